Source: an optimization exercise on an open RTL-to-GDS flow (aim: small area, a short achievable clock period and few clock cycles). Production flows keep margins and buffers that such runs may drop. Where RTL was checked, it was by simulation tests only, not by an equivalence proof against the original. Order is by start time. A run may have started before the one above it ended, and the first run may already hold edits. The series may have gaps, and a smaller design here may also do less where the tests do not look. For runs 2 and 4, only the layout was checked, not whether the RTL still works.

`config.mk`:
```
export PLATFORM = sky130hd
export DESIGN_NAME = divider
export DESIGN_NICKNAME = divider
export VERILOG_FILES = /design/flow/design.v
export SDC_FILE = /design/flow/constraint.sdc
export NUM_CORES = 4
export LEC_CHECK = 0
export CAP_MARGIN = 20
export CORE_MARGIN = 2
export CORE_UTILIZATION = 40
export PLACE_DENSITY = 0.6
export SLEW_MARGIN = 20
```
`constraint.sdc`:
```
create_clock -name core_clock -period 5.5 [get_ports {clk}]
set_input_delay 1.1000 -clock core_clock [delete_from_list [all_inputs] [get_ports {clk}]]
set_output_delay 1.1000 -clock core_clock [all_outputs]
set_load 0.01 [all_outputs]
```
`design.v`:
```
module divider(
	      input wire 	 clk,
	      input wire 	 resetn,
	      input wire 	 div,
	      input wire 	 isSigned,
	      input wire [31:0]  A,
	      input wire [31:0]  B,
	      output wire [31:0] Q,
	      output wire [31:0] R,
	      output wire 	 complete
	      );
    wire [31:0] 			 absoluteA;
    wire [31:0] 			 absoluteB;
    wire [32:0] 			 extendedA;
    wire [32:0] 			 extendedB;
    wire                  zeroCounter;
    reg [63:0] 			 tempResult;
    reg [6:0] 			 counter;
    reg [31:0] 			 regQ;
    reg [63:0] 			 regA;
    reg [32:0] 			 regB;
    wire 			 Less;
    wire [31:0] 			 remainder;
    assign absoluteA = (isSigned && A[31]) ? ~A+1 : A;
    assign absoluteB = (isSigned && B[31]) ? ~B+1 : B;
    assign extendedA = {32'b0, absoluteA[31:0]};
    assign extendedB = {1'b0, absoluteB[31:0]};
    assign Less = (tempResult[63:31] < extendedB);
    assign complete = (counter == 7'd33);
    assign zeroCounter = (counter == 7'b0);
    always@(posedge clk) begin
        counter <=  (!resetn )?         7'b0 :
	                (div && !complete)? counter + 1 : 
                                        counter;
        tempResult  <=  (!resetn) ?     64'b0 :
                        (complete)?     tempResult : 
	     	            (zeroCounter)?  extendedA : 
	     	            (Less) ?        tempResult << 1 :
                                        {tempResult[63:31] - extendedB, tempResult[30:0]} << 1;
        regQ <= (~resetn || zeroCounter) ? 32'b0 :
                (complete)? regQ :
	            (Less) ?    regQ << 1 : 
                            (regQ << 1) | 32'b1 ;
    end
    assign Q = (complete && (~isSigned)) ? regQ :
	          (complete && (A[31] ^ B[31])) ? ~regQ+1 : regQ;
    assign R = (complete && (~isSigned)) ? tempResult[63:32] :
	          (complete && A[31]) ? ~tempResult[63:32]+1 : tempResult[63:32];
endmodule
```
`run.sh`:
```
#!/bin/bash
# synth_recipe.tcl (not shown) runs the flow's synth.tcl, then flattens the netlist and writes it again
# the make line also repeats each setting of config.mk as NAME=value (left out here)
make -C /OpenROAD-flow-scripts/flow DESIGN_CONFIG=/design/flow/config.mk WORK_HOME=/design/flow/orfs CLKGATE_MAP_FILE= SYNTH_SCRIPT=/design/flow/synth_recipe.tcl finish
```
==> reports/results.txt, run 1 <==
Crit path top cell by count -> buf_4
synth cell count leaders -> 137 x nand2_1, 134 x a21oi_1, 103 x dfxtp_1, 86 x xnor2_1, 79 x o21ai_0
Max stage delay on crit path -> 0.54 ns
met1 Usage GRT -> 30.96%
outcome -> timing/DRC/antenna clean
clock latency on the worst-skew pair -> 0.34 ns
Final GP Congestion -> 0.9089
fin cells -> 1,556
first-pass GRT wire length -> 40,380 um
# diodes -> 0
Core ar. -> 0.02010 sq mm
area delta synth->final -> 34.43%
final worst-path cycle share -> 96.41%
Initial Util -> 40.45%
CP required -> 5.70 ns
Setup crit end kind -> register
DRC viols -> 0
ranking of synthesized cells by area -> dfxtp_1 25%, xnor2_1 9.3%, a21oi_1 8.2%
antenna violations before repair -> 0
detailed-route via count -> 8,559
synthesized area per cell -> 7.579 sq um
Top FF cell, synth -> dfxtp_1
drt pass-1 iters -> 5
placed instance count -> 1,534
Final Util -> 54.38%
gr busiest metal -> met2
Root Buffer -> clkbuf_16
WL/cell -> 15.77 um
chip height -> 146.6 um
RSZ-0062 raised after global routing -> no
hold_buf cts -> 0
CP cell instances -> clkbuf_2, or4_4, or4_4, buf_6, nor4b_4, buf_4, nand3b_1, o41ai_2, buf_4, xor2_1, ha_1, and4_4, or3b_4, o2bb2ai_4, and2_4, a21oi_2, buf_4, o21ai_4, buf_6, buf_16, mux2i_1, o21ai_0
Slew @ Worst Pin -> 0.9820 ns
Arr. time, crit path -> 5.50 ns
Vias/cell -> 5.501
CP Class -> in -> reg
cell family with most CP delay -> simple AND/OR/NAND/NOR gates
hold crit path type -> reg -> reg
drt initial violations -> 494
FP Rows -> 52
cts bufs inserted -> 9
warnings from Yosys -> 1
HPWL after detailed placement -> 18,440 um
Yosys top cell by area -> dfxtp_1
Port Buffers -> 132
clk_skew -> 0.007931 ns
Synth top area share -> 25.35%
vias in the first global route -> 8,056
layout cell share with drive strength beyond 1 -> 13.61%
Synth Register Bits -> 103
Post-Syn Area -> 0.008133 sq mm
Fmax -> 0.1886 GHz
GRT overflow -> 0
final max-slew violation count -> 0
Final Hold Fails -> 0
CTS H-Tree Depth -> 3
Yosys cell types -> 65
Post-synth EDFFs -> 0
number of setup violations in the final report -> 0
CP bufs+invs -> 7
slowest cell on the critical path -> or4_4
met2 Usage GRT -> 38.22%
startpoint types -> input port
Die Footprint -> 0.02149 sq mm
top-count cell post-synth -> nand2_1
Post-Syn Nets -> 1,181
Crit Path Max Fanout -> 6
Setup TNS Final -> 0 ns
Final ANT Viol Nets -> 0
fin crit period -> 5.302 ns
number of clock sinks -> 103
final wirelength -> 24,530 um
I/O pin cnt -> 133
nets -> 1,390
GRT Overall Usage -> 22.58%
asr flop ratio synth -> 0%
die width -> 146.6 um
Max-slew headroom -> 34.38%
max-cap viol count -> 0
GR met3 Demand/Resource -> 2.750%
clock-pin slew on the worst setup and hold paths -> 0.07 ns
Clock Path Buffers -> 2
Post-Synthesis Cells -> 1,073
CTS tree -> yes
largest net degree at the start of global routing -> 68
sequential fraction of the synthesis area -> 25.35%
==> placed cells by master (no fill, tap or decap), types with 4 or more instances in the layout <==
cell             Yosys  routed
dfxtp_1            103     103
or4_1                7       7
nor3_1              23      23
o21ai_0             79      69
o31ai_1             23      23
a21o_1              14      14
xnor2_1             86      86
o41ai_1             13      13
a31oi_1             11      11
nor4_1              15      15
inv_1               26      26
a22o_1               4       4
a21boi_0             6       6
nor2_1              71      70
nand3_1             17      16
a21oi_2              0       6
o21ai_1              1      11
buf_6                0       6
a32oi_1              9       9
clkdlybuf4s50_1      0     128
nor2b_1              4       4
nand2b_1             7       7
and2_1              11      10
a21oi_1            134     128
xor2_1              61      61
nand4_1              9       9
or3_1                6       6
ha_1                39      39
mux2i_1             11      11
buf_4                3     116
o221ai_1            32      31
clkbuf_16            0       9
o21bai_1             4       4
nand2_1            137     136
==> final cells by class <==
cell class / instances / area, sq um
multi-input cells: 887 / 5853
clock buffers: 10 / 229.0
clock inverters: 5 / 81.33
inverters: 26 / 97.59
fillers: 1950 / 9171
repair buffers: 255 / 2272
flip-flops and latches: 103 / 2062
well taps: 270 / 337.8
==> worst paths after layout <==
path	startpoint	to	slack, ns	cells after the start
max reg2reg	tempResult[31]	tempResult[60]	2.16	14
min	regQ[31]	regQ[31]	0.46	2
min reg2reg	regQ[31]	regQ[31]	0.46	2
max	B[2]	tempResult[46]	0.20	22
==> cells by family (layout without fill, tap and decap cells) <==
logic type      count (synthesis)  count (layout)  synth area share, %
compound gates                357             357                27.43
simple gates                  331             331                19.63
xor+xnor                      147             147                15.83
flops                         103             103                25.35
buf+inv                        83             296                4.015
fa+ha+maj                      40              40                6.246
mux                            12              12                1.492
==> flip-flops by register name, summed over array words and instances, names as in the netlist <==
signal	cells
counter	7
regQ	32
tempResult	64
==> repair_timing <==
| action | in CTS | in global routing |
|---|---|---|
| endpoints found under the setup margin | 32 | 33 |
| pin swaps | 18 | 16 |
| setup buffers | 7 | 0 |
| gates resized for setup | 32 | 16 |
| cloned | 1 | 0 |
==> worst reg2reg max path, delay by kind of cell, from the launching register on <==
kind	cells	cell delay, ns
AOI/OAI and AO/OA	8	1.75
adders and majority gates	2	0.60
DFF	1	0.34
buffers and inverters	3	0.31
muxes	1	0.26
==> through the flow <==
stage	setup WS [ns]	instance area [sq um]	hold WS, ns
3_5_place_dp	-0.5167	10460	0.4585
3_3_place_gp	-0.4421	10460	0.4530
5_1_grt	0.006815	10930	0.4922
2_1_floorplan	0.008343	8143	0.4436
4_1_cts	0.01562	10930	0.4682
6_report	0.1975	10930	0.4636
==> metal layers <==
| metal | wire (um) | up-vias |
|---|---|---|
| met5 | 0 | - |
| li1 | - | 4314 |
| met3 | 806 | 27 |
| met4 | 343 | 0 |
| met1 | 11860 | 4028 |
| met2 | 11520 | 190 |
Testbench counts, summed over its fixed seeds: cycles 81,600.
Power of run 1 is not shown: the default activity estimate is doubtful for this run.
==> inputs of run 2 (changes only) <==
==> design.v (replaced) <==
module divider(
	      input wire 	 clk,
	      input wire 	 resetn,
	      input wire 	 div,
	      input wire 	 isSigned,
	      input wire [31:0]  A,
	      input wire [31:0]  B,
	      output wire [31:0] Q,
	      output wire [31:0] R,
	      output wire 	 complete
	      );
    localparam IDLE = 2'd0, NORM = 2'd1, ITER = 2'd2, DONE = 2'd3;
    reg [1:0]  st;
    reg        sA, sB;      
    reg [31:0] P;           
    reg [33:0] M;           
    reg [31:0] Qr;          
    reg [4:0]  cnt;
    function [5:0] clz32(input [31:0] x);
        reg [15:0] x16; reg [7:0] x8; reg [3:0] x4; reg [1:0] x2;
        reg z16, z8, z4, z2, z1;
        begin
            z16 = ~|x[31:16]; x16 = z16 ? x[15:0]  : x[31:16];
            z8  = ~|x16[15:8]; x8 = z8  ? x16[7:0] : x16[15:8];
            z4  = ~|x8[7:4];   x4 = z4  ? x8[3:0]  : x8[7:4];
            z2  = ~|x4[3:2];   x2 = z2  ? x4[1:0]  : x4[3:2];
            z1  = ~x2[1];
            clz32 = (x == 32'd0) ? 6'd32 : {1'b0, z16, z8, z4, z2, z1};
        end
    endfunction
    wire [31:0] X   = P ^ {32{sA}};           
    wire [31:0] Y   = M[31:0] ^ {32{sB}};     
    wire [5:0]  cA  = clz32(X);
    wire [5:0]  cB  = clz32(Y);
    wire signed [7:0] s = $signed({2'b0, cB}) - $signed({2'b0, cA}) + $signed({7'b0, sA});
    wire [4:0]  sc  = (s > 8'sd31) ? 5'd31 : s[4:0];
    wire [33:0] Bx  = {{2{sB}}, M[31:0]};
    wire [33:0] Msh = (Bx << sc) ^ {34{~sB}};
    wire [31:0] absP = sA ? (~P + 32'd1) : P;
    wire [33:0] T   = {2'b0, P} + M + {33'd0, ~sB};
    wire        q   = ~T[33];
    always @(posedge clk) begin
        if (!resetn) begin
            st <= IDLE;
        end else begin
            case (st)
            IDLE: begin
                P  <= A;
                M  <= {2'b0, B};
                sA <= isSigned & A[31];
                sB <= isSigned & B[31];
                if (div) st <= NORM;
            end
            NORM: begin
                P   <= absP;
                M   <= Msh;
                cnt <= sc;
                Qr  <= 32'd0;
                st  <= s[7] ? DONE : ITER;
            end
            ITER: begin
                if (q) P <= T[31:0];
                M   <= {M[33], M[33:1]};
                Qr  <= {Qr[30:0], q};
                cnt <= cnt - 5'd1;
                if (cnt == 5'd0) st <= DONE;
            end
            default: ;
            endcase
        end
    end
    assign complete = (st == DONE);
    assign Q = (sA ^ sB) ? (~Qr + 32'd1) : Qr;
    assign R = sA ? (~P + 32'd1) : P;
endmodule
==> reports/results.txt, run 2 <==
Fmax -> 0.1386 GHz
warnings from Yosys -> 1
cell family with most CP delay -> compound AO/OA/AOI/OAI gates
most frequent cells in the layout -> 339 x buf_4, 157 x nor2_1, 131 x clkdlybuf4s50_1
max reg flops -> 34
largest net degree at the start of global routing -> 57
CP bufs+invs -> 5
FP Rows -> 62
slowest cell on the critical path -> or4_4
GRT Overall Usage -> 33.26%
biggest regs -> M: 34 flops, P: 32 flops, Qr: 32 flops
synthesized area per cell -> 8.116 sq um
Max-slew headroom -> 44.62%
Yosys top cell by area -> edfxtp_1
Max stage delay on crit path -> 0.58 ns
CP Class -> reg -> reg
asr flop ratio synth -> 0%
Slew @ Worst Pin -> 0.8308 ns
Synth top area share -> 26.70%
layout check fault list -> setup timing
ranking of synthesized cells by area -> edfxtp_1 27%, xnor2_1 6.3%, nor2_1 5.3%
top-count cell post-synth -> nor2_1
final worst-path cycle share -> 131.2%
area delta synth->final -> 44.63%
fin cells -> 2,237
Vias/cell -> 6.061
Core ar. -> 0.02886 sq mm
drt initial violations -> 1,514
Synth Register Bits -> 107
clk_skew -> 0.009080 ns
Crit Path Max Fanout -> 7
CTS tree -> yes
synth cell count leaders -> 167 x nor2_1, 105 x edfxtp_1, 94 x nand2_1, 90 x o21ai_0, 88 x clkbuf_1
I/O pin cnt -> 133
number of clock sinks -> 107
startpoint types -> register
# diodes -> 0
fin crit period -> 7.215 ns
hold crit path type -> reg -> reg
RSZ-0062 raised after global routing -> yes
WL/cell -> 23.41 um
drt pass-1 iters -> 6
Final ANT Viol Nets -> 0
Post-synth EDFFs -> 105
placed instance count -> 2,184
vias in the first global route -> 12,800
clock latency on the worst-skew pair -> 0.38 ns
Yosys cell types -> 79
Largest Register -> M
Final WS setup -> -1.715 ns
max-cap viol count -> 0
commonest non-fill, non-tap cell in the layout -> buf_4
Setup crit end kind -> register
Final Hold Fails -> 0
sequential fraction of the synthesis area -> 27.04%
Root Buffer -> clkbuf_16
Post-Synthesis Cells -> 1,455
hold_ws -> 0.6127 ns
Post-Syn Nets -> 1,573
Arr. time, crit path -> 7.35 ns
HPWL after detailed placement -> 40,160 um
final max-slew violation count -> 0
CTS H-Tree Depth -> 3
chip height -> 175.8 um
Post-Syn Area -> 0.01181 sq mm
Initial Util -> 40.92%
antenna violations before repair -> 0
DRC viols -> 0
CP required -> 5.63 ns
clock-pin slew on the worst setup and hold paths -> 0.09 ns
number of setup violations in the final report -> 39
outcome -> complete, but fails checks
Final GP Congestion -> 1.014
detailed-route via count -> 13,560
GRT overflow -> 0
nets -> 1,966
die width -> 175.8 um
cts bufs inserted -> 9
Die Footprint -> 0.03091 sq mm
Final Util -> 59.18%
Clock Path Buffers -> 2
first-pass GRT wire length -> 78,180 um
Top FF cell, synth -> edfxtp_1
Port Buffers -> 132
final wirelength -> 52,380 um
layout cell share with drive strength beyond 1 -> 27.52%
-- run 2: cell type report --
type | instances | area [sq um]
inverters | 44 | 165.2
clock buffers | 9 | 225.2
well taps | 384 | 480.5
fillers | 2668 | 11780
flip-flops and latches | 107 | 3193
clock inverters | 7 | 78.83
repair buffers | 499 | 4290
multi-input cells | 1187 | 8646
-- run 2: kinds of logic (layout without fill, tap and decap cells) --
| family | after synthesis | in the layout | synth area share, % |
|---|---|---|---|
| flip-flops | 107 | 107 | 27.04 |
| adder cells (fa/ha/maj) | 50 | 50 | 5.488 |
| multiplexers | 68 | 68 | 5.849 |
| buffers and inverters | 161 | 559 | 5.435 |
| AO/OA/AOI/OAI | 456 | 456 | 26.88 |
| AND/OR/NAND/NOR | 497 | 497 | 20.70 |
| XOR/XNOR | 116 | 116 | 8.603 |
-- run 2: per-stage QoR --
stage	setup slack [ns]	TNS (ns)	cell area [sq um]
2_1_floorplan	-1.130	-32.59	12050
3_3_place_gp	-1.796	-57.49	15850
5_1_grt	-1.914	-61.45	17080
6_report	-1.715	-53.67	17080
3_5_place_dp	-1.897	-60.28	15850
4_1_cts	-1.549	-47.47	16640
-- run 2: worst reg2reg max path: cells and delay by family (launching register included) --
| kind | cells | cell delay, ns |
|---|---|---|
| compound gates | 13 | 2.39 |
| mux | 4 | 0.84 |
| fa+ha+maj | 2 | 0.65 |
| buf+inv | 5 | 0.72 |
| flops | 1 | 0.53 |
| simple gates | 7 | 1.82 |
-- run 2: final timing paths --
kind	slack (ns)	depth (start not counted)	end	from
worst min-delay path	0.61	1	Qr[5]	Qr[4]
worst min register to register	0.61	1	Qr[5]	Qr[4]
worst max-delay path	-1.72	31	M[25]	sA
worst max register to register	-1.72	31	M[25]	sA
-- run 2: what timing repair did --
action / 4_1_cts / 5_1_grt
pin swaps: 18 / 13
hold buffers: 0 / 0
resized for setup: 71 / 59
cloned: 2 / 2
endpoints found under the hold margin: 0 / 0
buffers inserted: 17 / 17
setup endpoints to repair: 39 / 42
-- run 2: per-layer routing --
| metal | share of wire (%) | global-route usage [%] | wire, um | vias to the layer above |
|---|---|---|---|---|
| li1 | - | - | - | 6264 |
| met1 | 45 | 47.57 | 23360 | 6483 |
| met2 | 44 | 51.26 | 22890 | 712 |
| met3 | 8.5 | 5.325 | 4476 | 100 |
| met4 | 3.1 | 10.54 | 1648 | 0 |
| met5 | 0 | 0 | 0 | - |
Power of run 2 is left out: the tool's default activity adds up to more than one toggle a clock period on the data nets, which glitch-free logic cannot reach.
==> inputs of run 3 (changes only) <==
--- a/design.v
+++ b/design.v
@@ -18,2 +18,3 @@
     reg [4:0]  cnt;
+    reg [5:0]  cA, cB;      
     function [5:0] clz32(input [31:0] x);
@@ -30,8 +31,6 @@
     endfunction
-    wire [31:0] X   = P ^ {32{sA}};           
-    wire [31:0] Y   = M[31:0] ^ {32{sB}};     
-    wire [5:0]  cA  = clz32(X);
-    wire [5:0]  cB  = clz32(Y);
-    wire signed [7:0] s = $signed({2'b0, cB}) - $signed({2'b0, cA}) + $signed({7'b0, sA});
-    wire [4:0]  sc  = (s > 8'sd31) ? 5'd31 : s[4:0];
+    wire       nA = isSigned & A[31];
+    wire       nB = isSigned & B[31];
+    wire [6:0]  s   = {1'b0, cB} - {1'b0, cA} + {6'd0, sA};
+    wire [4:0]  sc  = s[4:0] | {5{s[5]}};
     wire [33:0] Bx  = {{2{sB}}, M[31:0]};
@@ -49,4 +48,6 @@
                 M  <= {2'b0, B};
-                sA <= isSigned & A[31];
-                sB <= isSigned & B[31];
+                sA <= nA;
+                sB <= nB;
+                cA <= clz32(A ^ {32{nA}});
+                cB <= clz32(B ^ {32{nB}});
                 if (div) st <= NORM;
@@ -58,3 +59,3 @@
                 Qr  <= 32'd0;
-                st  <= s[7] ? DONE : ITER;
+                st  <= s[6] ? DONE : ITER;
             end
==> reports/results.txt, run 3 <==
I/O pin cnt -> 133
FP Rows -> 65
drt initial violations -> 1,916
first-pass GRT wire length -> 77,380 um
Top FF cell, synth -> edfxtp_1
post-CTS sizing -> 0
Final GP Congestion -> 0.9739
CTS tree -> yes
Post-Syn Area -> 0.01297 sq mm
max-cap viol count -> 0
CTS H-Tree Depth -> 4
Post-Syn Nets -> 1,708
post-CTS setup buffers -> 0
fin crit period -> 4.962 ns
RSZ-0062 raised after global routing -> no
sequential fraction of the synthesis area -> 27.39%
vias in the first global route -> 12,590
hold_buf cts -> 0
outcome -> timing/DRC/antenna clean
CP Class -> reg -> out
Largest Register -> M
number of clock sinks -> 119
final wirelength -> 51,460 um
final max-slew violation count -> 0
synth cell count leaders -> 163 x nor2_1, 117 x edfxtp_1, 112 x nand2_1, 107 x xnor2_1, 105 x a21oi_1
Post-Synthesis Cells -> 1,586
Vias/cell -> 6.592
Final Hold Fails -> 0
CP required -> 4.40 ns
Port Buffers -> 132
warnings from Yosys -> 1
Max stage delay on crit path -> 0.55 ns
hold crit path type -> reg -> reg
Initial Util -> 40.91%
GRT Overall Usage -> 30.10%
final worst-path cycle share -> 90.21%
clock-pin slew on the worst setup and hold paths -> 0.06 ns
slowest cell on the critical path -> clkdlybuf4s50_1
Final ANT Viol Nets -> 0
clock latency on the worst-skew pair -> 0.45 ns
Clock Path Buffers -> 2
detailed-route via count -> 13,760
startpoint types -> register
chip height -> 184.1 um
number of setup violations in the final report -> 0
Post-synth EDFFs -> 117
ranking of synthesized cells by area -> edfxtp_1 27%, xnor2_1 7.2%, ha_1 4.9%
HPWL after detailed placement -> 38,360 um
Arr. time, crit path -> 3.86 ns
Max-slew headroom -> 25.67%
Slew @ Worst Pin -> 1.115 ns
clk_skew -> 0.01309 ns
CP cell instances -> or4_1, or3_1, nor3_1, or3b_1, nand2_1, nand2_1, a21oi_1, xnor2_1, clkdlybuf4s50_1
WL/cell -> 24.64 um
drt pass-1 iters -> 6
Yosys cell types -> 95
layout cell share with drive strength beyond 1 -> 7.770%
GRT overflow -> 0
Setup TNS Final -> 0 ns
max reg flops -> 34
cts bufs inserted -> 17
biggest regs -> M: 34 flops, P: 32 flops, Qr: 32 flops
most frequent cells in the layout -> 162 x nor2_1, 132 x clkdlybuf4s50_1, 117 x edfxtp_1
top-count cell post-synth -> nor2_1
Yosys top cell by area -> edfxtp_1
Synth top area share -> 27.08%
Crit path top cell by count -> nand2_1
largest net degree at the start of global routing -> 62
# diodes -> 0
commonest non-fill, non-tap cell in the layout -> nor2_1
Die Footprint -> 0.03389 sq mm
nets -> 1,795
Core ar. -> 0.03172 sq mm
Fmax -> 0.2015 GHz
area delta synth->final -> 18.46%
die width -> 184.1 um
synthesized area per cell -> 8.181 sq um
Root Buffer -> clkbuf_16
antenna violations before repair -> 0
DRC viols -> 0
Synth Register Bits -> 119
asr flop ratio synth -> 0%
Crit Path Max Fanout -> 6
Setup crit end kind -> output port
==> run 3: changes by cell type in the layout (fill, tap and decap cells not counted), sizes merged, moves of 13 or more <==
cell    change
buf       -323
mux2i      -23
nand3      +23
xnor2      +22
a21oi      +21
nor3       +18
nor4       +18
nand2      +17
o221ai     +14
a221o      -13
inv        +13
o31ai      -13
==> run 3: metrics by stage <==
step	hold WS (ns)	setup WS (ns)	instance area [sq um]	cells	util, %
2_1_floorplan	0.5277	0.7873	12990	1586	-
3_5_place_dp	0.5660	0.6381	14710	2056	46.37
3_3_place_gp	0.5591	0.7524	14710	2056	46.37
4_1_cts	0.5752	0.4901	15370	2088	48.46
5_1_grt	0.6145	0.3290	15370	2088	48.46
6_report	0.5820	0.5384	15370	2088	48.46
==> run 3: worst paths after layout <==
path / startpoint / end / slack (ns) / cells past startpoint
worst max-delay path: Qr[6] / Q[31] / 0.54 / 9
worst min-delay path: st[1] / st[1] / 0.58 / 2
worst max register to register: M[0] / P[22] / 0.98 / 12
worst min register to register: st[1] / st[1] / 0.58 / 2
==> run 3: worst max-delay path: cells and delay by family (launching register included) <==
family,cells,cell delay (ns)
DFF,1,0.48
and+or+nand+nor,6,2.06
AOI/OAI and AO/OA,1,0.18
xor gates and xnor gates,1,0.13
buffers and inverters,1,0.55
==> run 3: routing by layer <==
metal / GRT usage [%] / vias to the layer above / wire length [um]
li1: - / 6220 / -
met1: 41.77 / 6574 / 21630
met5: 0 / - / 0
met4: 13.73 / 0 / 2329
met2: 45.81 / 833 / 22560
met3: 4.959 / 137 / 4939
==> run 3: final cells by class <==
class	instances	area, sq um
fillers	3153	16350
inverters	54	202.7
multi-input cells	1307	8812
clock buffers	17	425.4
repair buffers	174	1637
well taps	402	503.0
flip-flops and latches	119	3553
clock inverters	15	236.5
==> run 3: logic make-up (layout without fill, tap and decap cells) <==
logic type / count (synthesis) / in the layout / synth area share [%]
AOI/OAI and AO/OA: 495 / 495 / 26.92
and+or+nand+nor: 573 / 573 / 22.01
buffers and inverters: 160 / 260 / 4.976
DFF: 119 / 119 / 27.39
xor gates and xnor gates: 132 / 132 / 8.910
muxes: 53 / 53 / 4.417
adders and majority gates: 54 / 54 / 5.381
Testbench counts for the RTL of run 3, summed over its fixed seeds: cycles 27,305.
Power of run 3 is not shown: the default activity estimate is doubtful for this run.
==> inputs of run 4 (changes only) <==
--- a/design.v
+++ b/design.v
@@ -20,19 +20,33 @@
     function [5:0] clz32(input [31:0] x);
-        reg [15:0] x16; reg [7:0] x8; reg [3:0] x4; reg [1:0] x2;
-        reg z16, z8, z4, z2, z1;
+        reg [15:0] v1, c1; reg [7:0] v2; reg [15:0] c2;
+        reg [3:0] v3; reg [11:0] c3; reg [1:0] v4; reg [7:0] c4; reg [4:0] c5;
+        integer i;
         begin
-            z16 = ~|x[31:16]; x16 = z16 ? x[15:0]  : x[31:16];
-            z8  = ~|x16[15:8]; x8 = z8  ? x16[7:0] : x16[15:8];
-            z4  = ~|x8[7:4];   x4 = z4  ? x8[3:0]  : x8[7:4];
-            z2  = ~|x4[3:2];   x2 = z2  ? x4[1:0]  : x4[3:2];
-            z1  = ~x2[1];
-            clz32 = (x == 32'd0) ? 6'd32 : {1'b0, z16, z8, z4, z2, z1};
+            for (i = 0; i < 16; i = i + 1) begin
+                v1[i] = x[2*i+1] | x[2*i];
+                c1[i] = ~x[2*i+1];
+            end
+            for (i = 0; i < 8; i = i + 1) begin
+                v2[i] = v1[2*i+1] | v1[2*i];
+                c2[2*i+:2] = v1[2*i+1] ? {1'b0, c1[2*i+1]} : {1'b1, c1[2*i]};
+            end
+            for (i = 0; i < 4; i = i + 1) begin
+                v3[i] = v2[2*i+1] | v2[2*i];
+                c3[3*i+:3] = v2[2*i+1] ? {1'b0, c2[4*i+2+:2]} : {1'b1, c2[4*i+:2]};
+            end
+            for (i = 0; i < 2; i = i + 1) begin
+                v4[i] = v3[2*i+1] | v3[2*i];
+                c4[4*i+:4] = v3[2*i+1] ? {1'b0, c3[6*i+3+:3]} : {1'b1, c3[6*i+:3]};
+            end
+            c5 = v4[1] ? {1'b0, c4[7:4]} : {1'b1, c4[3:0]};
+            clz32 = (v4[1] | v4[0]) ? {1'b0, c5} : 6'd32;
         end
     endfunction
-    wire       nA = isSigned & A[31];
-    wire       nB = isSigned & B[31];
-    wire [6:0]  s   = {1'b0, cB} - {1'b0, cA} + {6'd0, sA};
+    wire        nA = isSigned & A[31];
+    wire        nB = isSigned & B[31];
+    wire [31:0] XA = nA ? {~A[30:0], 1'b1} : A;
+    wire [31:0] YB = B ^ {32{nB}};
+    wire [6:0]  s   = {1'b0, cB} - {1'b0, cA};
     wire [4:0]  sc  = s[4:0] | {5{s[5]}};
-    wire [33:0] Bx  = {{2{sB}}, M[31:0]};
-    wire [33:0] Msh = (Bx << sc) ^ {34{~sB}};
+    wire [33:0] Msh = ({2'b11, M[31:0]} << sc) | ~({34{1'b1}} << sc) & {34{~sB}};
     wire [31:0] absP = sA ? (~P + 32'd1) : P;
@@ -47,7 +61,7 @@
                 P  <= A;
-                M  <= {2'b0, B};
+                M  <= {2'b11, ~YB};
                 sA <= nA;
                 sB <= nB;
-                cA <= clz32(A ^ {32{nA}});
-                cB <= clz32(B ^ {32{nB}});
+                cA <= clz32(XA);
+                cB <= clz32(YB);
                 if (div) st <= NORM;
--- a/config.mk
+++ b/config.mk
@@ -11,2 +11,3 @@
 export PLACE_DENSITY = 0.6
+export SETUP_SLACK_MARGIN = 1.5
 export SLEW_MARGIN = 20
==> reports/results.txt, run 4 <==
outcome -> timing/DRC/antenna clean
clk_skew -> 0.01362 ns
biggest regs -> M: 34 flops, P: 32 flops, Qr: 32 flops
number of setup violations in the final report -> 0
CTS tree -> yes
Die Footprint -> 0.03234 sq mm
antenna violations before repair -> 0
fin crit period -> 4.140 ns
worst reg2reg path endpoint -> M[25]
clock-pin slew on the worst setup and hold paths -> 0.06 ns
# diodes -> 0
CP required -> 4.40 ns
Root Buffer -> clkbuf_16
top-count cell post-synth -> nand2_1
Final Hold Fails -> 0
synth cell count leaders -> 142 x nand2_1, 125 x nor2_1, 124 x a21oi_1, 117 x edfxtp_1, 94 x xnor2_1
layout cell share with drive strength beyond 1 -> 13.51%
nets -> 1,761
commonest non-fill, non-tap cell in the layout -> nand2_1
Slew @ Worst Pin -> 1.054 ns
RSZ-0062 raised after global routing -> yes
Vias/cell -> 6.284
asr flop ratio synth -> 0%
critical path endpoint -> R[23]
drt initial violations -> 1,436
detailed-route via count -> 12,910
HPWL after detailed placement -> 31,960 um
first-pass GRT wire length -> 68,080 um
Port Buffers -> 132
worst reg2reg path depth -> 12
DRC viols -> 0
warnings from Yosys -> 1
Core ar. -> 0.03051 sq mm
Post-Synthesis Cells -> 1,507
Fmax -> 0.2415 GHz
max-cap viol count -> 0
RR Startpoint -> cA[0]
drt pass-1 iters -> 5
max reg flops -> 34
I/O pin cnt -> 133
Final GP Congestion -> 0.9989
hold_buf cts -> 0
Setup TNS Final -> 0 ns
startpoint types -> register
largest net degree at the start of global routing -> 71
final wirelength -> 45,130 um
Clock Path Buffers -> 2
ranking of synthesized cells by area -> edfxtp_1 28%, xnor2_1 6.7%, mux2i_1 6.3%
Hold Crit Depth -> 1
Setup crit end kind -> output port
Synth Register Bits -> 119
Yosys cell types -> 80
number of clock sinks -> 119
Yosys top cell by area -> edfxtp_1
area delta synth->final -> 25.63%
vias in the first global route -> 11,740
R2R Setup Slk -> 1.48 ns
GRT overflow -> 0
final worst-path cycle share -> 75.28%
WL/cell -> 21.97 um
clock latency on the worst-skew pair -> 0.43 ns
Synth top area share -> 28.41%
CP Class -> reg -> out
final max-slew violation count -> 0
Post-Syn Nets -> 1,623
Top FF cell, synth -> edfxtp_1
Arr. time, crit path -> 3.04 ns
Post-Syn Area -> 0.01237 sq mm
chip height -> 179.8 um
Max-slew headroom -> 29.72%
Crit. Startpoint -> P[10]
GRT Overall Usage -> 26.43%
CTS H-Tree Depth -> 4
Crit Path Max Fanout -> 7
Final ANT Viol Nets -> 0
design area -> 0.01553 sq mm
Placed Area -> 0.01405 sq mm
sequential fraction of the synthesis area -> 28.74%
Post-synth EDFFs -> 117
hold crit path type -> reg -> reg
FP Rows -> 64
most frequent cells in the layout -> 139 x nand2_1, 123 x a21oi_1, 122 x nor2_1
die width -> 179.8 um
cts bufs inserted -> 17
synthesized area per cell -> 8.205 sq um
Initial Util -> 40.53%
Largest Register -> M
## run 4: timing repair
action	in CTS	in global routing
setup endpoints to repair	84	86
pin swaps	12	20
buffers inserted	32	22
gates cloned	1	2
gates resized for setup	82	81
## run 4: layer usage
metal	GRT usage (%)	share of wire (%)
met5	0	0
met3	5.592	9.6
met1	35.85	42
met2	40.72	44
met4	11.19	4.3
## run 4: final cells by class
| class | instances | area, sq um |
|---|---|---|
| clock inverters | 15 | 152.6 |
| fillers | 2884 | 14970 |
| inverters | 59 | 222.7 |
| flip-flops and latches | 119 | 3553 |
| well taps | 396 | 495.5 |
| repair buffers | 215 | 1943 |
| multi-input cells | 1233 | 8742 |
| clock buffers | 17 | 425.4 |
## run 4: cell families after synthesis
group | Yosys count | share of synthesized area (%)
DFF | 119 | 28.74
and+or+nand+nor | 499 | 19.62
xor gates and xnor gates | 119 | 8.429
muxes | 83 | 6.860
buffers and inverters | 158 | 5.079
adders and majority gates | 48 | 5.039
AOI/OAI and AO/OA | 481 | 26.24
## run 4: worst min-delay path by stage
| stage | to | startpoint | slack, ns |
|---|---|---|---|
| 2_1_floorplan | st[1] | st[1] | 0.53 |
| 3_3_place_gp | Qr[31] | Qr[30] | 0.54 |
| 3_5_place_dp | Qr[31] | Qr[30] | 0.56 |
| 4_1_cts | Qr[31] | Qr[30] | 0.57 |
| 5_1_grt | Qr[31] | Qr[30] | 0.61 |
| 6_report | Qr[31] | Qr[30] | 0.56 |
## run 4: critical path, cell delays in order (launching register included)
cell and delay [ns]:
edfxtp_1 0.41, or4_4 0.58, nor4_4 0.20, nand2b_2 0.11, or4_4 0.52, buf_4 0.19
o31ai_4 0.26, xnor2_2 0.17, buf_2 0.17
## run 4: metrics by stage
step                utilization (%)  instances  setup WS [ns]  hold slack, ns
global placement              46.06       1965          1.042          0.5425
finish                        50.92       2054          1.360          0.5642
CTS                           49.27       2030          1.299          0.5748
detailed placement            46.06       1965         0.8752          0.5595
global route                  50.92       2054          1.268          0.6058
floorplan                         -       1507          1.768          0.5277
Power of run 4 is not shown: the default activity estimate is doubtful for this run.
==> inputs of run 5 (changes only) <==
--- a/design.v
+++ b/design.v
@@ -11,7 +11,7 @@
 	      );
-    localparam IDLE = 2'd0, NORM = 2'd1, ITER = 2'd2, DONE = 2'd3;
-    reg [1:0]  st;
+    localparam IDLE = 3'd0, NORM = 3'd1, ITER = 3'd2, FIX = 3'd3, DONE = 3'd4;
+    reg [2:0]  st;
     reg        sA, sB;      
     reg [31:0] P;           
-    reg [33:0] M;           
+    reg [32:0] M;           
     reg [31:0] Qr;          
@@ -50,6 +50,7 @@
     wire [4:0]  sc  = s[4:0] | {5{s[5]}};
-    wire [33:0] Msh = ({2'b11, M[31:0]} << sc) | ~({34{1'b1}} << sc) & {34{~sB}};
+    wire [32:0] Msh = ({1'b1, M[31:0]} << sc) | ~({33{1'b1}} << sc) & {33{~sB}};
     wire [31:0] absP = sA ? (~P + 32'd1) : P;
-    wire [33:0] T   = {2'b0, P} + M + {33'd0, ~sB};
-    wire        q   = ~T[33];
+    wire [31:0] negQ = (sA ^ sB) ? (~Qr + 32'd1) : Qr;
+    wire [32:0] T   = {1'b0, P} + M + {32'd0, ~sB};
+    wire        q   = ~T[32];
     always @(posedge clk) begin
@@ -61,3 +62,3 @@
                 P  <= A;
-                M  <= {2'b11, ~YB};
+                M  <= {1'b1, ~YB};
                 sA <= nA;
@@ -69,3 +70,3 @@
             NORM: begin
-                P   <= absP;
+                if (!s[6]) P <= absP;
                 M   <= Msh;
@@ -77,6 +78,11 @@
                 if (q) P <= T[31:0];
-                M   <= {M[33], M[33:1]};
+                M   <= {M[32], M[32:1]};
                 Qr  <= {Qr[30:0], q};
                 cnt <= cnt - 5'd1;
-                if (cnt == 5'd0) st <= DONE;
+                if (cnt == 5'd0) st <= (sA | sB) ? FIX : DONE;
+            end
+            FIX: begin
+                P   <= absP;
+                Qr  <= negQ;
+                st  <= DONE;
             end
@@ -87,4 +93,4 @@
     assign complete = (st == DONE);
-    assign Q = (sA ^ sB) ? (~Qr + 32'd1) : Qr;
-    assign R = sA ? (~P + 32'd1) : P;
+    assign Q = Qr;
+    assign R = P;
 endmodule
--- a/config.mk
+++ b/config.mk
@@ -7,2 +7,3 @@
 export LEC_CHECK = 0
+export ABC_AREA = 1
 export CAP_MARGIN = 20
@@ -11,3 +12,3 @@
 export PLACE_DENSITY = 0.6
-export SETUP_SLACK_MARGIN = 1.5
+export SETUP_SLACK_MARGIN = 2.5
 export SLEW_MARGIN = 20
==> reports/results.txt, run 5 <==
Root Buffer -> clkbuf_16
fin crit period -> 2.950 ns
DRC viols -> 0
antenna violations before repair -> 0
final max-slew violation count -> 0
sequential fraction of the synthesis area -> 29.21%
simple-gate share of the synthesized area -> 36.19%
most frequent cells in the layout -> 447 x nand2_1, 244 x nand3_1, 200 x inv_1
CTS tree -> yes
Core ar. -> 0.02972 sq mm
die width -> 178.2 um
clock-pin slew on the worst setup and hold paths -> 0.06 ns
post-synthesis mux area share -> 0.09282%
I/O pin cnt -> 133
pre-CTS setup slack -> 1.468 ns
Synth Area in XOR/XNOR -> 2.816%
CP required -> 5.65 ns
biggest regs -> M: 33 flops, P: 32 flops, Qr: 32 flops
Max-slew headroom -> 48.04%
ranking of synthesized cells by area -> edfxtp_1 29%, nand2_1 14%, nand3_1 10%
Synth Area in Compound Gates -> 17.40%
number of clock sinks -> 119
Yosys top cell by area -> edfxtp_1
drt pass-1 iters -> 8
GRT overflow -> 0
hold crit path type -> reg -> reg
CP Class -> reg -> reg
WL/cell -> 20.29 um
layout cell share with drive strength beyond 1 -> 11.17%
synthesized area per cell -> 6.604 sq um
Yosys cell types -> 57
Initial Util -> 40.82%
clock latency on the worst-skew pair -> 0.45 ns
drt initial violations -> 1,484
# diodes -> 0
Final Hold Fails -> 0
Setup TNS Final -> 0 ns
Fmax -> 0.3389 GHz
detailed-route via count -> 14,090
max-cap viol count -> 0
Final WS setup -> 2.550 ns
Slew @ Worst Pin -> 0.7722 ns
outcome -> timing/DRC/antenna clean
Top FF cell, synth -> edfxtp_1
Post-Syn Area -> 0.01213 sq mm
Final GP Congestion -> 0.9585
first-pass GRT wire length -> 72,500 um
Post-Syn Nets -> 1,950
Crit Path Max Fanout -> 8
nets -> 2,114
final wirelength -> 48,780 um
Arr. time, crit path -> 3.10 ns
Post-Synthesis Cells -> 1,837
top-count cell post-synth -> nand2_1
Vias/cell -> 5.862
synth cell count leaders -> 459 x nand2_1, 251 x nand3_1, 206 x inv_1, 147 x o21ai_0, 132 x nor2_1
Largest Register -> M
hold_buf cts -> 0
vias in the first global route -> 12,750
CTS H-Tree Depth -> 4
RSZ-0062 raised after global routing -> yes
cts bufs inserted -> 17
Setup crit end kind -> register
max reg flops -> 33
Synth Area in Adders -> 4.827%
number of setup violations in the final report -> 0
clk_skew -> 0.01386 ns
Post-synth EDFFs -> 116
Synth Register Bits -> 119
FP Rows -> 63
Final ANT Viol Nets -> 0
asr flop ratio synth -> 0%
Die Footprint -> 0.03174 sq mm
largest net degree at the start of global routing -> 57
HPWL after detailed placement -> 35,910 um
area delta synth->final -> 26.42%
final worst-path cycle share -> 53.64%
Port Buffers -> 132
commonest non-fill, non-tap cell in the layout -> nand2_1
startpoint types -> register
warnings from Yosys -> 1
GRT Overall Usage -> 30.12%
chip height -> 178.2 um
Synth top area share -> 28.71%
largest family of logic cells by synthesized area -> simple AND/OR/NAND/NOR gates
Clock Path Buffers -> 2
run 5: changes by cell type in the layout (fill, tap and decap cells not counted), sizes merged, moves of 78 or more:
cell and change:
nand2 +324, nand3 +212, inv +155, xnor2 -89, o21ai +88, mux2i -78
run 5: worst paths after layout:
check	startpoint	to	slack, ns	depth (start not counted)
max	M[10]	P[25]	2.55	13
min	st[1]	st[1]	0.52	2
max reg2reg	M[10]	P[25]	2.55	13
min reg2reg	st[1]	st[1]	0.52	2
run 5: logic make-up after synthesis:
group / Yosys count
buffers and inverters: 281
and+or+nand+nor: 980
AOI/OAI and AO/OA: 372
muxes: 1
xor gates and xnor gates: 39
adders and majority gates: 45
DFF: 119
run 5: area by class of cell:
class	instances	area [sq um]
fillers	2974	14380
multi-input cells	1441	7821
flip-flops and latches	119	3543
repair buffers	203	1966
inverters	217	854.6
well taps	390	488.0
clock buffers	17	425.4
clock inverters	15	224.0
repair inverters	2	15.01
run 5: routing by layer:
metal / routed length, um / track usage, %
met1: 20810 / 41.21
met5: 0 / 0
met3: 4563 / 5.328
met4: 1624 / 10.52
met2: 21780 / 47.76
run 5: what timing repair did:
item / 4_1_cts / 5_1_grt
pin swaps: 6 / 20
gates cloned: 5 / 3
endpoints found under the setup margin: 118 / 117
resized for setup: 53 / 63
buffers inserted: 19 / 30
run 5: through the flow:
step	utilization (%)	hold slack (ns)	instances	area, sq um
floorplan	-	0.4716	1837	12150
global placement	46.41	0.5010	2315	13790
detailed placement	46.41	0.5085	2315	13790
CTS	49.93	0.5150	2371	14840
global route	51.61	0.5573	2404	15340
finish	51.61	0.5226	2404	15340
run 5: critical path, stage by stage, from the launching register on:
cell and delay, ns:
edfxtp_1 0.57, ha_1 0.44, nand2_1 0.15, o21a_1 0.25
o21ai_0 0.25, a21oi_1 0.07, inv_1 0.13, nand3_2 0.08
nand2_1 0.09, nand2_2 0.06, nand3_2 0.09, nand3_4 0.14
clkinvlp_4 0.17, buf_12 0.16
Testbench counts for the RTL of run 5, summed over its fixed seeds: cycles 27,961.
Power of run 5 is not shown: the default activity estimate is doubtful for this run.
==> inputs of run 6 (changes only) <==
--- a/design.v
+++ b/design.v
@@ -11,3 +11,3 @@
 	      );
-    localparam IDLE = 3'd0, NORM = 3'd1, ITER = 3'd2, FIX = 3'd3, DONE = 3'd4;
+    localparam IDLE = 3'd0, NORM = 3'd1, ITER = 3'd2, NEGR = 3'd3, NEGQ = 3'd4, DONE = 3'd5;
     reg [2:0]  st;
@@ -51,6 +51,37 @@
     wire [32:0] Msh = ({1'b1, M[31:0]} << sc) | ~({33{1'b1}} << sc) & {33{~sB}};
-    wire [31:0] absP = sA ? (~P + 32'd1) : P;
-    wire [31:0] negQ = (sA ^ sB) ? (~Qr + 32'd1) : Qr;
-    wire [32:0] T   = {1'b0, P} + M + {32'd0, ~sB};
+    wire [31:0] ngi = (st == NEGQ) ? Qr : P;
+    wire [31:0] ngo = ~ngi + 32'd1;
+    reg  [33:0] g, p, gn, pn;
+    reg  [32:0] T;
+    integer i, k;
+    always @* begin
+        g[0] = ~sB; p[0] = 1'b0;
+        for (i = 0; i < 33; i = i + 1) begin
+            g[i+1] = (i < 32 ? P[i] : 1'b0) & M[i];
+            p[i+1] = (i < 32 ? P[i] : 1'b0) ^ M[i];
+        end
+        for (k = 1; k < 34; k = k * 2) begin
+            gn = g; pn = p;
+            for (i = 0; i < 34; i = i + 1)
+                if (i >= k) begin
+                    gn[i] = g[i] | (p[i] & g[i-k]);
+                    pn[i] = p[i] & p[i-k];
+                end
+            g = gn; p = pn;
+        end
+        for (i = 0; i < 33; i = i + 1)
+            T[i] = (i < 32 ? P[i] : 1'b0) ^ M[i] ^ g[i];
+    end
     wire        q   = ~T[32];
+    always @(posedge clk) begin
+        sA <= nA;
+        sB <= nB;
+        cA <= clz32(XA);
+        cB <= clz32(YB);
+    end
+    always @(posedge clk) begin
+        cnt <= (st == NORM) ? sc : cnt - 5'd1;
+        M   <= (st == IDLE) ? {1'b1, ~YB} :
+               (st == NORM) ? Msh : {M[32], M[32:1]};
+    end
     always @(posedge clk) begin
@@ -62,7 +93,2 @@
                 P  <= A;
-                M  <= {1'b1, ~YB};
-                sA <= nA;
-                sB <= nB;
-                cA <= clz32(XA);
-                cB <= clz32(YB);
                 if (div) st <= NORM;
@@ -70,5 +96,3 @@
             NORM: begin
-                if (!s[6]) P <= absP;
-                M   <= Msh;
-                cnt <= sc;
+                if (!s[6] && sA) P <= ngo;
                 Qr  <= 32'd0;
@@ -78,10 +102,11 @@
                 if (q) P <= T[31:0];
-                M   <= {M[32], M[32:1]};
                 Qr  <= {Qr[30:0], q};
-                cnt <= cnt - 5'd1;
-                if (cnt == 5'd0) st <= (sA | sB) ? FIX : DONE;
+                if (cnt == 5'd0) st <= sA ? NEGR : sB ? NEGQ : DONE;
             end
-            FIX: begin
-                P   <= absP;
-                Qr  <= negQ;
+            NEGR: begin
+                P   <= ngo;
+                st  <= sB ? DONE : NEGQ;
+            end
+            NEGQ: begin
+                Qr  <= ngo;
                 st  <= DONE;
--- a/config.mk
+++ b/config.mk
@@ -12,3 +12,3 @@
 export PLACE_DENSITY = 0.6
-export SETUP_SLACK_MARGIN = 2.5
+export SETUP_SLACK_MARGIN = 2.8
 export SLEW_MARGIN = 20
==> reports/results.txt, run 6 <==
number of clock sinks -> 119
Max-slew headroom -> 46.09%
die width -> 176.0 um
CP Class -> reg -> out
worst reg2reg path depth -> 13
Setup TNS Final -> 0 ns
max layer used -> met4
FP Rows -> 62
Hold Path Sink -> cnt[0]
worst reg2reg path endpoint -> P[28]
outcome -> timing/DRC/antenna clean
ranking of synthesized cells by area -> edfxtp_1 16%, nand2_1 15%, nand3_1 11%
Synth top area share -> 16.50%
Multi-input gate area -> 0.008780 sq mm
Fmax -> 0.3577 GHz
final max-slew violation count -> 0
clock latency on the worst-skew pair -> 0.44 ns
top-count cell post-synth -> nand2_1
Largest Register -> M
largest net degree at the start of global routing -> 40
Slew @ Worst Pin -> 0.8077 ns
hold wc startpoint -> cnt[0]
final worst-path cycle share -> 50.83%
CP required -> 4.40 ns
Hold Crit Depth -> 1
R2R Setup Slk -> 2.77 ns
fin crit period -> 2.796 ns
Die Footprint -> 0.03097 sq mm
synthesized area per cell -> 6.317 sq um
most frequent cells in the layout -> 436 x nand2_1, 242 x nand3_1, 213 x inv_1
area delta synth->final -> 42.30%
Root Buffer -> clkbuf_16
max-cap viol count -> 0
synth cell count leaders -> 476 x nand2_1, 262 x nand3_1, 227 x inv_1, 130 x o21ai_0, 126 x nor2_1
first-pass GRT wire length -> 80,010 um
# diodes -> 0
hold_buf cts -> 0
Post-Syn Area -> 0.01183 sq mm
GRT Overall Usage -> 34.19%
Post-Syn Nets -> 1,984
Post-synth EDFFs -> 65
Final GP Congestion -> 1.020
Final Hold Fails -> 0
routed wl met2 -> 24,640 um
CTS tree -> yes
WL/cell -> 22.54 um
final wirelength -> 56,770 um
Yosys top cell by area -> edfxtp_1
RSZ-0062 raised after global routing -> yes
Vias/cell -> 5.919
commonest non-fill, non-tap cell in the layout -> nand2_1
CTS H-Tree Depth -> 4
layout cell share with drive strength beyond 1 -> 22.44%
Synth Register Bits -> 119
I/O pin cnt -> 133
GRT overflow -> 0
Port Buffers -> 132
cts bufs inserted -> 17
asr flop ratio synth -> 0%
detailed-route via count -> 14,910
startpoint types -> register
Initial Util -> 40.89%
Post-Synthesis Cells -> 1,873
max reg flops -> 33
Yosys cell types -> 56
DRC viols -> 0
Final ANT Viol Nets -> 0
hold crit path type -> reg -> reg
Clock Path Buffers -> 2
antenna violations before repair -> 2
sequential fraction of the synthesis area -> 25.63%
warnings from Yosys -> 1
FF/Latch Area -> 0.003072 sq mm
Metal-1 WL -> 24,270 um
Arr. time, crit path -> 1.70 ns
Final Util -> 58.19%
metal3 WL -> 6148 um
HPWL after detailed placement -> 38,480 um
chip height -> 176.0 um
clk_skew -> 0.02061 ns
RR Startpoint -> P[6]
drt pass-1 iters -> 6
Setup crit end kind -> output port
drt initial violations -> 1,993
Top FF cell, synth -> edfxtp_1
Core ar. -> 0.02894 sq mm
number of setup violations in the final report -> 0
biggest regs -> M: 33 flops, P: 32 flops, Qr: 32 flops
nets -> 2,233
clock-pin slew on the worst setup and hold paths -> 0.07 ns
Crit Path Max Fanout -> 2
fill count -> 2,779
vias in the first global route -> 13,310
run 6: through the flow:
| step | setup slack [ns] | std cells | instance area, sq um | hold WS, ns |
|---|---|---|---|---|
| finish | 2.704 | 2519 | 16840 | 0.4926 |
| CTS | 2.729 | 2439 | 15270 | 0.5007 |
| global route | 2.685 | 2519 | 16840 | 0.5346 |
| global placement | 1.554 | 2337 | 13470 | 0.4827 |
| detailed placement | 1.404 | 2337 | 13470 | 0.4878 |
| floorplan | 2.801 | 1873 | 11850 | 0.4499 |
run 6: how the worst max path moves through the flow:
stage             start    end  slack, ns  depth (start not counted)
2_1_floorplan     P[21]   P[0]       2.80                         12
3_5_place_dp   isSigned  cB[2]       1.40                         13
4_1_cts            P[3]   R[3]       2.73                          3
5_1_grt            P[6]   R[6]       2.69                          3
6_report           P[6]   R[6]       2.70                          3
3_3_place_gp   isSigned  cB[2]       1.55                         13
run 6: cell families after synthesis:
kind of cell,after synthesis,share of synthesized area (%)
AND/OR/NAND/NOR,955,35.64
AO/OA/AOI/OAI,381,19.05
buffers and inverters,316,10.63
adder cells (fa/ha/maj),43,4.674
multiplexers,1,0.08460
flip-flops,119,25.63
XOR/XNOR,58,4.293
run 6: final cells by class:
type	count	share of cell area [%]
clock buffer	17	2.527
clock inverter	15	0.9512
inverter	243	5.722
multi-input combinational	1444	52.14
sequential	119	18.24
tap	384	2.854
timing repair buffer	294	17.40
timing repair inverter	3	0.1561
run 6: what timing repair did:
item,CTS,global route
setup buffers,59,71
gates cloned,11,9
gates resized for setup,147,212
pin swaps,31,71
setup endpoints to repair,127,145
run 6: metal layers:
layer	track usage (%)	up-vias
li1	-	6829
met1	49.26	7022
met2	51.28	929
met3	6.525	130
met4	11.26	0
met5	0	-
run 6: critical path, cell delays in order, from the launching register on:
cell and delay, ns:
edfxtp_1 0.47, buf_4 0.17, buf_4 0.13, clkdlybuf4s50_1 0.50
Testbench counts for the RTL of run 6, summed over its fixed seeds: cycles 28,255.
Power of run 6 is not shown: the default activity estimate is doubtful for this run.
==> inputs of run 7 (changes only) <==
==> flow/run.sh (new file) <==
#!/bin/bash
# The standard layout, with the smallest buffer (buf_1) on every input and
# output port instead of ORFS's default port buffer.
set -euo pipefail
bash standard.sh "BUFFER_PORTS_ARGS=-buffer_cell sky130_fd_sc_hd__buf_1" finish > flow_make.log 2>&1
==> standard.sh (new file) <==
#!/bin/bash
# synth_recipe.tcl (not shown) runs the flow's synth.tcl, then flattens the netlist and writes it again
# the make line also repeats each setting of config.mk as NAME=value (left out here)
make -C /OpenROAD-flow-scripts/flow DESIGN_CONFIG=/design/flow/config.mk WORK_HOME=/design/flow/orfs CLKGATE_MAP_FILE= SYNTH_SCRIPT=/design/flow/synth_recipe.tcl "${@:-finish}"
--- a/config.mk
+++ b/config.mk
@@ -14 +14,2 @@
 export SLEW_MARGIN = 20
+export TNS_END_PERCENT = 0
removed: run.sh
==> reports/results.txt, run 7 <==
warnings from Yosys -> 1
Port Buffers -> 132
top-count cell post-synth -> nand2_1
I/O pin cnt -> 133
synth cell count leaders -> 476 x nand2_1, 262 x nand3_1, 227 x inv_1, 130 x o21ai_0, 126 x nor2_1
detailed-route via count -> 14,280
CP cell instances -> inv_1, ha_4, nand2_1, nor2_1, nand2_1, nand4_1, buf_4, nand3_4, nor2_4, buf_4, nor2_1, o21ai_1, o21ai_1, nand2_1, nand4_1, nand2_1, o21ai_1
number of setup violations in the final report -> 0
Post-Syn Nets -> 1,984
FP Rows -> 62
Setup crit end kind -> register
Final GP Congestion -> 1.014
fin cells -> 2,459
number of clock sinks -> 119
Final Hold Fails -> 0
Crit path top cell by count -> nand2_1
Vias/cell -> 5.808
fin crit period -> 2.758 ns
Yosys cell types -> 56
CP Class -> reg -> reg
synthesized area per cell -> 6.317 sq um
Setup TNS Final -> 0 ns
Max-slew headroom -> 50.08%
Fmax -> 0.3626 GHz
routed wl met2 -> 23,480 um
clock latency on the worst-skew pair -> 0.43 ns
antenna violations before repair -> 0
# diodes -> 0
Arr. time, crit path -> 3.07 ns
die width -> 176.0 um
drt initial violations -> 1,786
area delta synth->final -> 26.62%
GRT overflow -> 0
cts bufs inserted -> 17
hold crit path type -> reg -> reg
clock-pin slew on the worst setup and hold paths -> 0.07 ns
Crit Path Max Fanout -> 8
RSZ-0062 raised after global routing -> yes
max-cap viol count -> 0
final max-slew violation count -> 0
most frequent cells in the layout -> 456 x nand2_1, 247 x nand3_1, 220 x inv_1
Final WS setup -> 2.742 ns
DRC viols -> 0
final worst-path cycle share -> 50.15%
Root Buffer -> clkbuf_16
pre-CTS setup slack -> 1.715 ns
outcome -> timing/DRC/antenna clean
nets -> 2,173
biggest regs -> M: 33 flops, P: 32 flops, Qr: 32 flops
asr flop ratio synth -> 0%
Slew @ Worst Pin -> 0.7480 ns
ranking of synthesized cells by area -> edfxtp_1 16%, nand2_1 15%, nand3_1 11%
max layer used -> met4
Clock Path Buffers -> 2
Core ar. -> 0.02894 sq mm
Die Footprint -> 0.03097 sq mm
first-pass GRT wire length -> 76,250 um
Yosys top cell by area -> edfxtp_1
final wirelength -> 53,370 um
sequential fraction of the synthesis area -> 25.63%
fill count -> 3,017
placed instance count -> 2,335
Post-synth EDFFs -> 65
Metal-1 WL -> 23,080 um
GRT Overall Usage -> 32.57%
Max stage delay on crit path -> 0.33 ns
max reg flops -> 33
CTS tree -> yes
commonest non-fill, non-tap cell in the layout -> nand2_1
vias in the first global route -> 12,750
Largest Register -> M
Top FF cell, synth -> edfxtp_1
layout cell share with drive strength beyond 1 -> 17.01%
Initial Util -> 40.89%
startpoint types -> register
clk_skew -> 0.01580 ns
Final ANT Viol Nets -> 0
CP required -> 5.81 ns
WL/cell -> 21.70 um
Synth Register Bits -> 119
Post-Synthesis Cells -> 1,873
CTS H-Tree Depth -> 4
largest net degree at the start of global routing -> 40
Synth top area share -> 16.50%
Post-Syn Area -> 0.01183 sq mm
metal3 WL -> 5383 um
slowest cell on the critical path -> dfxtp_1
drt pass-1 iters -> 6
chip height -> 176.0 um
HPWL after detailed placement -> 38,730 um
[run 7: cell counts after synthesis]
Identical to the previous run, type by type.
[run 7: kinds of logic (layout without fill, tap and decap cells)]
family          after synthesis  in the layout  synth area share [%]
compound gates              381            381                 19.05
xor+xnor                     58             58                 4.293
fa+ha+maj                    43             43                 4.674
buf+inv                     316            511                 10.63
flops                       119            119                 25.63
mux                           1              1               0.08460
simple gates                955            962                 35.64
[run 7: worst max-delay path, delay by kind of cell, from the launching register on]
| kind | cells | cell delay [ns] |
|---|---|---|
| compound gates | 3 | 0.36 |
| fa+ha+maj | 1 | 0.30 |
| buf+inv | 3 | 0.38 |
| flops | 1 | 0.33 |
| simple gates | 10 | 1.24 |
[run 7: final cells by class]
class | instances | area (sq um) | share of cell area [%]
repair inverters | 2 | 16.27 | 0.1086
clock buffers | 17 | 425.4 | 2.839
flip-flops and latches | 119 | 3063 | 20.44
clock inverters | 15 | 175.2 | 1.169
well taps | 384 | 480.5 | 3.207
multi-input cells | 1445 | 8446 | 56.37
inverters | 243 | 947.2 | 6.322
repair buffers | 234 | 1429 | 9.537
[run 7: timing repair]
action | in CTS | in global routing
setup buffers | 26 | 56
endpoints found under the setup margin | 168 | 121
pin swaps | 12 | 34
gates cloned | 4 | 6
hold buffers | 0 | 0
gates resized for setup | 67 | 168
[run 7: final timing paths]
path / start / end / slack [ns] / depth (start not counted)
setup / recovery: cA[2] / M[18] / 2.74 / 17
hold / removal: cnt[0] / cnt[0] / 0.51 / 1
setup reg to reg: cA[2] / M[18] / 2.74 / 17
hold reg to reg: cnt[0] / cnt[0] / 0.51 / 1
[run 7: routing by layer]
metal	global-route usage [%]	vias to the layer above
li1	-	6706
met1	46.40	6720
met2	49.13	763
met3	6.912	94
met4	10.26	0
met5	0	-
[run 7: stage by stage]
stage               util, %  hold WS (ns)  instance area, sq um
CTS                   47.58        0.5158                 13770
global placement      43.62        0.4801                 12620
finish                51.78        0.5075                 14980
global route          51.78        0.5410                 14980
floorplan                 -        0.4499                 11850
detailed placement    43.65        0.5037                 12630
Power of run 7 is not shown: the default activity estimate is doubtful for this run.
==> inputs of run 8 (changes only) <==
--- a/design.v
+++ b/design.v
@@ -19,2 +19,3 @@
     reg [5:0]  cA, cB;      
+    reg        cA1;         
     function [5:0] clz32(input [31:0] x);
@@ -47,4 +48,6 @@
     wire [31:0] XA = nA ? {~A[30:0], 1'b1} : A;
+    wire        A2k = &(A[31:1] | ~A[30:0]);
     wire [31:0] YB = B ^ {32{nB}};
-    wire [6:0]  s   = {1'b0, cB} - {1'b0, cA};
+    wire [7:0]  s2  = {1'b0, cB, 1'b1} + {1'b1, ~cA, ~cA1};
+    wire [6:0]  s   = s2[7:1];
     wire [4:0]  sc  = s[4:0] | {5{s[5]}};
@@ -75,2 +78,9 @@
     wire        q   = ~T[32];
+    reg  [32:0] TM;
+    integer j;
+    always @* begin
+        TM[32] = M[32];
+        for (j = 31; j >= 0; j = j - 1) TM[j] = TM[j+1] & M[j];
+    end
+    wire        skip2 = ~|(P & {1'b1, TM[32:2]}) & (cnt != 5'd0);
     always @(posedge clk) begin
@@ -79,2 +89,3 @@
         cA <= clz32(XA);
+        cA1 <= nA & ~A2k;
         cB <= clz32(YB);
@@ -82,5 +93,6 @@
     always @(posedge clk) begin
-        cnt <= (st == NORM) ? sc : cnt - 5'd1;
+        cnt <= (st == NORM) ? sc : skip2 ? cnt - 5'd2 : cnt - 5'd1;
         M   <= (st == IDLE) ? {1'b1, ~YB} :
-               (st == NORM) ? Msh : {M[32], M[32:1]};
+               (st == NORM) ? Msh :
+               skip2 ? {M[32], M[32], M[32:2]} : {M[32], M[32:1]};
     end
@@ -101,5 +113,9 @@
             ITER: begin
-                if (q) P <= T[31:0];
-                Qr  <= {Qr[30:0], q};
-                if (cnt == 5'd0) st <= sA ? NEGR : sB ? NEGQ : DONE;
+                if (skip2) begin
+                    Qr  <= {Qr[29:0], 2'b00};
+                end else begin
+                    if (q) P <= T[31:0];
+                    Qr  <= {Qr[30:0], q};
+                end
+                if (cnt == 5'd0 || (skip2 && cnt == 5'd1)) st <= sA ? NEGR : sB ? NEGQ : DONE;
             end
==> reports/results.txt, run 8 <==
first-pass GRT wire length -> 83,010 um
final max-slew violation count -> 0
die width -> 178.1 um
# diodes -> 0
max-cap viol count -> 0
antenna violations before repair -> 0
Vias/cell -> 6.038
Yosys top cell by area -> edfxtp_1
Arr. time, crit path -> 3.36 ns
Root Buffer -> clkbuf_16
Max-slew headroom -> 39.74%
Initial Util -> 40.80%
Core ar. -> 0.02972 sq mm
final worst-path cycle share -> 58.20%
chip height -> 178.1 um
Post-synth EDFFs -> 66
detailed-route via count -> 15,270
synth cell count leaders -> 467 x nand2_1, 245 x o21ai_0, 238 x inv_1, 156 x nor2_1, 130 x a21oi_1
HPWL after detailed placement -> 40,170 um
biggest regs -> M: 33 flops, P: 32 flops, Qr: 32 flops
Post-Synthesis Cells -> 1,920
worst reg2reg path endpoint -> P[15]
sequential fraction of the synthesis area -> 25.26%
I/O pin cnt -> 133
commonest non-fill, non-tap cell in the layout -> nand2_1
vias in the first global route -> 14,070
fin crit period -> 3.201 ns
Synth Register Bits -> 120
CP cell instances -> nor2_4, nand2_8, buf_16, buf_12, nand2_1, o21ai_4, inv_2, nor2_4, nand3_2, nor3_4, buf_4, buf_4, buf_4, buf_4, buf_4, buf_4, buf_4, buf_4, nand2_2, xor2_2, o221ai_1
pre-CTS setup slack -> 0.9872 ns
CP Class -> reg -> reg
Setup crit end kind -> register
number of clock sinks -> 120
top-count cell post-synth -> nand2_1
CP required -> 5.65 ns
hold wc startpoint -> st[1]
Hold Crit Depth -> 2
largest net degree at the start of global routing -> 49
Final WS setup -> 2.299 ns
Max stage delay on crit path -> 0.36 ns
area delta synth->final -> 28.58%
Final Hold Fails -> 0
worst reg2reg path depth -> 21
Synth top area share -> 16.35%
DRC viols -> 0
RR Startpoint -> st[0]
ranking of synthesized cells by area -> edfxtp_1 16%, nand2_1 14%, o21ai_0 10%
Final GP Congestion -> 1.020
GRT Overall Usage -> 34.95%
CTS H-Tree Depth -> 4
Yosys cell types -> 64
Hold Path Sink -> st[1]
Placed Area -> 0.01300 sq mm
Slew @ Worst Pin -> 0.8983 ns
Crit Path Max Fanout -> 7
number of setup violations in the final report -> 0
clock-pin slew on the worst setup and hold paths -> 0.06 ns
warnings from Yosys -> 1
Setup TNS Final -> 0 ns
synthesized area per cell -> 6.315 sq um
asr flop ratio synth -> 0%
most frequent cells in the layout -> 441 x nand2_1, 227 x inv_1, 189 x o21ai_0
max reg flops -> 33
Crit path top cell by count -> buf_4
R2R Setup Slk -> 2.30 ns
design area -> 0.01559 sq mm
Post-Syn Area -> 0.01213 sq mm
CTS tree -> yes
startpoint types -> register
GRT overflow -> 0
CP bufs+invs -> 11
final wirelength -> 57,110 um
Die Footprint -> 0.03172 sq mm
FP Rows -> 63
Port Buffers -> 132
clock latency on the worst-skew pair -> 0.44 ns
hold_ws -> 0.5247 ns
RSZ-0062 raised after global routing -> yes
Top FF cell, synth -> edfxtp_1
drt initial violations -> 2,009
Clock Path Buffers -> 2
layout cell share with drive strength beyond 1 -> 16.69%
outcome -> timing/DRC/antenna clean
slowest cell on the critical path -> dfxtp_4
cts bufs inserted -> 17
clk_skew -> 0.01126 ns
Post-Syn Nets -> 2,033
Largest Register -> M
cell family with most CP delay -> buffers and inverters
WL/cell -> 22.58 um
drt pass-1 iters -> 8
nets -> 2,239
hold crit path type -> reg -> reg
Fmax -> 0.3124 GHz
Final ANT Viol Nets -> 0
==> run 8: cell types whose count changed in the layout (fill, tap and decap cells not counted), sizes merged, moves of 16 or more <==
cell	delta
nor2	+20
o21ai	+94
nand3	-140
o221ai	+16
o22ai	+35
buf	+25
nand2	-18
xor2	+16
a21oi	+18
==> run 8: routing by layer <==
metal / global-route usage (%) / share of wire (%) / vias to the layer above
li1: - / - / 6928
met1: 45.40 / 39 / 7134
met2: 54.10 / 44 / 975
met3: 5.392 / 9.7 / 233
met4: 22.23 / 7.1 / 0
met5: 0 / 0 / -
==> run 8: area by class of cell <==
type                    count  area [sq um]
repair buffers            264          1917
multi-input cells        1475          8553
fillers                  2926         14130
well taps                 390         488.0
repair inverters            2         13.76
inverters                 246         957.2
clock inverters            12         110.1
flip-flops and latches    120          3084
clock buffers              20         467.9
==> run 8: worst max-delay path by stage <==
| stage | from | end | slack (ns) | cells after the start |
|---|---|---|---|---|
| after floorplan | P[1] | P[0] | 2.32 | 20 |
| after CTS | st[1] | P[30] | 2.29 | 17 |
| final | st[0] | P[15] | 2.30 | 21 |
| after global routing | cA[1] | M[21] | 2.09 | 24 |
| after global placement | M[31] | M[3] | 0.95 | 15 |
| after detailed placement | M[31] | M[3] | 0.99 | 15 |
==> run 8: repair_timing <==
| action | CTS | global route |
|---|---|---|
| hold buffers | 0 | 0 |
| pin swaps | 33 | 48 |
| gates cloned | 10 | 8 |
| gates resized for setup | 128 | 144 |
| endpoints found under the setup margin | 150 | 149 |
| buffers inserted | 69 | 27 |
==> run 8: worst reg2reg max path, stage by stage (launching register included) <==
cell and delay [ns]:
dfxtp_4 0.36, nor2_4 0.22, nand2_8 0.16, buf_16 0.18, buf_12 0.12, nand2_1 0.09
o21ai_4 0.08, inv_2 0.10, nor2_4 0.06, nand3_2 0.07, nor3_4 0.05, buf_4 0.13
buf_4 0.13, buf_4 0.12, buf_4 0.12, buf_4 0.12, buf_4 0.12, buf_4 0.12
buf_4 0.13, nand2_2 0.10, xor2_2 0.22, o221ai_1 0.13
==> run 8: per-stage QoR <==
step / utilization (%) / cells
final: 52.47 / 2529
after global routing: 52.47 / 2529
after CTS: 49.65 / 2493
after detailed placement: 43.76 / 2382
after global placement: 43.72 / 2381
after floorplan: - / 1920
==> run 8: logic make-up (layout without fill, tap and decap cells) <==
logic type	count (synthesis)	after routing	share of synthesized area, %
AO/OA/AOI/OAI	527	528	24.95
XOR/XNOR	69	69	4.984
adder cells (fa/ha/maj)	45	45	4.767
buffers and inverters	329	544	10.46
flip-flops	120	120	25.26
AND/OR/NAND/NOR	821	824	28.83
multiplexers	9	9	0.7430
Testbench counts for the RTL of run 8, summed over its fixed seeds: cycles 25,708.
Power of run 8 is not shown: the default activity estimate is doubtful for this run.
==> inputs of run 9 (changes only) <==
--- a/design.v
+++ b/design.v
@@ -50,4 +50,3 @@
     wire [31:0] YB = B ^ {32{nB}};
-    wire [7:0]  s2  = {1'b0, cB, 1'b1} + {1'b1, ~cA, ~cA1};
-    wire [6:0]  s   = s2[7:1];
+    wire [6:0]  s   = {1'b0, cB} - {1'b0, cA} - {6'd0, cA1};
     wire [4:0]  sc  = s[4:0] | {5{s[5]}};
@@ -78,9 +77,2 @@
     wire        q   = ~T[32];
-    reg  [32:0] TM;
-    integer j;
-    always @* begin
-        TM[32] = M[32];
-        for (j = 31; j >= 0; j = j - 1) TM[j] = TM[j+1] & M[j];
-    end
-    wire        skip2 = ~|(P & {1'b1, TM[32:2]}) & (cnt != 5'd0);
     always @(posedge clk) begin
@@ -93,6 +85,5 @@
     always @(posedge clk) begin
-        cnt <= (st == NORM) ? sc : skip2 ? cnt - 5'd2 : cnt - 5'd1;
+        cnt <= (st == NORM) ? sc : cnt - 5'd1;
         M   <= (st == IDLE) ? {1'b1, ~YB} :
-               (st == NORM) ? Msh :
-               skip2 ? {M[32], M[32], M[32:2]} : {M[32], M[32:1]};
+               (st == NORM) ? Msh : {M[32], M[32:1]};
     end
@@ -113,9 +104,5 @@
             ITER: begin
-                if (skip2) begin
-                    Qr  <= {Qr[29:0], 2'b00};
-                end else begin
-                    if (q) P <= T[31:0];
-                    Qr  <= {Qr[30:0], q};
-                end
-                if (cnt == 5'd0 || (skip2 && cnt == 5'd1)) st <= sA ? NEGR : sB ? NEGQ : DONE;
+                if (q) P <= T[31:0];
+                Qr  <= {Qr[30:0], q};
+                if (cnt == 5'd0) st <= sA ? NEGR : sB ? NEGQ : DONE;
             end
==> reports/results.txt, run 9 <==
Port Buffers -> 132
final wirelength -> 50,620 um
CP cell instances -> inv_2, fa_2, inv_2, ha_4, or2_1, nand2_2, nand2_2, nand2_2, buf_12, nand2_8, nor2_4, clkinvlp_4, buf_6, nand4_1, nand2_1, nand3b_1, nand3_1, a21oi_1
Root Buffer -> clkbuf_16
CP Class -> reg -> reg
number of setup violations in the final report -> 0
Crit. Startpoint -> cA[0]
Final Hold Fails -> 0
slowest cell on the critical path -> fa_2
Max-slew headroom -> 44.14%
final worst-path cycle share -> 58.08%
Final GP Congestion -> 0.9955
chip height -> 177.5 um
FF/Latch Area -> 0.003055 sq mm
Setup TNS Final -> 0 ns
Largest Register -> M
synth cell count leaders -> 501 x nand2_1, 236 x inv_1, 218 x nand3_1, 134 x nor2_1, 122 x o21ai_0
HPWL after detailed placement -> 39,200 um
number of cells on the critical path -> 18
Slew @ Worst Pin -> 0.8368 ns
Clock Path Buffers -> 2
gr busiest metal -> met2
final max-slew violation count -> 0
met2 Usage GRT -> 46.53%
Die Footprint -> 0.03151 sq mm
warnings from Yosys -> 1
GR met3 Demand/Resource -> 6.448%
nets -> 2,152
worst reg2reg path depth -> 18
Setup crit end kind -> register
asr flop ratio synth -> 0%
Post-Syn Nets -> 2,015
GRT Overall Usage -> 31.85%
Top FF cell, synth -> edfxtp_1
drt initial violations -> 1,614
most frequent cells in the layout -> 494 x nand2_1, 223 x inv_1, 213 x nand3_1
fill count -> 3,200
R2R Setup Slk -> 2.31 ns
detailed-route via count -> 14,130
vias in the first global route -> 12,840
cts bufs inserted -> 17
CTS H-Tree Depth -> 4
Hold Crit Depth -> 1
Placed Area -> 0.01287 sq mm
Synth Register Bits -> 120
hold crit path type -> reg -> reg
CP required -> 5.81 ns
synthesized area per cell -> 6.342 sq um
WL/cell -> 20.75 um
layout cell share with drive strength beyond 1 -> 10.49%
Final ANT Viol Nets -> 0
number of clock sinks -> 120
first-pass GRT wire length -> 75,540 um
Fmax -> 0.3131 GHz
top-count cell post-synth -> nand2_1
Vias/cell -> 5.792
critical path endpoint -> M[28]
Core ar. -> 0.02964 sq mm
Post-Synthesis Cells -> 1,899
RSZ-0062 raised after global routing -> yes
CTS tree -> yes
RR Startpoint -> cA[0]
ranking of synthesized cells by area -> edfxtp_1 16%, nand2_1 16%, dfxtp_1 9.1%
# diodes -> 0
outcome -> timing/DRC/antenna clean
Arr. time, crit path -> 3.50 ns
clock latency on the worst-skew pair -> 0.44 ns
Multi-input gate area -> 0.007943 sq mm
cell family with most CP delay -> simple AND/OR/NAND/NOR gates
area delta synth->final -> 17.44%
Max stage delay on crit path -> 0.57 ns
startpoint types -> register
design area -> 0.01414 sq mm
die width -> 177.5 um
max-cap viol count -> 0
max reg flops -> 33
CP bufs+invs -> 5
met1 Usage GRT -> 45.76%
commonest non-fill, non-tap cell in the layout -> nand2_1
Crit path top cell by count -> nand2_2
Initial Util -> 40.63%
Yosys cell types -> 58
Yosys top cell by area -> edfxtp_1
worst reg2reg path endpoint -> M[28]
antenna violations before repair -> 2
I/O pin cnt -> 133
largest net degree at the start of global routing -> 50
biggest regs -> M: 33 flops, P: 32 flops, Qr: 32 flops
drt pass-1 iters -> 6
DRC viols -> 0
hold_buf cts -> 0
Synth top area share -> 16.21%
GRT overflow -> 0
Crit Path Max Fanout -> 5
clk_skew -> 0.009286 ns
fin crit period -> 3.194 ns
Post-synth EDFFs -> 65
Post-Syn Area -> 0.01204 sq mm
clock-pin slew on the worst setup and hold paths -> 0.06 ns
hold wc startpoint -> cnt[0]
sequential fraction of the synthesis area -> 25.35%
FP Rows -> 63
run 9: kinds of logic after synthesis:
| family | Yosys count | synth area share (%) |
|---|---|---|
| buffers and inverters | 318 | 10.64 |
| adder cells (fa/ha/maj) | 48 | 5.174 |
| flip-flops | 120 | 25.35 |
| XOR/XNOR | 60 | 4.426 |
| AND/OR/NAND/NOR | 969 | 35.65 |
| AO/OA/AOI/OAI | 384 | 18.76 |
run 9: area by class of cell:
cell class	count	share of cell area [%]
multi-input combinational	1461	56.16
tap	390	3.450
inverter	246	6.776
clock inverter	14	1.283
timing repair buffer	186	7.502
clock buffer	18	3.034
sequential	120	21.60
timing repair inverter	4	0.1946
run 9: worst min path at each step:
stage                     endpoint
after detailed placement    cnt[0]
final                       cnt[0]
after global placement      cnt[0]
after global routing        cnt[0]
after CTS                   cnt[0]
after floorplan             cnt[0]
run 9: per-layer routing:
layer	share of wire [%]	vias up
li1	-	6695
met1	44	6517
met2	41	797
met3	11	113
met4	3.8	4
met5	0.12	-
run 9: repair_timing:
action	CTS	global route
endpoints found under the hold margin	0	0
pin swaps	9	10
endpoints found under the setup margin	135	136
resized for setup	76	16
cloned	5	0
buffers inserted	31	4
run 9: metrics by stage:
stage	std cells	setup slack [ns]	hold slack, ns	utilization, %
floorplan	1899	2.766	0.4499	-
global placement	2367	1.616	0.4887	43.41
detailed placement	2367	1.608	0.4861	43.41
CTS	2435	2.392	0.4946	47.43
global route	2439	2.162	0.5331	47.72
finish	2439	2.306	0.4957	47.72
Testbench counts for the RTL of run 9, summed over its fixed seeds: cycles 27,699.
Power of run 9 is not shown: the default activity estimate is doubtful for this run.
==> inputs of run 10 (changes only) <==
--- a/design.v
+++ b/design.v
@@ -50,6 +50,8 @@
     wire [31:0] YB = B ^ {32{nB}};
-    wire [6:0]  s   = {1'b0, cB} - {1'b0, cA} - {6'd0, cA1};
+    wire [7:0]  s2  = {1'b0, cB, 1'b1} + {1'b1, ~cA, ~cA1};
+    wire [6:0]  s   = s2[7:1];
     wire [4:0]  sc  = s[4:0] | {5{s[5]}};
     wire [32:0] Msh = ({1'b1, M[31:0]} << sc) | ~({33{1'b1}} << sc) & {33{~sB}};
-    wire [31:0] ngi = (st == NEGQ) ? Qr : P;
+    reg         inq;        
+    wire [31:0] ngi = inq ? Qr : P;
     wire [31:0] ngo = ~ngi + 32'd1;
@@ -77,2 +79,9 @@
     wire        q   = ~T[32];
+    reg  [32:0] TM;
+    integer j;
+    always @* begin
+        TM[32] = M[32];
+        for (j = 31; j >= 0; j = j - 1) TM[j] = TM[j+1] & M[j];
+    end
+    wire        skip2 = ~|(P & {1'b1, TM[32:2]}) & (cnt != 5'd0);
     always @(posedge clk) begin
@@ -85,6 +94,10 @@
     always @(posedge clk) begin
-        cnt <= (st == NORM) ? sc : cnt - 5'd1;
+        cnt <= (st == NORM) ? sc : skip2 ? cnt - 5'd2 : cnt - 5'd1;
         M   <= (st == IDLE) ? {1'b1, ~YB} :
-               (st == NORM) ? Msh : {M[32], M[32:1]};
+               (st == NORM) ? Msh :
+               skip2 ? {M[32], M[32], M[32:2]} : {M[32], M[32:1]};
     end
+    wire        last = (cnt == 5'd0) | (skip2 & (cnt == 5'd1));
+    always @(posedge clk)
+        inq <= resetn & (((st == ITER) & last & ~sA & sB) | ((st == NEGR) & ~sB));
     always @(posedge clk) begin
@@ -104,5 +117,9 @@
             ITER: begin
-                if (q) P <= T[31:0];
-                Qr  <= {Qr[30:0], q};
-                if (cnt == 5'd0) st <= sA ? NEGR : sB ? NEGQ : DONE;
+                if (skip2) begin
+                    Qr  <= {Qr[29:0], 2'b00};
+                end else begin
+                    if (q) P <= T[31:0];
+                    Qr  <= {Qr[30:0], q};
+                end
+                if (last) st <= sA ? NEGR : sB ? NEGQ : DONE;
             end
==> reports/results.txt, run 10 <==
synth cell count leaders -> 430 x nand2_1, 249 x inv_1, 196 x o21ai_0, 157 x a21oi_1, 150 x nor2_1
cts bufs inserted -> 17
Post-Syn Nets -> 2,026
CTS H-Tree Depth -> 4
FP Rows -> 63
vias in the first global route -> 13,140
Synth Register Bits -> 121
Final ANT Viol Nets -> 0
CP required -> 5.64 ns
Final WS setup -> 2.364 ns
antenna violations before repair -> 1
CP Class -> reg -> reg
detailed-route via count -> 14,290
max-cap viol count -> 0
final max-slew violation count -> 0
CP bufs+invs -> 3
Final Hold Fails -> 0
drt pass-1 iters -> 5
synthesized area per cell -> 6.336 sq um
Arr. time, crit path -> 3.28 ns
final wirelength -> 50,980 um
nets -> 2,181
clk_skew -> 0.008609 ns
outcome -> timing/DRC/antenna clean
biggest regs -> M: 33 flops, P: 32 flops, Qr: 32 flops
die width -> 178.1 um
Die Footprint -> 0.03171 sq mm
layout cell share with drive strength beyond 1 -> 13.98%
Post-Syn Area -> 0.01212 sq mm
sequential fraction of the synthesis area -> 25.44%
hold crit path type -> reg -> reg
GRT Overall Usage -> 31.67%
drt initial violations -> 1,611
CTS tree -> yes
largest net degree at the start of global routing -> 69
first-pass GRT wire length -> 76,330 um
Crit Path Max Fanout -> 3
fin crit period -> 3.136 ns
Slew @ Worst Pin -> 0.9525 ns
worst reg2reg path endpoint -> P[24]
Yosys top cell by area -> edfxtp_1
number of clock sinks -> 121
Vias/cell -> 5.781
Max-slew headroom -> 36.50%
GRT overflow -> 0
most frequent cells in the layout -> 414 x nand2_1, 243 x inv_1, 174 x o21ai_0
Yosys cell types -> 63
ranking of synthesized cells by area -> edfxtp_1 16%, nand2_1 13%, dfxtp_1 9.1%
Post-synth EDFFs -> 66
asr flop ratio synth -> 0%
RSZ-0062 raised after global routing -> yes
fill count -> 3,079
RR Startpoint -> P[0]
pre-CTS setup slack -> 1.421 ns
Port Buffers -> 132
Synth top area share -> 16.35%
WL/cell -> 20.63 um
top-count cell post-synth -> nand2_1
Top FF cell, synth -> edfxtp_1
cell family with most CP delay -> simple AND/OR/NAND/NOR gates
HPWL after detailed placement -> 37,710 um
R2R Setup Slk -> 2.36 ns
hold_buf cts -> 0
max reg flops -> 33
I/O pin cnt -> 133
slowest cell on the critical path -> edfxtp_1
Post-Synthesis Cells -> 1,913
Fmax -> 0.3189 GHz
clock latency on the worst-skew pair -> 0.44 ns
clock-pin slew on the worst setup and hold paths -> 0.06 ns
Root Buffer -> clkbuf_16
Initial Util -> 40.79%
Setup TNS Final -> 0 ns
final worst-path cycle share -> 57.02%
chip height -> 178.1 um
DRC viols -> 0
worst reg2reg path depth -> 15
area delta synth->final -> 21.67%
number of setup violations in the final report -> 0
Largest Register -> M
Max stage delay on crit path -> 0.42 ns
Crit. Startpoint -> P[0]
Clock Path Buffers -> 2
number of cells on the critical path -> 15
Final GP Congestion -> 1.025
Setup crit end kind -> register
commonest non-fill, non-tap cell in the layout -> nand2_1
hold_ws -> 0.6044 ns
startpoint types -> register
critical path endpoint -> P[24]
warnings from Yosys -> 1
Core ar. -> 0.02972 sq mm
# diodes -> 0
CP cell instances -> buf_4, o21ai_4, ha_2, inv_2, nor2_4, inv_2, nor2_4, nand2_4, nor4_4, nand4_1, nor2_2, nand3_2, nor2_2, xor2_1, o221ai_1
-- run 10: changes by cell type after synthesis, moves of 9 or more --
cell,before,now
nand3_1,218,71
o21ai_1,24,129
o21ai_0,122,196
nand2_1,501,430
a21oi_1,120,157
nand4_1,35,16
nor2_1,134,150
inv_1,236,249
o221ai_1,16,29
or2_2,15,2
xor2_1,51,63
clkbuf_1,35,46
o211ai_1,13,22
o22ai_1,21,12
-- run 10: metrics by stage --
stage,instance area [sq um],util [%],cells
finish,14750,49.62,2471
global route,14750,49.62,2471
CTS,14220,47.85,2445
detailed placement,12930,43.51,2377
global placement,12930,43.51,2377
floorplan,12140,-,1913
-- run 10: routing by layer --
metal | vias to the layer above | part of all wire, % | GRT usage (%)
met5 | - | 0 | 0
li1 | 6811 | - | -
met1 | 6681 | 42 | 42.59
met2 | 684 | 46 | 50.06
met3 | 110 | 8.6 | 5.413
met4 | 0 | 4.1 | 13.32
-- run 10: final cells by class --
cell class	instances	area, sq um	area share [%]
Clock buffer	22	475.5	3.224
Clock inverter	10	65.06	0.4412
Inverter	266	1036	7.025
Multi-Input combinational cell	1449	8344	56.58
Sequential cell	121	3094	20.98
Tap cell	390	488.0	3.309
Timing Repair Buffer	211	1234	8.366
Timing Repair inverter	2	10.01	0.06788
-- run 10: how the worst min path moves through the flow --
| stage | slack, ns | from | to | cells after the start |
|---|---|---|---|---|
| 2_1_floorplan | 0.54 | M[32] | M[32] | 2 |
| 3_3_place_gp | 0.59 | st[0] | st[0] | 4 |
| 3_5_place_dp | 0.59 | st[0] | st[0] | 4 |
| 4_1_cts | 0.58 | M[32] | M[32] | 2 |
| 5_1_grt | 0.64 | M[32] | M[32] | 2 |
| 6_report | 0.60 | st[0] | st[0] | 4 |
-- run 10: tightest hold or removal path, delay by kind of cell, from the launching register on --
family	cells	cell delay (ns)
buffers and inverters	1	0.09
DFF	1	0.33
and+or+nand+nor	3	0.14
-- run 10: cells by family (layout without fill, tap and decap cells) --
group / count (synthesis) / after routing / share of synthesized area (%)
buffers and inverters: 346 / 511 / 11.24
AOI/OAI and AO/OA: 610 / 610 / 28.30
muxes: 5 / 5 / 0.4129
adders and majority gates: 45 / 45 / 4.769
and+or+nand+nor: 716 / 719 / 24.79
DFF: 121 / 121 / 25.44
xor gates and xnor gates: 70 / 70 / 5.058
-- run 10: repair_timing --
action                     4_1_cts  5_1_grt
cloned                           5        3
pin swaps                       26       24
gates resized for setup        126       85
buffers inserted                31       23
setup endpoints to repair      144      173
Testbench counts for the RTL of run 10, summed over its fixed seeds: cycles 25,708.
Power of run 10 is not shown: the default activity estimate is doubtful for this run.
==> inputs of run 11 (changes only) <==
--- a/design.v
+++ b/design.v
@@ -17,3 +17,3 @@
     reg [31:0] Qr;          
-    reg [4:0]  cnt;
+    reg [5:0]  cnt;
     reg [5:0]  cA, cB;      
@@ -52,4 +52,9 @@
     wire [6:0]  s   = s2[7:1];
-    wire [4:0]  sc  = s[4:0] | {5{s[5]}};
-    wire [32:0] Msh = ({1'b1, M[31:0]} << sc) | ~({33{1'b1}} << sc) & {33{~sB}};
+    reg  [32:0] Msh;
+    integer j;
+    always @* begin
+        Msh = {1'b1, M[31:0]};
+        for (j = 0; j < 6; j = j + 1)
+            if (s[j]) Msh = (Msh << (1 << j)) | ({33{~sB}} & ~({33{1'b1}} << (1 << j)));
+    end
     reg         inq;        
@@ -79,9 +84,2 @@
     wire        q   = ~T[32];
-    reg  [32:0] TM;
-    integer j;
-    always @* begin
-        TM[32] = M[32];
-        for (j = 31; j >= 0; j = j - 1) TM[j] = TM[j+1] & M[j];
-    end
-    wire        skip2 = ~|(P & {1'b1, TM[32:2]}) & (cnt != 5'd0);
     always @(posedge clk) begin
@@ -94,10 +92,8 @@
     always @(posedge clk) begin
-        cnt <= (st == NORM) ? sc : skip2 ? cnt - 5'd2 : cnt - 5'd1;
+        cnt <= (st == NORM) ? s[5:0] : cnt - 6'd1;
         M   <= (st == IDLE) ? {1'b1, ~YB} :
-               (st == NORM) ? Msh :
-               skip2 ? {M[32], M[32], M[32:2]} : {M[32], M[32:1]};
+               (st == NORM) ? Msh : {M[32], M[32:1]};
     end
-    wire        last = (cnt == 5'd0) | (skip2 & (cnt == 5'd1));
     always @(posedge clk)
-        inq <= resetn & (((st == ITER) & last & ~sA & sB) | ((st == NEGR) & ~sB));
+        inq <= resetn & (((st == ITER) & (cnt == 6'd0) & ~sA & sB) | ((st == NEGR) & ~sB));
     always @(posedge clk) begin
@@ -117,9 +113,5 @@
             ITER: begin
-                if (skip2) begin
-                    Qr  <= {Qr[29:0], 2'b00};
-                end else begin
-                    if (q) P <= T[31:0];
-                    Qr  <= {Qr[30:0], q};
-                end
-                if (last) st <= sA ? NEGR : sB ? NEGQ : DONE;
+                if (q) P <= T[31:0];
+                Qr  <= {Qr[30:0], q};
+                if (cnt == 6'd0) st <= sA ? NEGR : sB ? NEGQ : DONE;
             end
==> reports/results.txt, run 11 <==
Post-Synthesis Cells -> 2,064
Yosys cell types -> 61
top-count cell post-synth -> nand2_1
Die Footprint -> 0.03267 sq mm
DRC viols -> 0
Slew @ Worst Pin -> 0.8308 ns
layout cell share with drive strength beyond 1 -> 8.925%
HPWL after detailed placement -> 38,520 um
drt initial violations -> 1,677
ranking of synthesized cells by area -> nand2_1 21%, edfxtp_1 16%, nand3_1 11%
Setup crit end kind -> register
final worst-path cycle share -> 48.43%
Synth top area share -> 20.85%
R2R Setup Slk -> 2.84 ns
drt pass-1 iters -> 9
Largest Register -> M
FP Rows -> 64
commonest non-fill, non-tap cell in the layout -> nand2_1
GRT overflow -> 0
vias in the first global route -> 12,740
Max stage delay on crit path -> 0.57 ns
Top FF cell, synth -> edfxtp_1
Fmax -> 0.3754 GHz
Final ANT Viol Nets -> 0
# diodes -> 0
number of setup violations in the final report -> 0
Clock Path Buffers -> 2
Final Hold Fails -> 0
Vias/cell -> 5.598
biggest regs -> M: 33 flops, P: 32 flops, Qr: 32 flops
Crit. Startpoint -> cB[0]
slowest cell on the critical path -> fa_2
CTS tree -> yes
Port Buffers -> 132
most frequent cells in the layout -> 687 x nand2_1, 264 x nand3_1, 216 x inv_1
I/O pin cnt -> 133
asr flop ratio synth -> 0%
Arr. time, crit path -> 2.84 ns
number of clock sinks -> 122
RR Startpoint -> cB[0]
antenna violations before repair -> 0
Post-synth EDFFs -> 65
Yosys top cell by area -> nand2_1
WL/cell -> 19.15 um
Crit path top cell by count -> nand2_1
Root Buffer -> clkbuf_16
clock latency on the worst-skew pair -> 0.44 ns
outcome -> timing/DRC/antenna clean
hold wc startpoint -> cnt[0]
CP bufs+invs -> 4
CTS H-Tree Depth -> 4
warnings from Yosys -> 1
fin crit period -> 2.664 ns
Initial Util -> 40.75%
largest net degree at the start of global routing -> 66
Crit Path Max Fanout -> 13
Final GP Congestion -> 0.9913
detailed-route via count -> 14,510
Max-slew headroom -> 44.53%
first-pass GRT wire length -> 74,470 um
cell family with most CP delay -> simple AND/OR/NAND/NOR gates
chip height -> 180.8 um
Setup TNS Final -> 0 ns
CP required -> 5.67 ns
synth cell count leaders -> 694 x nand2_1, 270 x nand3_1, 218 x inv_1, 141 x nor2_1, 128 x o21ai_0
final max-slew violation count -> 0
startpoint types -> register
Synth Register Bits -> 122
sequential fraction of the synthesis area -> 24.75%
RSZ-0062 raised after global routing -> yes
hold_ws -> 0.4732 ns
clk_skew -> 0.01771 ns
max-cap viol count -> 0
CP cell instances -> inv_1, fa_2, buf_12, clkinvlp_4, buf_4, nand2_4, nand4_1, nand2_1, nand2_1, nand3_1, nand3_1, nand3_1, nand2_1, nand2_1, nand2_1
Core ar. -> 0.03067 sq mm
final wirelength -> 49,630 um
CP Class -> reg -> reg
die width -> 180.8 um
nets -> 2,294
GRT Overall Usage -> 29.28%
synthesized area per cell -> 6.055 sq um
area delta synth->final -> 15.48%
hold crit path type -> reg -> reg
Post-Syn Area -> 0.01250 sq mm
max reg flops -> 33
cts bufs inserted -> 17
Post-Syn Nets -> 2,175
clock-pin slew on the worst setup and hold paths -> 0.06 ns
==> run 11: changes by cell type in the layout (fill, tap and decap cells not counted), sizes merged, moves of 9 or more <==
cell / change
a21oi: -31
a31oi: -10
buf: -44
inv: -36
nand2: +270
nand3: +201
nand3b: +9
o211ai: -14
o21ai: -168
o221ai: -24
xor2: -23
==> run 11: logic make-up (layout without fill, tap and decap cells) <==
| group | count (synthesis) | after routing | synth area share (%) |
|---|---|---|---|
| AND/OR/NAND/NOR | 1206 | 1206 | 41.83 |
| AO/OA/AOI/OAI | 344 | 344 | 15.27 |
| XOR/XNOR | 46 | 46 | 3.584 |
| flip-flops | 122 | 122 | 24.75 |
| adder cells (fa/ha/maj) | 43 | 43 | 4.425 |
| buffers and inverters | 303 | 435 | 10.14 |
==> run 11: path summary, 6_finish.rpt <==
check                           depth (start not counted)     end
worst max-delay path                                   15   M[31]
worst min register to register                          1  cnt[0]
worst min-delay path                                    1  cnt[0]
worst max register to register                         15   M[31]
==> run 11: metal layers <==
| metal | global-route usage (%) | wire length [um] | up-vias |
|---|---|---|---|
| li1 | - | - | 7053 |
| met1 | 43.36 | 22650 | 6707 |
| met2 | 45.23 | 21590 | 696 |
| met3 | 3.890 | 4485 | 55 |
| met4 | 6.226 | 891 | 0 |
| met5 | 0 | 0 | - |
==> run 11: repair_timing <==
| item | CTS | global route |
|---|---|---|
| setup endpoints to repair | 86 | 108 |
| pin swaps | 0 | 6 |
| buffers inserted | 6 | 19 |
| gates resized for setup | 16 | 58 |
| gates cloned | 1 | 3 |
| hold buffers | 0 | 0 |
==> run 11: stage by stage <==
step | instances | util, % | instance area (sq um) | worst slack (ns)
CTS | 2570 | 45.42 | 13930 | 2.727
detailed placement | 2531 | 42.99 | 13180 | 2.282
global placement | 2531 | 42.99 | 13180 | 2.289
global route | 2592 | 47.05 | 14430 | 2.721
finish | 2592 | 47.05 | 14430 | 2.836
floorplan | 2064 | - | 12500 | 2.963
==> run 11: cell type report <==
cell class	instances	area [sq um]
Fill cell	3324	16240
Multi-Input combinational cell	1639	8421
Sequential cell	122	3095
Inverter	232	899.6
Timing Repair Buffer	170	889.6
Tap cell	396	495.5
Clock buffer	21	494.2
Clock inverter	11	128.9
Timing Repair inverter	1	7.507
Testbench counts for the RTL of run 11, summed over its fixed seeds: cycles 27,699.
Power of run 11 is not shown: the default activity estimate is doubtful for this run.
==> inputs of run 12 (changes only) <==
--- a/design.v
+++ b/design.v
@@ -84,2 +84,10 @@
     wire        q   = ~T[32];
+    reg  [32:0] TM;
+    integer n;
+    always @* begin
+        TM[32] = M[32];
+        for (n = 31; n >= 0; n = n - 1) TM[n] = TM[n+1] & M[n];
+    end
+    wire        skip2 = ~|(P & {1'b1, TM[32:2]}) & (cnt != 6'd0);
+    wire        last  = (cnt == 6'd0) | (skip2 & (cnt == 6'd1));
     always @(posedge clk) begin
@@ -92,8 +100,9 @@
     always @(posedge clk) begin
-        cnt <= (st == NORM) ? s[5:0] : cnt - 6'd1;
+        cnt <= (st == NORM) ? s[5:0] : skip2 ? cnt - 6'd2 : cnt - 6'd1;
         M   <= (st == IDLE) ? {1'b1, ~YB} :
-               (st == NORM) ? Msh : {M[32], M[32:1]};
+               (st == NORM) ? Msh :
+               skip2 ? {M[32], M[32], M[32:2]} : {M[32], M[32:1]};
     end
     always @(posedge clk)
-        inq <= resetn & (((st == ITER) & (cnt == 6'd0) & ~sA & sB) | ((st == NEGR) & ~sB));
+        inq <= resetn & (((st == ITER) & last & ~sA & sB) | ((st == NEGR) & ~sB));
     always @(posedge clk) begin
@@ -113,5 +122,9 @@
             ITER: begin
-                if (q) P <= T[31:0];
-                Qr  <= {Qr[30:0], q};
-                if (cnt == 6'd0) st <= sA ? NEGR : sB ? NEGQ : DONE;
+                if (skip2) begin
+                    Qr  <= {Qr[29:0], 2'b00};
+                end else begin
+                    if (q) P <= T[31:0];
+                    Qr  <= {Qr[30:0], q};
+                end
+                if (last) st <= sA ? NEGR : sB ? NEGQ : DONE;
             end
==> reports/results.txt, run 12 <==
fin crit period -> 3.177 ns
drt pass-1 iters -> 6
Synth Register Bits -> 122
top-count cell post-synth -> nand2_1
I/O pin cnt -> 133
slowest cell on the critical path -> nor3_1
chip height -> 178.4 um
# diodes -> 0
Final ANT Viol Nets -> 0
FF/Latch Area -> 0.003118 sq mm
max reg flops -> 33
Synth top area share -> 16.29%
number of clock sinks -> 122
Final GP Congestion -> 0.9464
Crit Path Max Fanout -> 32
clock-pin slew on the worst setup and hold paths -> 0.06 ns
Initial Util -> 40.84%
Hold Crit Depth -> 2
drt initial violations -> 1,176
CTS H-Tree Depth -> 4
Setup TNS Final -> 0 ns
Die Footprint -> 0.03183 sq mm
area delta synth->final -> 19.08%
warnings from Yosys -> 1
Hold Path Sink -> st[0]
hold wc startpoint -> st[0]
Post-Syn Nets -> 2,036
antenna violations before repair -> 0
clk_skew -> 0.01285 ns
placed instance count -> 2,373
final max-slew violation count -> 0
largest net degree at the start of global routing -> 99
layout cell share with drive strength beyond 1 -> 10.90%
synth cell count leaders -> 407 x nand2_1, 262 x o21ai_0, 252 x inv_1, 155 x a21oi_1, 154 x nor2_1
Final Util -> 48.63%
GRT Overall Usage -> 28.82%
Post-Synthesis Cells -> 1,922
Final Hold Fails -> 0
outcome -> timing/DRC/antenna clean
FP Rows -> 63
CP cell instances -> buf_1, nand2_8, xor2_1, nand2_1, nor3_1, nand4_1, nor2_1, nand3_1, nor3_2, nor3_1
R2R Setup Slk -> 2.35 ns
synthesized area per cell -> 6.331 sq um
Core ar. -> 0.02980 sq mm
fin cells -> 2,463
first-pass GRT wire length -> 70,570 um
biggest regs -> M: 33 flops, P: 32 flops, Qr: 32 flops
Setup crit end kind -> register
vias in the first global route -> 13,030
max-cap viol count -> 0
Post-synth EDFFs -> 66
Multi-input gate area -> 0.008014 sq mm
Placed Area -> 0.01298 sq mm
final wirelength -> 46,850 um
Post-Syn Area -> 0.01217 sq mm
Crit path top cell by count -> nor3_1
ranking of synthesized cells by area -> edfxtp_1 16%, nand2_1 13%, o21ai_0 11%
RSZ-0062 raised after global routing -> yes
cts bufs inserted -> 17
hold crit path type -> reg -> reg
HPWL after detailed placement -> 34,740 um
CP required -> 5.81 ns
final worst-path cycle share -> 57.76%
Yosys cell types -> 62
sequential fraction of the synthesis area -> 25.50%
Largest Register -> M
die width -> 178.4 um
worst reg2reg path depth -> 14
design area -> 0.01449 sq mm
Clock Path Buffers -> 2
CTS tree -> yes
Slew @ Worst Pin -> 0.9396 ns
most frequent cells in the layout -> 395 x nand2_1, 251 x o21ai_0, 247 x inv_1
GRT overflow -> 0
Max stage delay on crit path -> 0.38 ns
Vias/cell -> 5.691
Root Buffer -> clkbuf_16
worst reg2reg path endpoint -> M[29]
nets -> 2,174
asr flop ratio synth -> 0%
RR Startpoint -> cB[0]
Top FF cell, synth -> edfxtp_1
fill count -> 3,145
number of setup violations in the final report -> 0
WL/cell -> 19.02 um
startpoint types -> input port
DRC viols -> 0
Arr. time, crit path -> 3.48 ns
clock latency on the worst-skew pair -> 0.44 ns
detailed-route via count -> 14,020
Max-slew headroom -> 37.29%
CP Class -> in -> reg
Yosys top cell by area -> edfxtp_1
commonest non-fill, non-tap cell in the layout -> nand2_1
Port Buffers -> 132
Fmax -> 0.3148 GHz
[run 12: kinds of logic after synthesis]
group / Yosys count / synth area share [%]
simple gates: 695 / 24.13
compound gates: 626 / 28.64
buf+inv: 356 / 11.28
flops: 122 / 25.50
xor+xnor: 72 / 5.182
fa+ha+maj: 46 / 4.854
mux: 5 / 0.4113
[run 12: how the worst max path moves through the flow]
stage	startpoint	end	cells after the start	slack, ns
floorplan	P[0]	P[0]	29	2.22
global placement	isSigned	cB[1]	10	1.67
detailed placement	isSigned	cB[3]	10	1.53
CTS	P[0]	P[26]	18	2.38
global route	P[0]	P[16]	31	2.18
finish	B[31]	cB[3]	10	2.32
[run 12: timing repair]
action                     4_1_cts  5_1_grt
setup endpoints to repair      144      175
gates cloned                     5        2
pin swaps                        7       16
gates resized for setup         70       39
setup buffers                   30       21
hold buffers                     0        0
[run 12: final cells by class]
type | instances | area share, %
Timing Repair inverter | 5 | 0.2245
Multi-Input combinational cell | 1444 | 55.31
Sequential cell | 122 | 21.52
Clock buffer | 24 | 3.255
Inverter | 266 | 7.089
Clock inverter | 8 | 0.9757
Timing Repair Buffer | 204 | 8.264
Tap cell | 390 | 3.368
[run 12: metal layers]
layer  up-vias  part of all wire [%]  global-route usage (%)
met5         -                     0                       0
met4         0                   2.5                   8.943
met3        82                   6.8                   3.858
met2       561                    47                   47.86
met1      6570                    44                   38.76
li1       6805                     -                       -
[run 12: through the flow]
stage,setup WS (ns),hold slack [ns]
floorplan,2.223,0.5065
global placement,1.666,0.5761
detailed placement,1.535,0.5916
CTS,2.378,0.5959
global route,2.182,0.6254
finish,2.323,0.5994
[run 12: critical path, delay by kind of cell]
family | cells | cell delay [ns]
buffers and inverters | 1 | 0.24
and+or+nand+nor | 8 | 1.79
xor gates and xnor gates | 1 | 0.33
Testbench counts for the RTL of run 12, summed over its fixed seeds: cycles 25,708.
Power of run 12 is not shown: the default activity estimate is doubtful for this run.
==> inputs of run 13 (changes only) <==
--- a/design.v
+++ b/design.v
@@ -84,10 +84,2 @@
     wire        q   = ~T[32];
-    reg  [32:0] TM;
-    integer n;
-    always @* begin
-        TM[32] = M[32];
-        for (n = 31; n >= 0; n = n - 1) TM[n] = TM[n+1] & M[n];
-    end
-    wire        skip2 = ~|(P & {1'b1, TM[32:2]}) & (cnt != 6'd0);
-    wire        last  = (cnt == 6'd0) | (skip2 & (cnt == 6'd1));
     always @(posedge clk) begin
@@ -100,9 +92,8 @@
     always @(posedge clk) begin
-        cnt <= (st == NORM) ? s[5:0] : skip2 ? cnt - 6'd2 : cnt - 6'd1;
+        cnt <= (st == NORM) ? s[5:0] : cnt - 6'd1;
         M   <= (st == IDLE) ? {1'b1, ~YB} :
-               (st == NORM) ? Msh :
-               skip2 ? {M[32], M[32], M[32:2]} : {M[32], M[32:1]};
+               (st == NORM) ? Msh : {M[32], M[32:1]};
     end
     always @(posedge clk)
-        inq <= resetn & (((st == ITER) & last & ~sA & sB) | ((st == NEGR) & ~sB));
+        inq <= resetn & (((st == ITER) & (cnt == 6'd0) & ~sA & sB) | ((st == NEGR) & ~sB));
     always @(posedge clk) begin
@@ -122,9 +113,5 @@
             ITER: begin
-                if (skip2) begin
-                    Qr  <= {Qr[29:0], 2'b00};
-                end else begin
-                    if (q) P <= T[31:0];
-                    Qr  <= {Qr[30:0], q};
-                end
-                if (last) st <= sA ? NEGR : sB ? NEGQ : DONE;
+                if (q) P <= T[31:0];
+                Qr  <= {Qr[30:0], q};
+                if (cnt == 6'd0) st <= sA ? NEGR : sB ? NEGQ : DONE;
             end
--- a/config.mk
+++ b/config.mk
@@ -12,3 +12,3 @@
 export PLACE_DENSITY = 0.6
-export SETUP_SLACK_MARGIN = 2.8
+export SETUP_SLACK_MARGIN = 3.0
 export SLEW_MARGIN = 20
==> reports/results.txt, run 13 <==
outcome -> timing/DRC/antenna clean
hold_buf cts -> 0
Max stage delay on crit path -> 0.37 ns
synth cell count leaders -> 694 x nand2_1, 270 x nand3_1, 218 x inv_1, 141 x nor2_1, 128 x o21ai_0
largest net degree at the start of global routing -> 61
clock latency on the worst-skew pair -> 0.44 ns
Yosys top cell by area -> nand2_1
antenna violations before repair -> 1
Synth Area in Compound Gates -> 15.27%
hold crit path type -> reg -> reg
Synth Area in XOR/XNOR -> 3.584%
simple-gate share of the synthesized area -> 41.83%
synthesized area per cell -> 6.055 sq um
Final GP Congestion -> 0.9504
area delta synth->final -> 15.95%
max reg flops -> 33
final wirelength -> 50,140 um
commonest non-fill, non-tap cell in the layout -> nand2_1
layout cell share with drive strength beyond 1 -> 9.132%
clock-pin slew on the worst setup and hold paths -> 0.06 ns
warnings from Yosys -> 1
CP Class -> reg -> reg
Synth top area share -> 20.85%
Initial Util -> 40.75%
FP Rows -> 64
most frequent cells in the layout -> 690 x nand2_1, 269 x nand3_1, 216 x inv_1
Clock Path Buffers -> 2
RSZ-0062 raised after global routing -> yes
Crit path top cell by count -> nand2_1
Final Util -> 47.25%
vias in the first global route -> 13,140
clk_skew -> 0.01824 ns
top-count cell post-synth -> nand2_1
Die Footprint -> 0.03267 sq mm
Post-Syn Nets -> 2,175
post-synthesis mux area share -> 0%
Yosys cell types -> 61
biggest regs -> M: 33 flops, P: 32 flops, Qr: 32 flops
asr flop ratio synth -> 0%
chip height -> 180.8 um
Crit Path Max Fanout -> 21
fin crit period -> 2.571 ns
cts bufs inserted -> 17
fill count -> 3,379
Setup crit end kind -> register
die width -> 180.8 um
Setup TNS Final -> 0 ns
final max-slew violation count -> 0
drt initial violations -> 1,569
CP required -> 5.82 ns
detailed-route via count -> 14,490
Synth Area in Adders -> 4.425%
Arr. time, crit path -> 2.89 ns
Core ar. -> 0.03067 sq mm
nets -> 2,299
pre-CTS setup slack -> 2.245 ns
number of setup violations in the final report -> 0
largest family of logic cells by synthesized area -> simple AND/OR/NAND/NOR gates
Fmax -> 0.3889 GHz
final worst-path cycle share -> 46.75%
WL/cell -> 19.31 um
Synth Register Bits -> 122
startpoint types -> register
Final ANT Viol Nets -> 0
ranking of synthesized cells by area -> nand2_1 21%, edfxtp_1 16%, nand3_1 11%
# diodes -> 0
CP cell instances -> inv_1, ha_1, nand2_1, inv_1, nand4_1, nand3_1, nand2_1, nand2_2, nand2_2, inv_2, nand3_1, nand2_1, a21oi_1
Port Buffers -> 132
Final Hold Fails -> 0
Post-Syn Area -> 0.01250 sq mm
sequential fraction of the synthesis area -> 24.75%
Post-synth EDFFs -> 65
GRT overflow -> 0
Final WS setup -> 2.929 ns
first-pass GRT wire length -> 75,400 um
Largest Register -> M
slowest cell on the critical path -> nand2_2
Root Buffer -> clkbuf_16
drt pass-1 iters -> 6
CTS tree -> yes
Slew @ Worst Pin -> 0.8484 ns
CTS H-Tree Depth -> 4
HPWL after detailed placement -> 39,190 um
GRT Overall Usage -> 29.81%
Max-slew headroom -> 43.44%
Post-Synthesis Cells -> 2,064
DRC viols -> 0
Top FF cell, synth -> edfxtp_1
number of clock sinks -> 122
I/O pin cnt -> 133
max-cap viol count -> 0
Vias/cell -> 5.580
run 13: cell count changes after synthesis, moves of 34 or more:
cell	before	now
inv_1	252	218
nand2_1	407	694
nand3_1	59	270
o21ai_1	82	27
o21ai_0	262	128
clkbuf_1	71	30
run 13: worst paths after layout:
check	from	endpoint	slack, ns	cells past startpoint
worst min-delay path	cnt[0]	cnt[0]	0.48	1
worst max register to register	cA[4]	M[9]	2.93	13
worst min register to register	cnt[0]	cnt[0]	0.48	1
worst max-delay path	cA[4]	M[9]	2.93	13
run 13: repair_timing:
action | in CTS | in global routing
setup endpoints to repair | 125 | 124
gates cloned | 3 | 1
setup buffers | 13 | 19
gates resized for setup | 35 | 35
pin swaps | 4 | 3
run 13: cell type report:
cell class / instances / area, sq um / share of cell area, %
Tap cell: 396 / 495.5 / 3.419
Sequential cell: 122 / 3097 / 21.37
Timing Repair Buffer: 173 / 877.1 / 6.053
Timing Repair inverter: 1 / 7.507 / 0.05181
Clock inverter: 5 / 76.32 / 0.5267
Multi-Input combinational cell: 1641 / 8481 / 58.53
Inverter: 232 / 900.9 / 6.217
Clock buffer: 27 / 555.5 / 3.834
run 13: logic make-up (layout without fill, tap and decap cells):
logic type / Yosys count / in the layout
AND/OR/NAND/NOR: 1206 / 1208
AO/OA/AOI/OAI: 344 / 344
buffers and inverters: 303 / 438
flip-flops: 122 / 122
XOR/XNOR: 46 / 46
adder cells (fa/ha/maj): 43 / 43
run 13: worst max-delay path, delay by kind of cell (launching register included):
family          cells  cell delay [ns]
buf+inv             3             0.40
flops               1             0.32
simple gates        8             1.28
fa+ha+maj           1             0.36
compound gates      1             0.07
run 13: stage by stage:
| step | hold slack (ns) | cells | cell area [sq um] |
|---|---|---|---|
| 3_5_place_dp | 0.4614 | 2529 | 13280 |
| 6_report | 0.4839 | 2597 | 14490 |
| 3_3_place_gp | 0.4491 | 2529 | 13280 |
| 5_1_grt | 0.5219 | 2597 | 14490 |
| 4_1_cts | 0.4686 | 2577 | 14180 |
| 2_1_floorplan | 0.4266 | 2064 | 12610 |
run 13: metal layers:
| metal | global-route usage, % | vias up | routed length, um |
|---|---|---|---|
| li1 | - | 7071 | - |
| met1 | 41.71 | 6687 | 22100 |
| met2 | 46.56 | 671 | 22260 |
| met3 | 6.148 | 61 | 4767 |
| met4 | 8.000 | 2 | 1000 |
| met5 | 0 | - | 13 |
Testbench counts for the RTL of run 13, summed over its fixed seeds: cycles 27,699.
Power of run 13 is not shown: the default activity estimate is doubtful for this run.
==> inputs of run 14 (changes only) <==
--- a/config.mk
+++ b/config.mk
@@ -10,5 +10,5 @@
 export CORE_MARGIN = 2
-export CORE_UTILIZATION = 40
-export PLACE_DENSITY = 0.6
-export SETUP_SLACK_MARGIN = 3.0
+export CORE_UTILIZATION = 55
+export PLACE_DENSITY = 0.75
+export SETUP_SLACK_MARGIN = 2.8
 export SLEW_MARGIN = 20
==> reports/results.txt, run 14 <==
chip height -> 154.7 um
GRT Overall Usage -> 38.36%
Vias/cell -> 5.979
CP Class -> reg -> reg
Final GP Congestion -> 1.054
drt initial violations -> 1,985
FP Rows -> 55
Crit Path Max Fanout -> 6
Top FF cell, synth -> edfxtp_1
Post-Syn Area -> 0.01250 sq mm
fill count -> 2,228
simple-gate share of the synthesized area -> 41.83%
max reg flops -> 33
Largest Register -> M
WL/cell -> 19.18 um
Yosys top cell by area -> nand2_1
CP required -> 5.68 ns
max-cap viol count -> 0
asr flop ratio synth -> 0%
Final ANT Viol Nets -> 0
RSZ-0062 raised after global routing -> yes
first-pass GRT wire length -> 71,000 um
warnings from Yosys -> 1
area delta synth->final -> 12.56%
CTS tree -> yes
most frequent cells in the layout -> 687 x nand2_1, 263 x nand3_1, 216 x inv_1
layout cell share with drive strength beyond 1 -> 8.375%
outcome -> timing/DRC/antenna clean
Root Buffer -> clkbuf_16
clock latency on the worst-skew pair -> 0.44 ns
Arr. time, crit path -> 2.86 ns
hold_buf cts -> 0
cts bufs inserted -> 17
clock-pin slew on the worst setup and hold paths -> 0.06 ns
Initial Util -> 55.54%
Max-slew headroom -> 42.58%
final wirelength -> 47,380 um
post-synthesis mux area share -> 0%
final worst-path cycle share -> 48.82%
final max-slew violation count -> 0
Synth Area in XOR/XNOR -> 3.584%
Clock Path Buffers -> 2
DRC viols -> 0
I/O pin cnt -> 133
startpoint types -> register
drt pass-1 iters -> 7
top-count cell post-synth -> nand2_1
Setup crit end kind -> register
# diodes -> 0
largest family of logic cells by synthesized area -> simple AND/OR/NAND/NOR gates
Slew @ Worst Pin -> 0.8601 ns
detailed-route via count -> 14,770
clk_skew -> 0.01560 ns
HPWL after detailed placement -> 36,640 um
synth cell count leaders -> 694 x nand2_1, 270 x nand3_1, 218 x inv_1, 141 x nor2_1, 128 x o21ai_0
biggest regs -> M: 33 flops, P: 32 flops, Qr: 32 flops
Synth Area in Compound Gates -> 15.27%
Post-Syn Nets -> 2,175
commonest non-fill, non-tap cell in the layout -> nand2_1
ranking of synthesized cells by area -> nand2_1 21%, edfxtp_1 16%, nand3_1 11%
Post-synth EDFFs -> 65
Post-Synthesis Cells -> 2,064
nets -> 2,283
vias in the first global route -> 12,870
Fmax -> 0.3724 GHz
sequential fraction of the synthesis area -> 24.75%
hold crit path type -> reg -> reg
CP cell instances -> inv_1, fa_2, clkinvlp_4, nand2_4, nand4_1, nand2_1, nand2_1, nand3_2, nand3_2, nand3_2, nand2_1, nand2_1, nand2_1
slowest cell on the critical path -> fa_2
Synth top area share -> 20.85%
Max stage delay on crit path -> 0.65 ns
synthesized area per cell -> 6.055 sq um
Port Buffers -> 132
Die Footprint -> 0.02394 sq mm
Final Hold Fails -> 0
Crit path top cell by count -> nand2_1
die width -> 154.7 um
Synth Register Bits -> 122
fin crit period -> 2.685 ns
Synth Area in Adders -> 4.425%
antenna violations before repair -> 1
number of clock sinks -> 122
largest net degree at the start of global routing -> 68
Yosys cell types -> 61
Core ar. -> 0.02250 sq mm
GRT overflow -> 0
Setup TNS Final -> 0 ns
CTS H-Tree Depth -> 4
number of setup violations in the final report -> 0
[run 14: cell families after synthesis]
group / count (synthesis)
AO/OA/AOI/OAI: 344
XOR/XNOR: 46
adder cells (fa/ha/maj): 43
buffers and inverters: 303
flip-flops: 122
AND/OR/NAND/NOR: 1206
[run 14: final timing paths]
| kind | cells past startpoint | slack (ns) | end | from |
|---|---|---|---|---|
| hold reg to reg | 1 | 0.46 | cnt[0] | cnt[0] |
| setup / recovery | 13 | 2.81 | M[31] | cB[0] |
| setup reg to reg | 13 | 2.81 | M[31] | cB[0] |
| hold / removal | 1 | 0.46 | cnt[0] | cnt[0] |
[run 14: repair_timing]
action / in CTS / in global routing
resized for setup: 10 / 76
pin swaps: 0 / 9
setup buffers: 3 / 12
cloned: 1 / 2
setup endpoints to repair: 83 / 109
[run 14: final cells by class]
type / instances / area (sq um) / area share (%)
Clock buffer: 17 / 425.4 / 3.024
Timing Repair Buffer: 158 / 759.5 / 5.399
Sequential cell: 122 / 3097 / 22.01
Tap cell: 285 / 356.6 / 2.535
Clock inverter: 15 / 102.6 / 0.7293
Multi-Input combinational cell: 1639 / 8407 / 59.76
Timing Repair inverter: 2 / 15.01 / 0.1067
Inverter: 232 / 904.6 / 6.431
[run 14: worst max-delay path, delay by kind of cell, from the launching register on]
kind | cells | cell delay, ns
fa+ha+maj | 1 | 0.65
buf+inv | 2 | 0.35
flops | 1 | 0.33
simple gates | 10 | 1.10
[run 14: metal layers]
layer	wire length [um]	global-route usage (%)	up-vias
li1	-	-	7034
met1	19540	53.76	6680
met2	20130	57.50	925
met3	6387	10.96	126
met4	1289	10.80	2
met5	31	2.277	-
[run 14: stage by stage]
step | area, sq um | setup slack, ns | util [%] | hold WS [ns] | cells
4_1_cts | 13640 | 2.703 | 60.62 | 0.4622 | 2456
5_1_grt | 14070 | 2.696 | 62.51 | 0.4728 | 2470
3_5_place_dp | 13040 | 2.309 | 57.96 | 0.4500 | 2420
6_report | 14070 | 2.815 | 62.51 | 0.4587 | 2470
3_3_place_gp | 13040 | 2.315 | 57.96 | 0.4440 | 2420
2_1_floorplan | 12500 | 2.963 | - | 0.4266 | 2064
Power of run 14 is not shown: the default activity estimate is doubtful for this run.

-- port drivers added, routing unchanged --
Ports are ideal in the flow. The routed layouts listed here were re-timed in OpenROAD. Step 1 sets driving cells, clkbuf_16 on the clock port and buf_2 on the other inputs (assumed; they add their load-dependent delay and slew). Step 2 adds t to the input delays and takes it off the output delays; t is the mean of the earliest and latest rising clock arrival at the registers after step 1. Input paths then give back, and output paths get back, about the clock's delay inside the block. Three values: ideal ports, drivers, drivers and shift; two values: the first two.
| run | shift t [ns] | setup WS [ns] | slew at the worst register clock pin (ns) |
|---|---|---|---|
| run 1 | 0.380 | 0.198 / 0.217 / -0.163 | 0.07 / 0.07 |
| run 2 | 0.430 | -1.715 / -1.715 / -1.715 | 0.09 / 0.09 |
| run 3 | 0.490 | 0.538 / 0.486 / 0.603 | 0.07 / 0.07 |
| run 4 | 0.477 | 1.360 / 1.310 / 1.364 | 0.07 / 0.07 |
| run 5 | 0.493 | 2.550 / 2.547 / 2.229 | 0.07 / 0.07 |
| run 6 | 0.481 | 2.704 / 2.651 / 2.416 | 0.08 / 0.08 |
| run 7 | 0.474 | 2.742 / 2.742 / 2.419 | 0.07 / 0.07 |
| run 8 | 0.489 | 2.299 / 2.299 / 1.983 | 0.07 / 0.07 |
| run 9 | 0.485 | 2.306 / 2.306 / 1.977 | 0.06 / 0.06 |
| run 10 | 0.487 | 2.364 / 2.364 / 2.010 | 0.06 / 0.06 |
| run 11 | 0.482 | 2.836 / 2.836 / 2.424 | 0.07 / 0.07 |
| run 12 | 0.480 | 2.323 / 2.346 / 1.866 | 0.06 / 0.06 |
| run 13 | 0.487 | 2.929 / 2.929 / 2.489 | 0.07 / 0.07 |
| run 14 | 0.477 | 2.815 / 2.815 / 2.467 | 0.07 / 0.07 |
Met with ideal ports but missed after step 2: setup timing in run 1. The setup slack of run 12, which loses most, moves by +0.023 ns with the drivers and by -0.457 ns with both steps.
